This is an optimization exercise on Yosys and OpenROAD, whose aim is small area, not a production implementation. RTL that was checked went through simulation tests only; none was proved equivalent to the original. The runs stand in the order in which they began. Some may have run side by side, so a run need not build on the results above it, and the first need not be the original design. Not every run is shown, and edits may drop behaviour that the tests do not exercise. The RTL of run 1 was laid out without a check of its function. No activity file was given, so power comes from the tool's default toggle rates.

`flow/run.sh`:
```
#!/bin/bash
# synth_recipe.tcl (not shown) runs the flow's synth.tcl, then flattens the netlist and writes it again
# the make line also repeats each setting of config.mk as NAME=value (left out here)
make -C /OpenROAD-flow-scripts/flow DESIGN_CONFIG=/design/flow/config.mk WORK_HOME=/design/flow/orfs CLKGATE_MAP_FILE= SYNTH_SCRIPT=/design/flow/synth_recipe.tcl finish
```
`flow/config.mk`:
```
export PLATFORM = sky130hd
export DESIGN_NAME = mips_core
export DESIGN_NICKNAME = mips_core
export VERILOG_FILES = /design/flow/design.v
export SDC_FILE = /design/flow/constraint.sdc
export NUM_CORES = 4
export LEC_CHECK = 0
export CAP_MARGIN = 20
export CORE_MARGIN = 2
export CORE_UTILIZATION = 40
export PLACE_DENSITY = 0.6
export SLEW_MARGIN = 20
```
`flow/constraint.sdc`:
```
create_clock -name core_clock -period 12.0 [get_ports {clk}]
set_input_delay 2.4000 -clock core_clock [delete_from_list [all_inputs] [get_ports {clk}]]
set_output_delay 2.4000 -clock core_clock [all_outputs]
set_load 0.01 [all_outputs]
```
`flow/design.v`:
```
module IF(
    input wire clk,
    input wire rst,
    input wire[31:0] jpc,
    input wire if_pc_jump,
    input wire if_bubble,
    input wire[31:0] im_data,
    output reg[31:0] im_addr,
    output reg[31:0] npc,  
    output reg[31:0] ins
    );
reg[31:0] data_hold;
reg if_data_hold;
parameter IM_ADDR_INIT = 32'h80000000;
always @(*) begin
    ins <= if_data_hold ? data_hold : im_data;
end
always @(posedge clk or negedge rst) begin
    if (!rst) begin
        npc <= IM_ADDR_INIT;
        im_addr <= IM_ADDR_INIT - 32'd4;
        if_data_hold <= 1'b0;
    end
    else if (!if_bubble) begin
        if (if_pc_jump) begin
            im_addr <= jpc;
            npc <= jpc + 32'd4;
            if_data_hold <= 1'b0;
        end
        else begin
            im_addr <= npc;
            npc <= npc + 32'd4;
            if_data_hold <= 1'b0;
        end
    end
    else begin
        if_data_hold <= 1'b1;
    end
end
always @(posedge clk) begin
    data_hold <= ins;
end
endmodule
module ID(
    input wire clk,
    input wire rst,
    input wire[31:0] ins,
    input wire reg_write,
    input wire[4:0] write_reg,
    input wire[31:0] write_data,
    output reg if_reg_write,
    output reg if_mem_read,
    output reg if_mem_write,
    output reg[5:0] op,
    output reg[5:0] func,
    output reg[31:0] data_a,
    output reg[31:0] data_b,
    output reg[4:0] data_write_reg,
    output reg[31:0] simm,
    output reg[31:0] zimm,
    output reg[25:0] jpc,
    input wire[31:0] npc_i,
    output reg[31:0] npc_o
    );
reg[31:0] registers[0:31];
always@(*) begin
    npc_o <= npc_i;
    op <= ins[31:26];
    func <= ins[5:0];
    jpc <= ins[25:0];
    data_a <= (reg_write && (write_reg == ins[25:21])) ? write_data : registers[ins[25:21]];
    data_b <= (reg_write && (write_reg == ins[20:16])) ? write_data : registers[ins[20:16]];
    simm <= ins[15] ? {16'hffff, ins[15:0]} : {16'h0000, ins[15:0]};
    zimm <= {16'h0000, ins[15:0]};
    data_write_reg <= 5'b00000;
    case (ins[31:26])
        6'b000000, 6'b011100: begin
            if_reg_write <= 1'b0;  
            if_mem_read <= 1'b0;
            if_mem_write <= 1'b0;
            data_write_reg <= ins[15:11];
        end
        6'b010000: begin
            if_reg_write <= 1'b0;  
            if_mem_read <= 1'b0;
            if_mem_write <= 1'b0;
            data_write_reg <= ins[20:16];
        end
        6'b001000, 6'b001001, 6'b001100, 6'b001101, 6'b001110, 6'b001111, 6'b001010, 6'b001011: begin
            if_reg_write <= 1'b0;  
            if_mem_read <= 1'b0;
            if_mem_write <= 1'b0;
            data_write_reg <= ins[20:16];
        end
        6'b100011, 6'b100001, 6'b100101, 6'b100000, 6'b100100: begin
            if_reg_write <= 1'b1;
            if_mem_read <= 1'b1;
            if_mem_write <= 1'b0;
            data_write_reg <= ins[20:16];
        end
        6'b101011, 6'b101001, 6'b101000: begin
            if_reg_write <= 1'b0;
            if_mem_read <= 1'b0;
            if_mem_write <= 1'b1;
        end
        6'b000011, 6'b000001: begin
            if_reg_write <= 1'b0;  
            if_mem_read <= 1'b0;
            if_mem_write <= 1'b0;
            data_write_reg <= 5'b11111;
        end
        default: begin
            if_reg_write <= 1'b0;
            if_mem_read <= 1'b0;
            if_mem_write <= 1'b0;
        end
    endcase
end
always@(posedge clk or negedge rst) begin
    if (!rst) begin
        registers[0] <= 32'b0;
        registers[1] <= 32'b0;
        registers[2] <= 32'b0;
        registers[3] <= 32'b0;
        registers[4] <= 32'b0;
        registers[5] <= 32'b0;
        registers[6] <= 32'b0;
        registers[7] <= 32'b0;
        registers[8] <= 32'b0;
        registers[9] <= 32'b0;
        registers[10] <= 32'b0;
        registers[11] <= 32'b0;
        registers[12] <= 32'b0;
        registers[13] <= 32'b0;
        registers[14] <= 32'b0;
        registers[15] <= 32'b0;
        registers[16] <= 32'b0;
        registers[17] <= 32'b0;
        registers[18] <= 32'b0;
        registers[19] <= 32'b0;
        registers[20] <= 32'b0;
        registers[21] <= 32'b0;
        registers[22] <= 32'b0;
        registers[23] <= 32'b0;
        registers[24] <= 32'b0;
        registers[25] <= 32'b0;
        registers[26] <= 32'b0;
        registers[27] <= 32'b0;
        registers[28] <= 32'b0;
        registers[29] <= 32'b0;
        registers[30] <= 32'b0;
        registers[31] <= 32'b0;
    end
    else if (reg_write && (write_reg != 0)) begin
        registers[write_reg] <= write_data;
        registers[0] <= 32'b0;
    end
    else registers[0] <= 32'b0;
end
endmodule
module EX(
    input wire clk,
    input wire rst,
    input wire[5:0] op,
    input wire[5:0] func,
    input wire ex_stop,
    input wire[31:0] data_a,
    input wire[31:0] data_b,
    input wire[31:0] simm,
    input wire[31:0] zimm,
    input wire[31:0] npc,
    input wire[25:0] jpc,
    input wire if_dealing_ex,
    input wire[5:0] ip_7_2,
    output reg[31:0] result,
    output reg[31:0] mem_data,
    output reg if_pc_jump,
    output reg[31:0] pc_jumpto,
    output reg[4:0] load_byte,
    input wire[2:0] bubble_cnt_last,
    input wire[2:0] ex_stopcnt_last,
    output reg[2:0] bubble_cnt,
    output reg[2:0] ex_stopcnt,
    output wire delay_slot,
    output reg exception,
    output reg if_forward_reg_write,
    input wire if_reg_write_i,
    output reg if_reg_write_o,
    input wire if_mem_read_i,
    output reg if_mem_read_o,
    input wire if_mem_write_i,
    output reg if_mem_write_o,
    input wire[4:0] data_write_reg_i,
    output reg[4:0] data_write_reg_o
    );
wire[3:0] ffclo[0:31];
assign ffclo[0] = 0; assign ffclo[1] = 0; assign ffclo[2] = 0; assign ffclo[3] = 0;
assign ffclo[4] = 0; assign ffclo[5] = 0; assign ffclo[6] = 0; assign ffclo[7] = 0;
assign ffclo[8] = 1; assign ffclo[9] = 1; assign ffclo[10] = 1; assign ffclo[11] = 1;
assign ffclo[12] = 2; assign ffclo[13] = 2; assign ffclo[14] = 3; assign ffclo[15] = 4;
wire[3:0] ffclz[0:31];
assign ffclz[0] = 4; assign ffclz[1] = 3; assign ffclz[2] = 2; assign ffclz[3] = 2;
assign ffclz[4] = 1; assign ffclz[5] = 1; assign ffclz[6] = 1; assign ffclz[7] = 1;
assign ffclz[8] = 0; assign ffclz[9] = 0; assign ffclz[10] = 0; assign ffclz[11] = 0;
assign ffclz[12] = 0; assign ffclz[13] = 0; assign ffclz[14] = 0; assign ffclz[15] = 0;
reg[2:0] bubble_cnt_dec, ex_stopcnt_dec;
reg last_ds, if_b_njump;
assign delay_slot = if_pc_jump;
wire delay_slot_n = if_b_njump;
parameter EX_ADDR_INC = 12'h180;
parameter BVA = 8;
parameter STATUS = 12;
parameter CAUSE = 13;
parameter EPC = 14;
parameter EBASE = 15;
reg [31:0] hi, lo, cp0[0:31];
wire[31:0] sl_addr = data_a + simm;
wire[31:0] EX_ADDR_INIT = (cp0[EBASE] + EX_ADDR_INC);
reg[5:0] ex_cause;
reg [31:0] bad_addr;
wire[32:0] ext_data_a = {data_a[31], data_a};
wire[32:0] ext_data_b = {data_b[31], data_b};
wire[32:0] ext_simm = {simm[31], simm};
wire[32:0] ext_add = ext_data_a + ext_data_b;
wire[32:0] ext_sub = ext_data_a - ext_data_b;
wire[32:0] ext_addsimm = ext_data_a + ext_simm;
reg intq;
always @(*) begin
    if_reg_write_o <= ex_stop ? 1'b0 : if_reg_write_i;
    if_mem_read_o <= ex_stop ? 1'b0 : if_mem_read_i;  
    if_mem_write_o <= ex_stop ? 1'b0 : if_mem_write_i;
    data_write_reg_o <= data_write_reg_i;
    bubble_cnt_dec = bubble_cnt_last ? bubble_cnt_last - 3'b001 : 3'b000;
    ex_stopcnt_dec = ex_stopcnt_last ? ex_stopcnt_last - 3'b001 : 3'b000;
    mem_data <= data_b;
    result <= 32'h00000000;  
    pc_jumpto <= 32'h00000000;  
    load_byte <= 5'b01111;
    if_b_njump <= 1'b0;
    exception <= 1'b0;
    ex_cause <= 5'b00000;
    bad_addr <= 32'h00000000;
    if (intq) begin
        ex_cause <= 5'd0;
        bubble_cnt <= bubble_cnt_dec;
        ex_stopcnt <= ex_stop ? ex_stopcnt_dec : 3'b010;
        if_forward_reg_write <= 1'b0;
        if_pc_jump <= ~ex_stop;
        exception <= ~ex_stop;
        pc_jumpto <= EX_ADDR_INIT;
    end
    else case (op)
    6'b000000: begin
        case (func)
        6'b100000: if (jpc[10:6] != 5'b00000) begin ex_cause <= ~ex_stop ? 5'd10 : 5'd0; bubble_cnt <= bubble_cnt_dec; ex_stopcnt <= ex_stop ? ex_stopcnt_dec : 3'b010; if_forward_reg_write <= 1'b0; if_pc_jump <= ~ex_stop; exception <= ~ex_stop; pc_jumpto <= EX_ADDR_INIT; end else begin
            if (ext_add[32] == ext_add[31]) begin
                result <= data_a + data_b;
                bubble_cnt <= bubble_cnt_dec;
                ex_stopcnt <= ex_stopcnt_dec;
                if_forward_reg_write <= ~ex_stop;
                if_pc_jump <= 1'b0;
            end
            else begin
                ex_cause <= ~ex_stop ? 5'd12 : 5'd0;
                bubble_cnt <= bubble_cnt_dec;
                ex_stopcnt <= ex_stop ? ex_stopcnt_dec : 3'b010;
                if_forward_reg_write <= 1'b0;
                if_pc_jump <= ~ex_stop;
                exception <= ~ex_stop;
                pc_jumpto <= EX_ADDR_INIT;
            end
        end
        6'b100001: if (jpc[10:6] != 5'b00000) begin ex_cause <= ~ex_stop ? 5'd10 : 5'd0; bubble_cnt <= bubble_cnt_dec; ex_stopcnt <= ex_stop ? ex_stopcnt_dec : 3'b010; if_forward_reg_write <= 1'b0; if_pc_jump <= ~ex_stop; exception <= ~ex_stop; pc_jumpto <= EX_ADDR_INIT; end else begin
            result <= data_a + data_b;
            bubble_cnt <= bubble_cnt_dec;
            ex_stopcnt <= ex_stopcnt_dec;
            if_forward_reg_write <= ~ex_stop;
            if_pc_jump <= 1'b0;
        end
        6'b100010: if (jpc[10:6] != 5'b00000) begin ex_cause <= ~ex_stop ? 5'd10 : 5'd0; bubble_cnt <= bubble_cnt_dec; ex_stopcnt <= ex_stop ? ex_stopcnt_dec : 3'b010; if_forward_reg_write <= 1'b0; if_pc_jump <= ~ex_stop; exception <= ~ex_stop; pc_jumpto <= EX_ADDR_INIT; end else begin
            if (ext_sub[32] == ext_sub[31]) begin
                result <= data_a - data_b;
                bubble_cnt <= bubble_cnt_dec;
                ex_stopcnt <= ex_stopcnt_dec;
                if_forward_reg_write <= ~ex_stop;
                if_pc_jump <= 1'b0;
            end
            else begin
                ex_cause <= ~ex_stop ? 5'd12 : 5'd0;
                bubble_cnt <= bubble_cnt_dec;
                ex_stopcnt <= ex_stop ? ex_stopcnt_dec : 3'b010;
                if_forward_reg_write <= 1'b0;
                if_pc_jump <= ~ex_stop;
                exception <= ~ex_stop;
                pc_jumpto <= EX_ADDR_INIT;
            end
        end
        6'b100011: if (jpc[10:6] != 5'b00000) begin ex_cause <= ~ex_stop ? 5'd10 : 5'd0; bubble_cnt <= bubble_cnt_dec; ex_stopcnt <= ex_stop ? ex_stopcnt_dec : 3'b010; if_forward_reg_write <= 1'b0; if_pc_jump <= ~ex_stop; exception <= ~ex_stop; pc_jumpto <= EX_ADDR_INIT; end else begin
            result <= data_a - data_b;
            bubble_cnt <= bubble_cnt_dec;
            ex_stopcnt <= ex_stopcnt_dec;
            if_forward_reg_write <= ~ex_stop;
            if_pc_jump <= 1'b0;
        end
        6'b100100: if (jpc[10:6] != 5'b00000) begin ex_cause <= ~ex_stop ? 5'd10 : 5'd0; bubble_cnt <= bubble_cnt_dec; ex_stopcnt <= ex_stop ? ex_stopcnt_dec : 3'b010; if_forward_reg_write <= 1'b0; if_pc_jump <= ~ex_stop; exception <= ~ex_stop; pc_jumpto <= EX_ADDR_INIT; end else begin
            result <= data_a & data_b;
            bubble_cnt <= bubble_cnt_dec;
            ex_stopcnt <= ex_stopcnt_dec;
            if_forward_reg_write <= ~ex_stop;
            if_pc_jump <= 1'b0;
        end
        6'b100101: if (jpc[10:6] != 5'b00000) begin ex_cause <= ~ex_stop ? 5'd10 : 5'd0; bubble_cnt <= bubble_cnt_dec; ex_stopcnt <= ex_stop ? ex_stopcnt_dec : 3'b010; if_forward_reg_write <= 1'b0; if_pc_jump <= ~ex_stop; exception <= ~ex_stop; pc_jumpto <= EX_ADDR_INIT; end else begin
            result <= data_a | data_b;
            bubble_cnt <= bubble_cnt_dec;
            ex_stopcnt <= ex_stopcnt_dec;
            if_forward_reg_write <= ~ex_stop;
            if_pc_jump <= 1'b0;
        end
        6'b100110: if (jpc[10:6] != 5'b00000) begin ex_cause <= ~ex_stop ? 5'd10 : 5'd0; bubble_cnt <= bubble_cnt_dec; ex_stopcnt <= ex_stop ? ex_stopcnt_dec : 3'b010; if_forward_reg_write <= 1'b0; if_pc_jump <= ~ex_stop; exception <= ~ex_stop; pc_jumpto <= EX_ADDR_INIT; end else begin
            result <= data_a ^ data_b;
            bubble_cnt <= bubble_cnt_dec;
            ex_stopcnt <= ex_stopcnt_dec;
            if_forward_reg_write <= ~ex_stop;
            if_pc_jump <= 1'b0;
        end
        6'b100111: if (jpc[10:6] != 5'b00000) begin ex_cause <= ~ex_stop ? 5'd10 : 5'd0; bubble_cnt <= bubble_cnt_dec; ex_stopcnt <= ex_stop ? ex_stopcnt_dec : 3'b010; if_forward_reg_write <= 1'b0; if_pc_jump <= ~ex_stop; exception <= ~ex_stop; pc_jumpto <= EX_ADDR_INIT; end else begin
            result <= ~(data_a | data_b);
            bubble_cnt <= bubble_cnt_dec;
            ex_stopcnt <= ex_stopcnt_dec;
            if_forward_reg_write <= ~ex_stop;
            if_pc_jump <= 1'b0;
        end
        6'b000000: if (jpc[25:21] != 5'b00000) begin ex_cause <= ~ex_stop ? 5'd10 : 5'd0; bubble_cnt <= bubble_cnt_dec; ex_stopcnt <= ex_stop ? ex_stopcnt_dec : 3'b010; if_forward_reg_write <= 1'b0; if_pc_jump <= ~ex_stop; exception <= ~ex_stop; pc_jumpto <= EX_ADDR_INIT; end else begin
            result <= data_b << zimm[10:6];
            bubble_cnt <= bubble_cnt_dec;
            ex_stopcnt <= ex_stopcnt_dec;
            if_forward_reg_write <= ~ex_stop;
            if_pc_jump <= 1'b0;
        end
        6'b000100: if (jpc[10:6] != 5'b00000) begin ex_cause <= ~ex_stop ? 5'd10 : 5'd0; bubble_cnt <= bubble_cnt_dec; ex_stopcnt <= ex_stop ? ex_stopcnt_dec : 3'b010; if_forward_reg_write <= 1'b0; if_pc_jump <= ~ex_stop; exception <= ~ex_stop; pc_jumpto <= EX_ADDR_INIT; end else begin
            result <= data_b << data_a[4:0];
            bubble_cnt <= bubble_cnt_dec;
            ex_stopcnt <= ex_stopcnt_dec;
            if_forward_reg_write <= ~ex_stop;
            if_pc_jump <= 1'b0;
        end
        6'b000010: if (jpc[25:21] != 5'b00000) begin ex_cause <= ~ex_stop ? 5'd10 : 5'd0; bubble_cnt <= bubble_cnt_dec; ex_stopcnt <= ex_stop ? ex_stopcnt_dec : 3'b010; if_forward_reg_write <= 1'b0; if_pc_jump <= ~ex_stop; exception <= ~ex_stop; pc_jumpto <= EX_ADDR_INIT; end else begin
            result <= data_b >> zimm[10:6];
            bubble_cnt <= bubble_cnt_dec;
            ex_stopcnt <= ex_stopcnt_dec;
            if_forward_reg_write <= ~ex_stop;
            if_pc_jump <= 1'b0;
        end
        6'b000110: if (jpc[10:6] != 5'b00000) begin ex_cause <= ~ex_stop ? 5'd10 : 5'd0; bubble_cnt <= bubble_cnt_dec; ex_stopcnt <= ex_stop ? ex_stopcnt_dec : 3'b010; if_forward_reg_write <= 1'b0; if_pc_jump <= ~ex_stop; exception <= ~ex_stop; pc_jumpto <= EX_ADDR_INIT; end else begin
            result <= data_b >> data_a[4:0];
            bubble_cnt <= bubble_cnt_dec;
            ex_stopcnt <= ex_stopcnt_dec;
            if_forward_reg_write <= ~ex_stop;
            if_pc_jump <= 1'b0;
        end
        6'b000011: if (jpc[25:21] != 5'b00000) begin ex_cause <= ~ex_stop ? 5'd10 : 5'd0; bubble_cnt <= bubble_cnt_dec; ex_stopcnt <= ex_stop ? ex_stopcnt_dec : 3'b010; if_forward_reg_write <= 1'b0; if_pc_jump <= ~ex_stop; exception <= ~ex_stop; pc_jumpto <= EX_ADDR_INIT; end else begin
            result <= ($signed(data_b)) >>> zimm[10:6];
            bubble_cnt <= bubble_cnt_dec;
            ex_stopcnt <= ex_stopcnt_dec;
            if_forward_reg_write <= ~ex_stop;
            if_pc_jump <= 1'b0;
        end
        6'b000111: if (jpc[10:6] != 5'b00000) begin ex_cause <= ~ex_stop ? 5'd10 : 5'd0; bubble_cnt <= bubble_cnt_dec; ex_stopcnt <= ex_stop ? ex_stopcnt_dec : 3'b010; if_forward_reg_write <= 1'b0; if_pc_jump <= ~ex_stop; exception <= ~ex_stop; pc_jumpto <= EX_ADDR_INIT; end else begin
            result <= ($signed(data_b)) >>> data_a[4:0];
            bubble_cnt <= bubble_cnt_dec;
            ex_stopcnt <= ex_stopcnt_dec;
            if_forward_reg_write <= ~ex_stop;
            if_pc_jump <= 1'b0;
        end
        6'b101010: if (jpc[10:6] != 5'b00000) begin ex_cause <= ~ex_stop ? 5'd10 : 5'd0; bubble_cnt <= bubble_cnt_dec; ex_stopcnt <= ex_stop ? ex_stopcnt_dec : 3'b010; if_forward_reg_write <= 1'b0; if_pc_jump <= ~ex_stop; exception <= ~ex_stop; pc_jumpto <= EX_ADDR_INIT; end else begin
            result <= ($signed(data_a) < $signed(data_b));
            bubble_cnt <= bubble_cnt_dec;
            ex_stopcnt <= ex_stopcnt_dec;
            if_forward_reg_write <= ~ex_stop;
            if_pc_jump <= 1'b0;
        end
        6'b101011: if (jpc[10:6] != 5'b00000) begin ex_cause <= ~ex_stop ? 5'd10 : 5'd0; bubble_cnt <= bubble_cnt_dec; ex_stopcnt <= ex_stop ? ex_stopcnt_dec : 3'b010; if_forward_reg_write <= 1'b0; if_pc_jump <= ~ex_stop; exception <= ~ex_stop; pc_jumpto <= EX_ADDR_INIT; end else begin
            result <= data_a < data_b ? 32'h00000001 : 32'h00000000;
            bubble_cnt <= bubble_cnt_dec;
            ex_stopcnt <= ex_stopcnt_dec;
            if_forward_reg_write <= ~ex_stop;
            if_pc_jump <= 1'b0;
        end
        6'b001000: if (jpc[20:11] != 10'b0000000000) begin ex_cause <= ~ex_stop ? 5'd10 : 5'd0; bubble_cnt <= bubble_cnt_dec; ex_stopcnt <= ex_stop ? ex_stopcnt_dec : 3'b010; if_forward_reg_write <= 1'b0; if_pc_jump <= ~ex_stop; exception <= ~ex_stop; pc_jumpto <= EX_ADDR_INIT; end else begin
            bubble_cnt <= bubble_cnt_dec;
            ex_stopcnt <= ex_stop ? ex_stopcnt_dec : 3'b010;
            pc_jumpto <= data_a;
            if_forward_reg_write <= 1'b0;
            if_pc_jump <= ~ex_stop;
        end
        6'b001001: if (jpc[20:16] != 5'b00000) begin ex_cause <= ~ex_stop ? 5'd10 : 5'd0; bubble_cnt <= bubble_cnt_dec; ex_stopcnt <= ex_stop ? ex_stopcnt_dec : 3'b010; if_forward_reg_write <= 1'b0; if_pc_jump <= ~ex_stop; exception <= ~ex_stop; pc_jumpto <= EX_ADDR_INIT; end else begin
            result <= npc + 32'd4;
            bubble_cnt <= bubble_cnt_dec;
            ex_stopcnt <= ex_stop ? ex_stopcnt_dec : 3'b010;
            pc_jumpto <= data_a;
            if_forward_reg_write <= ~ex_stop;
            if_pc_jump <= ~ex_stop;
        end
        6'b010000: if (jpc[10:6] != 5'b00000 || jpc[25:16] != 10'b0000000000) begin ex_cause <= ~ex_stop ? 5'd10 : 5'd0; bubble_cnt <= bubble_cnt_dec; ex_stopcnt <= ex_stop ? ex_stopcnt_dec : 3'b010; if_forward_reg_write <= 1'b0; if_pc_jump <= ~ex_stop; exception <= ~ex_stop; pc_jumpto <= EX_ADDR_INIT; end else begin
            result <= hi;
            bubble_cnt <= bubble_cnt_dec;
            ex_stopcnt <= ex_stopcnt_dec;
            if_forward_reg_write <= ~ex_stop;
            if_pc_jump <= 1'b0;
        end
        6'b010010: if (jpc[10:6] != 5'b00000 || jpc[25:16] != 10'b0000000000) begin ex_cause <= ~ex_stop ? 5'd10 : 5'd0; bubble_cnt <= bubble_cnt_dec; ex_stopcnt <= ex_stop ? ex_stopcnt_dec : 3'b010; if_forward_reg_write <= 1'b0; if_pc_jump <= ~ex_stop; exception <= ~ex_stop; pc_jumpto <= EX_ADDR_INIT; end else begin
            result <= lo;
            bubble_cnt <= bubble_cnt_dec;
            ex_stopcnt <= ex_stopcnt_dec;
            if_forward_reg_write <= ~ex_stop;
            if_pc_jump <= 1'b0;
        end
        6'b010011, 6'b010001: if (jpc[20:6] != 15'b00000000000000) begin ex_cause <= ~ex_stop ? 5'd10 : 5'd0; bubble_cnt <= bubble_cnt_dec; ex_stopcnt <= ex_stop ? ex_stopcnt_dec : 3'b010; if_forward_reg_write <= 1'b0; if_pc_jump <= ~ex_stop; exception <= ~ex_stop; pc_jumpto <= EX_ADDR_INIT; end else begin
            bubble_cnt <= bubble_cnt_dec;
            ex_stopcnt <= ex_stopcnt_dec;
            if_forward_reg_write <= 1'b0;
            if_pc_jump <= 1'b0;
        end
        6'b001100: begin
            ex_cause <= ~ex_stop ? 5'd8 : 5'd0;
            bubble_cnt <= bubble_cnt_dec;
            ex_stopcnt <= ex_stop ? ex_stopcnt_dec : 3'b010;
            if_forward_reg_write <= 1'b0;
            if_pc_jump <= ~ex_stop;
            exception <= ~ex_stop;
            pc_jumpto <= EX_ADDR_INIT;
        end
        6'b001101: begin
            ex_cause <= ~ex_stop ? 5'd9 : 5'd0;
            bubble_cnt <= bubble_cnt_dec;
            ex_stopcnt <= ex_stop ? ex_stopcnt_dec : 3'b010;
            if_forward_reg_write <= 1'b0;
            if_pc_jump <= ~ex_stop;
            exception <= ~ex_stop;
            pc_jumpto <= EX_ADDR_INIT;
        end
        6'b001010: if (jpc[10:6] != 5'b00000) begin ex_cause <= ~ex_stop ? 5'd10 : 5'd0; bubble_cnt <= bubble_cnt_dec; ex_stopcnt <= ex_stop ? ex_stopcnt_dec : 3'b010; if_forward_reg_write <= 1'b0; if_pc_jump <= ~ex_stop; exception <= ~ex_stop; pc_jumpto <= EX_ADDR_INIT; end else begin
            result <= data_a;
            bubble_cnt <= bubble_cnt_dec;
            ex_stopcnt <= ex_stopcnt_dec;
            if_forward_reg_write <= ~ex_stop & (data_b == 32'h00000000);
            if_pc_jump <= 1'b0;
        end
        default: begin ex_cause <= ~ex_stop ? 5'd10 : 5'd0; bubble_cnt <= bubble_cnt_dec; ex_stopcnt <= ex_stop ? ex_stopcnt_dec : 3'b010; if_forward_reg_write <= 1'b0; if_pc_jump <= ~ex_stop; exception <= ~ex_stop; pc_jumpto <= EX_ADDR_INIT; end
        endcase
    end
    6'b011100: begin
        case (func)
        6'b100000: if (jpc[10:6] != 5'b00000) begin ex_cause <= ~ex_stop ? 5'd10 : 5'd0; bubble_cnt <= bubble_cnt_dec; ex_stopcnt <= ex_stop ? ex_stopcnt_dec : 3'b010; if_forward_reg_write <= 1'b0; if_pc_jump <= ~ex_stop; exception <= ~ex_stop; pc_jumpto <= EX_ADDR_INIT; end else begin
            result <= ((data_a[31:16] == 16'h0000)
                ? (5'd16 + ((data_a[15:8] == 8'h00)
                    ? (4'd8 + (data_a[7:4] == 4'h0)
                        ? 3'd4 + ffclz[data_a[3:0]]
                        : ffclz[data_a[7:4]])
                    : ((data_a[15:12] == 4'h0)
                        ? 3'd4 + ffclz[data_a[11:8]]
                        : ffclz[data_a[15:12]])))
                : ((data_a[31:24] == 8'h00)
                    ? (4'd8 + ((data_a[23:20] == 4'h0)
                        ? 3'd4 + ffclz[data_a[19:16]]
                        : ffclz[data_a[23:20]]))
                    : ((data_a[31:28] == 4'h0)
                        ? 3'd4 + ffclz[data_a[27:24]]
                        : ffclz[data_a[31:28]])));
            bubble_cnt <= bubble_cnt_dec;
            ex_stopcnt <= ex_stopcnt_dec;
            if_forward_reg_write <= ~ex_stop;
            if_pc_jump <= 1'b0;
        end
        6'b100001: if (jpc[10:6] != 5'b00000) begin ex_cause <= ~ex_stop ? 5'd10 : 5'd0; bubble_cnt <= bubble_cnt_dec; ex_stopcnt <= ex_stop ? ex_stopcnt_dec : 3'b010; if_forward_reg_write <= 1'b0; if_pc_jump <= ~ex_stop; exception <= ~ex_stop; pc_jumpto <= EX_ADDR_INIT; end else begin
            result <= ((data_a[31:16] == 16'hFFFF)
                ? (5'd16 + ((data_a[15:8] == 8'hFF)
                    ? (4'd8 + (data_a[7:4] == 4'hF)
                        ? 3'd4 + ffclo[data_a[3:0]]
                        : ffclo[data_a[7:4]])
                    : ((data_a[15:12] == 4'hF)
                        ? 3'd4 + ffclo[data_a[11:8]]
                        : ffclo[data_a[15:12]])))
                : ((data_a[31:24] == 8'hFF)
                    ? (4'd8 + ((data_a[23:20] == 4'hF)
                        ? 3'd4 + ffclo[data_a[19:16]]
                        : ffclo[data_a[23:20]]))
                    : ((data_a[31:28] == 4'hF)
                        ? 3'd4 + ffclo[data_a[27:24]]
                        : ffclo[data_a[31:28]])));
            bubble_cnt <= bubble_cnt_dec;
            ex_stopcnt <= ex_stopcnt_dec;
            if_forward_reg_write <= ~ex_stop;
            if_pc_jump <= 1'b0;
        end
        default: begin ex_cause <= ~ex_stop ? 5'd10 : 5'd0; bubble_cnt <= bubble_cnt_dec; ex_stopcnt <= ex_stop ? ex_stopcnt_dec : 3'b010; if_forward_reg_write <= 1'b0; if_pc_jump <= ~ex_stop; exception <= ~ex_stop; pc_jumpto <= EX_ADDR_INIT; end
        endcase
    end
    6'b010000: begin
        case (jpc[25:21])
        5'b00100: if (jpc[10:3] != 8'b00000000) begin ex_cause <= ~ex_stop ? 5'd10 : 5'd0; bubble_cnt <= bubble_cnt_dec; ex_stopcnt <= ex_stop ? ex_stopcnt_dec : 3'b010; if_forward_reg_write <= 1'b0; if_pc_jump <= ~ex_stop; exception <= ~ex_stop; pc_jumpto <= EX_ADDR_INIT; end else begin
            bubble_cnt <= bubble_cnt_dec;
            ex_stopcnt <= ex_stopcnt_dec;
            if_pc_jump <= 1'b0;
            if_forward_reg_write <= 1'b0;
        end
        5'b00000: if (jpc[10:3] != 8'b00000000) begin ex_cause <= ~ex_stop ? 5'd10 : 5'd0; bubble_cnt <= bubble_cnt_dec; ex_stopcnt <= ex_stop ? ex_stopcnt_dec : 3'b010; if_forward_reg_write <= 1'b0; if_pc_jump <= ~ex_stop; exception <= ~ex_stop; pc_jumpto <= EX_ADDR_INIT; end else begin
            result <= cp0[jpc[15:11]];
            bubble_cnt <= bubble_cnt_dec;
            ex_stopcnt <= ex_stopcnt_dec;
            if_pc_jump <= 1'b0;
            if_forward_reg_write <= ~ex_stop;
        end
        5'b10000: begin
            if (jpc == 26'b10000000000000000000011000) begin
                bubble_cnt <= bubble_cnt_dec;
                ex_stopcnt <= ex_stop ? ex_stopcnt_dec : 3'b010;
                if_forward_reg_write <= 1'b0;
                if_pc_jump <= ~ex_stop;
                pc_jumpto <= {cp0[EPC][31:2], 2'b00};  
            end
            else begin ex_cause <= ~ex_stop ? 5'd10 : 5'd0; bubble_cnt <= bubble_cnt_dec; ex_stopcnt <= ex_stop ? ex_stopcnt_dec : 3'b010; if_forward_reg_write <= 1'b0; if_pc_jump <= ~ex_stop; exception <= ~ex_stop; pc_jumpto <= EX_ADDR_INIT; end
        end
        default: begin ex_cause <= ~ex_stop ? 5'd10 : 5'd0; bubble_cnt <= bubble_cnt_dec; ex_stopcnt <= ex_stop ? ex_stopcnt_dec : 3'b010; if_forward_reg_write <= 1'b0; if_pc_jump <= ~ex_stop; exception <= ~ex_stop; pc_jumpto <= EX_ADDR_INIT; end
        endcase
    end
    6'b001000: begin
        if (ext_addsimm[32] == ext_addsimm[31]) begin
            bubble_cnt <= bubble_cnt_dec;
            ex_stopcnt <= ex_stopcnt_dec;
            if_pc_jump <= 1'b0;
            result <= data_a + simm;
            if_forward_reg_write <= ~ex_stop;
        end
        else begin
            ex_cause <= ~ex_stop ? 5'd12 : 5'd0;
            bubble_cnt <= bubble_cnt_dec;
            ex_stopcnt <= ex_stop ? ex_stopcnt_dec : 3'b010;
            if_forward_reg_write <= 1'b0;
            if_pc_jump <= ~ex_stop;
            exception <= ~ex_stop;
            pc_jumpto <= EX_ADDR_INIT;
        end
    end
    6'b001001: begin
        bubble_cnt <= bubble_cnt_dec;
        ex_stopcnt <= ex_stopcnt_dec;
        if_pc_jump <= 1'b0;
        result <= data_a + simm;
        if_forward_reg_write <= ~ex_stop;
    end
    6'b001100: begin
        bubble_cnt <= bubble_cnt_dec;
        ex_stopcnt <= ex_stopcnt_dec;
        if_pc_jump <= 1'b0;
        result <= data_a & zimm;
        if_forward_reg_write <= ~ex_stop;
    end
    6'b001101: begin
        bubble_cnt <= bubble_cnt_dec;
        ex_stopcnt <= ex_stopcnt_dec;
        if_pc_jump <= 1'b0;
        result <= data_a | zimm;
        if_forward_reg_write <= ~ex_stop;
    end
    6'b001110: begin
        bubble_cnt <= bubble_cnt_dec;
        ex_stopcnt <= ex_stopcnt_dec;
        if_pc_jump <= 1'b0;
        result <= data_a ^ zimm;
        if_forward_reg_write <= ~ex_stop;
    end
    6'b001010: begin
        bubble_cnt <= bubble_cnt_dec;
        ex_stopcnt <= ex_stopcnt_dec;
        if_pc_jump <= 1'b0;
        result <= ($signed(data_a) < $signed(simm));
        if_forward_reg_write <= ~ex_stop;
    end
    6'b001011: begin
        bubble_cnt <= bubble_cnt_dec;
        ex_stopcnt <= ex_stopcnt_dec;
        if_pc_jump <= 1'b0;
        result <= data_a < simm ? 32'h00000001 : 32'h00000000;
        if_forward_reg_write <= ~ex_stop;
    end
    6'b001111: if (jpc[25:21] != 5'b00000) begin ex_cause <= ~ex_stop ? 5'd10 : 5'd0; bubble_cnt <= bubble_cnt_dec; ex_stopcnt <= ex_stop ? ex_stopcnt_dec : 3'b010; if_forward_reg_write <= 1'b0; if_pc_jump <= ~ex_stop; exception <= ~ex_stop; pc_jumpto <= EX_ADDR_INIT; end else begin
        bubble_cnt <= bubble_cnt_dec;
        ex_stopcnt <= ex_stopcnt_dec;
        if_pc_jump <= 1'b0;
        result <= (zimm << 16);
        if_forward_reg_write <= ~ex_stop;
    end
    6'b000010: begin
        bubble_cnt <= bubble_cnt_dec;
        ex_stopcnt <= ex_stop ? ex_stopcnt_dec : 3'b010;
        if_pc_jump <= ~ex_stop;
        pc_jumpto <= {npc[31:28], jpc, 2'b00};  
        if_forward_reg_write <= 1'b0;
    end
    6'b000011: begin
        result <= npc + 32'd4;
        bubble_cnt <= bubble_cnt_dec;
        ex_stopcnt <= ex_stop ? ex_stopcnt_dec : 3'b010;
        if_pc_jump <= ~ex_stop;
        pc_jumpto <= {npc[31:28], jpc, 2'b00};  
        if_forward_reg_write <= ~ex_stop;
    end
    6'b000100: begin
        bubble_cnt <= bubble_cnt_dec;
        pc_jumpto <= npc + {simm[29:0], 2'b00};
        if_forward_reg_write <= 1'b0;
        if (data_a == data_b) begin
            ex_stopcnt <= ex_stop ? ex_stopcnt_dec : 3'b010;  
            if_pc_jump <= ~ex_stop;
            if_b_njump <= 1'b0;
        end
        else begin
            ex_stopcnt <= ex_stopcnt_dec;  
            if_pc_jump <= 1'b0;
            if_b_njump <= ~ex_stop;
        end
    end
    6'b000101: begin
        bubble_cnt <= bubble_cnt_dec;
        pc_jumpto <= npc + {simm[29:0], 2'b00};
        if_forward_reg_write <= 1'b0;
        if (data_a != data_b) begin
            ex_stopcnt <= ex_stop ? ex_stopcnt_dec : 3'b010;  
            if_pc_jump <= ~ex_stop;
            if_b_njump <= 1'b0;
        end
        else begin
            ex_stopcnt <= ex_stopcnt_dec;  
            if_pc_jump <= 1'b0;
            if_b_njump <= ~ex_stop;
        end
    end
    6'b000111: if (jpc[20:16] != 5'b00000) begin ex_cause <= ~ex_stop ? 5'd10 : 5'd0; bubble_cnt <= bubble_cnt_dec; ex_stopcnt <= ex_stop ? ex_stopcnt_dec : 3'b010; if_forward_reg_write <= 1'b0; if_pc_jump <= ~ex_stop; exception <= ~ex_stop; pc_jumpto <= EX_ADDR_INIT; end else begin
        bubble_cnt <= bubble_cnt_dec;
        pc_jumpto <= npc + {simm[29:0], 2'b00};
        if_forward_reg_write <= 1'b0;
        if ($signed(data_a) > $signed(data_b)) begin  
            ex_stopcnt <= ex_stop ? ex_stopcnt_dec : 3'b010;  
            if_pc_jump <= ~ex_stop;
            if_b_njump <= 1'b0;
        end
        else begin
            ex_stopcnt <= ex_stopcnt_dec;  
            if_pc_jump <= 1'b0;
            if_b_njump <= ~ex_stop;
        end
    end
    6'b000110: if (jpc[20:16] != 5'b00000) begin ex_cause <= ~ex_stop ? 5'd10 : 5'd0; bubble_cnt <= bubble_cnt_dec; ex_stopcnt <= ex_stop ? ex_stopcnt_dec : 3'b010; if_forward_reg_write <= 1'b0; if_pc_jump <= ~ex_stop; exception <= ~ex_stop; pc_jumpto <= EX_ADDR_INIT; end else begin
        bubble_cnt <= bubble_cnt_dec;
        pc_jumpto <= npc + {simm[29:0], 2'b00};
        if_forward_reg_write <= 1'b0;
        if ($signed(data_a) <= $signed(data_b)) begin  
            ex_stopcnt <= ex_stop ? ex_stopcnt_dec : 3'b010;  
            if_pc_jump <= ~ex_stop;
            if_b_njump <= 1'b0;
        end
        else begin
            ex_stopcnt <= ex_stopcnt_dec;  
            if_pc_jump <= 1'b0;
            if_b_njump <= ~ex_stop;
        end
    end
    6'b000001: begin
        bubble_cnt <= bubble_cnt_dec;
        pc_jumpto <= npc + {simm[29:0], 2'b00};
        result <= npc + 32'd4;
        case (jpc[20:16])  
        5'b00000, 5'b10000: begin
            if_forward_reg_write <= (~ex_stop) & jpc[20];
            if (data_a[31]) begin  
                ex_stopcnt <= ex_stop ? ex_stopcnt_dec : 3'b010;  
                if_pc_jump <= ~ex_stop;
                if_b_njump <= 1'b0;
            end
            else begin
                ex_stopcnt <= ex_stopcnt_dec;  
                if_pc_jump <= 1'b0;
                if_b_njump <= ~ex_stop;
            end
        end
        5'b00001, 5'b10001: begin
            if_forward_reg_write <= (~ex_stop) & jpc[20];
            if (~data_a[31]) begin  
                ex_stopcnt <= ex_stop ? ex_stopcnt_dec : 3'b010;  
                if_pc_jump <= ~ex_stop;
                if_b_njump <= 1'b0;
            end
            else begin
                ex_stopcnt <= ex_stopcnt_dec;  
                if_pc_jump <= 1'b0;
                if_b_njump <= ~ex_stop;
            end
        end
        default: begin ex_cause <= ~ex_stop ? 5'd10 : 5'd0; bubble_cnt <= bubble_cnt_dec; ex_stopcnt <= ex_stop ? ex_stopcnt_dec : 3'b010; if_forward_reg_write <= 1'b0; if_pc_jump <= ~ex_stop; exception <= ~ex_stop; pc_jumpto <= EX_ADDR_INIT; end
        endcase
    end
    6'b100011: begin
        if (sl_addr[1:0] == 2'b00) begin
            result <= sl_addr;
            bubble_cnt <= ex_stop ? bubble_cnt_dec : 3'b001;  
            ex_stopcnt <= ex_stop ? ex_stopcnt_dec : 3'b001;  
            if_pc_jump <= 1'b0;
            if_forward_reg_write <= 1'b0;
        end
        else begin
            ex_cause <= ~ex_stop ? 5'd4 : 5'd0;
            bad_addr <= sl_addr;
            bubble_cnt <= bubble_cnt_dec;
            ex_stopcnt <= ex_stop ? ex_stopcnt_dec : 3'b010;
            if_forward_reg_write <= 1'b0;
            if_pc_jump <= ~ex_stop;
            exception <= ~ex_stop;
            pc_jumpto <= EX_ADDR_INIT;
        end
    end
    6'b100001, 6'b100101: begin
        if (sl_addr[0] == 1'b0) begin
            load_byte <= {op[2], sl_addr[1], sl_addr[1], ~sl_addr[1], ~sl_addr[1]};
            result <= sl_addr;
            bubble_cnt <= ex_stop ? bubble_cnt_dec : 3'b001;  
            ex_stopcnt <= ex_stop ? ex_stopcnt_dec : 3'b001;  
            if_pc_jump <= 1'b0;
            if_forward_reg_write <= 1'b0;
        end
        else begin
            ex_cause <= ~ex_stop ? 5'd4 : 5'd0;
            bad_addr <= sl_addr;
            bubble_cnt <= bubble_cnt_dec;
            ex_stopcnt <= ex_stop ? ex_stopcnt_dec : 3'b010;
            if_forward_reg_write <= 1'b0;
            if_pc_jump <= ~ex_stop;
            exception <= ~ex_stop;
            pc_jumpto <= EX_ADDR_INIT;
        end
    end
    6'b100000, 6'b100100: begin
        load_byte <= {op[2],
            sl_addr[1] & sl_addr[0], sl_addr[1] & ~sl_addr[0],
            ~sl_addr[1] & sl_addr[0], ~sl_addr[1] & ~sl_addr[0]};
        result <= sl_addr;
        bubble_cnt <= ex_stop ? bubble_cnt_dec : (sl_addr == 32'hBFD003F8 ? 3'b111 : 3'b001);  
        ex_stopcnt <= ex_stop ? ex_stopcnt_dec : (sl_addr == 32'hBFD003F8 ? 3'b111 : 3'b001);  
        if_pc_jump <= 1'b0;
        if_forward_reg_write <= 1'b0;
    end
    6'b101011: begin
        if (sl_addr[1:0] == 2'b00) begin
            result <= sl_addr;
            mem_data <= data_b;  
            bubble_cnt <= ex_stop ? bubble_cnt_dec : 3'b001;  
            ex_stopcnt <= ex_stop ? ex_stopcnt_dec : 3'b001;
            if_pc_jump <= 1'b0;
            if_forward_reg_write <= 1'b0;
        end
        else begin
            ex_cause <= ~ex_stop ? 5'd5 : 5'd0;
            bad_addr <= sl_addr;
            bubble_cnt <= bubble_cnt_dec;
            ex_stopcnt <= ex_stop ? ex_stopcnt_dec : 3'b010;
            if_forward_reg_write <= 1'b0;
            if_pc_jump <= ~ex_stop;
            exception <= ~ex_stop;
            pc_jumpto <= EX_ADDR_INIT;
        end
    end
    6'b101001: begin
        if (sl_addr[0] == 1'b0) begin
            load_byte <= {1'b0, sl_addr[1], sl_addr[1], ~sl_addr[1], ~sl_addr[1]};
            result <= sl_addr;
            mem_data <= data_b;  
            bubble_cnt <= ex_stop ? bubble_cnt_dec : (sl_addr == 32'hBFD003F8 ? 3'b111 : 3'b001);  
            ex_stopcnt <= ex_stop ? ex_stopcnt_dec : (sl_addr == 32'hBFD003F8 ? 3'b111 : 3'b001);  
            if_pc_jump <= 1'b0;
            if_forward_reg_write <= 1'b0;
        end
        else begin
            ex_cause <= ~ex_stop ? 5'd5 : 5'd0;
            bad_addr <= sl_addr;
            bubble_cnt <= bubble_cnt_dec;
            ex_stopcnt <= ex_stop ? ex_stopcnt_dec : 3'b010;
            if_forward_reg_write <= 1'b0;
            if_pc_jump <= ~ex_stop;
            exception <= ~ex_stop;
            pc_jumpto <= EX_ADDR_INIT;
        end
    end
    6'b101000: begin
        load_byte <= {1'b0,
            sl_addr[1] & sl_addr[0], sl_addr[1] & ~sl_addr[0],
            ~sl_addr[1] & sl_addr[0], ~sl_addr[1] & ~sl_addr[0]};
        result <= sl_addr;
        mem_data <= data_b;  
        bubble_cnt <= ex_stop ? bubble_cnt_dec : 3'b001;  
        ex_stopcnt <= ex_stop ? ex_stopcnt_dec : 3'b001;
        if_pc_jump <= 1'b0;
        if_forward_reg_write <= 1'b0;
    end
    default: begin ex_cause <= ~ex_stop ? 5'd10 : 5'd0; bubble_cnt <= bubble_cnt_dec; ex_stopcnt <= ex_stop ? ex_stopcnt_dec : 3'b010; if_forward_reg_write <= 1'b0; if_pc_jump <= ~ex_stop; exception <= ~ex_stop; pc_jumpto <= EX_ADDR_INIT; end
    endcase
end
always@(posedge clk) begin
    if (ip_7_2[2] == 1'b1) begin     
        intq <= cp0[STATUS][0] == 1  
            && cp0[STATUS][12] == 1  
            && cp0[STATUS][1] == 0;  
    end
    else begin
        intq <= 0;
    end
end
always@(posedge clk or negedge rst) begin
    if (!rst) last_ds <= 1'b0;
    else last_ds <= delay_slot | delay_slot_n;
end
always@(posedge clk or negedge rst) begin
    if (!rst) begin
        hi <= 32'b0;
        lo <= 32'b0;
        cp0[0] <= 32'b0;
        cp0[1] <= 32'b0;
        cp0[2] <= 32'b0;
        cp0[3] <= 32'b0;
        cp0[4] <= 32'b0;
        cp0[5] <= 32'b0;
        cp0[6] <= 32'b0;
        cp0[7] <= 32'b0;
        cp0[8] <= 32'b0;
        cp0[9] <= 32'b0;
        cp0[10] <= 32'b0;
        cp0[11] <= 32'b0;
        cp0[12] <= 32'b0;  
        cp0[13] <= 32'h00000001;  
        cp0[14] <= 32'b0;  
        cp0[15] <= 32'h80001000;  
        cp0[16] <= 32'b0;
        cp0[17] <= 32'b0;
        cp0[18] <= 32'b0;
        cp0[19] <= 32'b0;
        cp0[20] <= 32'b0;
        cp0[21] <= 32'b0;
        cp0[22] <= 32'b0;
        cp0[23] <= 32'b0;
        cp0[24] <= 32'b0;
        cp0[25] <= 32'b0;
        cp0[26] <= 32'b0;
        cp0[27] <= 32'b0;
        cp0[28] <= 32'b0;
        cp0[29] <= 32'b0;
        cp0[30] <= 32'b0;
        cp0[31] <= 32'b0;
    end
    else begin
        if (exception) begin
            cp0[CAUSE][15:10] <= ip_7_2;
            cp0[CAUSE][6:2] <= ex_cause;  
            if (cp0[STATUS][1] == 1'b0) begin
                cp0[CAUSE][31] <= last_ds;  
                cp0[STATUS][1] <= 1;  
                cp0[EPC] <= npc - (last_ds ?  32'd8 : 32'd4);  
            end
            if (ex_cause == 5'd4 || ex_cause == 5'd5)
                cp0[BVA] <= bad_addr;  
        end
        else case (op)
        6'b000000:
            case (func)
            6'b010001: hi <= data_a;
            6'b010011: lo <= data_a;
            endcase
        6'b010000: begin
            if (jpc[25:21] == 5'b00100) begin
                cp0[jpc[15:11]] <= data_b;
            end
            else if (func == 6'b011000) begin 
                cp0[STATUS][1] <= 0;  
            end
        end
        endcase
    end
end
endmodule
    module MEM(
    input wire mem_read,
    input wire mem_write,
    output reg mem_read_o,
    input wire if_reg_write_i,
    output reg if_reg_write_o,
    input wire[31:0] ex_res_i,
    output reg[31:0] ex_res_o,
    input wire[4:0] data_write_reg_i,
    output reg[4:0] data_write_reg_o
    );
always @(*) begin
    mem_read_o <= mem_read;
    if_reg_write_o <= if_reg_write_i;
    ex_res_o <= ex_res_i;
    data_write_reg_o <= data_write_reg_i;
end
endmodule
`default_nettype none
module mips_core(
    input  wire        clk,
    input  wire        rst_n,       
    input  wire        int_req,     
    output wire [31:0] mem_addr,    
    output wire        mem_rd,      
    output wire        mem_wr,      
    output wire [3:0]  mem_be,      
    output wire [31:0] mem_wdata,   
    input  wire [31:0] mem_rdata    
);
wire rst = rst_n;
wire mmu_read_wire, mmu_write_wire;
wire[31:0] mmu_addr_wire, mmu_out_data, mmu_in_data;
wire ex_if_bubble, ex_reg_bubble, ex_if_ifpcjump;
wire ex_ex_i_delayslot;
wire ex_ex_i_exc;
reg  ex_ex_o_exc;
wire[2:0] ex_ex_i_bubblecnt, ex_ex_i_stopcnt;
reg [2:0] ex_ex_o_bubblecnt, ex_ex_o_stopcnt;  
wire[31:0] ex_if_pcjumpto;
wire ex_id_f_ifregwrite;
wire id_ifregwrite;
wire[4:0] id_regwrite;
wire[31:0] id_regdata;
wire[31:0] if_id_i_ins, if_id_i_npc;
reg [31:0] if_id_o_ins, if_id_o_npc;
wire[31:0] if_imdata, if_imaddr;
IF if_instance(
    .clk(clk),
    .rst(rst),
    .jpc(ex_if_pcjumpto),
    .if_pc_jump(ex_if_ifpcjump),
    .if_bubble(ex_if_bubble),
    .im_data(if_imdata),
    .im_addr(if_imaddr),
    .npc(if_id_i_npc),
    .ins(if_id_i_ins)
);
always@(posedge clk) begin
    if (!ex_reg_bubble) begin
        if_id_o_npc <= if_id_i_npc;
        if_id_o_ins <= if_id_i_ins;
    end
end
wire id_ex_i_ifregwrite, id_ex_i_ifmemread, id_ex_i_ifmemwrite;
reg  id_ex_o_ifregwrite, id_ex_o_ifmemread, id_ex_o_ifmemwrite;
wire[5:0] id_ex_i_op, id_ex_i_func;
reg [5:0] id_ex_o_op, id_ex_o_func;
wire[4:0] id_ex_i_regwrite;
reg [4:0] id_ex_o_regwrite;
wire[25:0] id_ex_i_jpc;
reg [25:0] id_ex_o_jpc;
wire[31:0] id_ex_i_data1, id_ex_i_data2, id_ex_i_zeroimm, id_ex_i_signimm, id_ex_i_npc;
reg [31:0] id_ex_o_data1, id_ex_o_data2, id_ex_o_zeroimm, id_ex_o_signimm, id_ex_o_npc;
ID id_instance(
    .clk(clk),
    .rst(rst),
    .ins(if_id_o_ins),
    .reg_write(id_ifregwrite),
    .write_reg(id_regwrite),
    .write_data(id_regdata),
    .npc_i(if_id_o_npc),
    .if_reg_write(id_ex_i_ifregwrite),
    .if_mem_read(id_ex_i_ifmemread),
    .if_mem_write(id_ex_i_ifmemwrite),
    .op(id_ex_i_op),
    .func(id_ex_i_func),
    .data_a(id_ex_i_data1),
    .data_b(id_ex_i_data2),
    .data_write_reg(id_ex_i_regwrite),
    .simm(id_ex_i_signimm),
    .zimm(id_ex_i_zeroimm),
    .jpc(id_ex_i_jpc),
    .npc_o(id_ex_i_npc)
);
reg id_ex_exstop;
assign ex_if_bubble = (ex_ex_i_bubblecnt != 0);
assign ex_reg_bubble = (ex_ex_i_bubblecnt != 0);
always@(posedge clk or negedge rst) begin
    if (!rst) begin
        id_ex_exstop <= 1'b1;
        id_ex_o_ifregwrite <= 0;
        id_ex_o_ifmemread <= 0;
        id_ex_o_ifmemwrite <= 0;
        id_ex_o_op <= 6'b000000;
        id_ex_o_func <= 6'b000000;
        ex_ex_o_bubblecnt <= 3'b000;
        ex_ex_o_stopcnt <= 3'b011;
        ex_ex_o_exc <= 1'b0;
    end
    else begin
        ex_ex_o_bubblecnt <= ex_ex_i_bubblecnt;
        ex_ex_o_stopcnt <= ex_ex_i_stopcnt;
        ex_ex_o_exc <= ex_ex_i_exc;
        if (!ex_reg_bubble) begin
            id_ex_exstop <= (~ex_ex_i_delayslot | ex_ex_i_exc) & (ex_ex_i_stopcnt != 0);
            id_ex_o_ifregwrite <= id_ex_i_ifregwrite;
            id_ex_o_ifmemread <= id_ex_i_ifmemread;
            id_ex_o_ifmemwrite <= id_ex_i_ifmemwrite;
            id_ex_o_op <= id_ex_i_op;
            id_ex_o_func <= id_ex_i_func;
        end
        else begin
            id_ex_exstop <= 1'b1;
        end
    end
end
always@(posedge clk) begin
    if (rst && !ex_reg_bubble) begin
        id_ex_o_npc <= id_ex_i_npc;
        id_ex_o_regwrite <= id_ex_i_regwrite;
        id_ex_o_data1 <= id_ex_i_data1;
        id_ex_o_data2 <= id_ex_i_data2;
        id_ex_o_zeroimm <= id_ex_i_zeroimm;
        id_ex_o_signimm <= id_ex_i_signimm;
        id_ex_o_jpc <= id_ex_i_jpc;
    end
end
wire ex_mem_i_ifregwrite, ex_mem_i_ifmemread, ex_mem_i_ifmemwrite;
reg  ex_mem_o_ifregwrite, ex_mem_o_ifmemread, ex_mem_o_ifmemwrite;
wire[4:0] ex_mem_i_regwrite, ex_mem_i_loadbyte;
reg [4:0] ex_mem_o_regwrite, ex_mem_o_loadbyte;
wire[31:0] ex_mem_i_res, ex_mem_i_memwrite;
reg [31:0] ex_mem_o_res, ex_mem_o_memwrite;
wire[5:0] ex_ip = {3'b000, int_req, 2'b00};
EX ex_instance(
    .clk(clk),
    .rst(rst),
    .op(id_ex_o_op),
    .func(id_ex_o_func),
    .ex_stop(id_ex_exstop),
    .data_a(id_ex_o_data1),
    .data_b(id_ex_o_data2),
    .simm(id_ex_o_signimm),
    .zimm(id_ex_o_zeroimm),
    .npc(id_ex_o_npc),
    .jpc(id_ex_o_jpc),
    .if_reg_write_i(id_ex_o_ifregwrite),
    .if_mem_read_i(id_ex_o_ifmemread),
    .if_mem_write_i(id_ex_o_ifmemwrite),
    .data_write_reg_i(id_ex_o_regwrite),
    .if_dealing_ex(ex_ex_o_exc),
    .ip_7_2(ex_ip),
    .bubble_cnt_last(ex_ex_o_bubblecnt),
    .ex_stopcnt_last(ex_ex_o_stopcnt),
    .bubble_cnt(ex_ex_i_bubblecnt),
    .ex_stopcnt(ex_ex_i_stopcnt),
    .delay_slot(ex_ex_i_delayslot),
    .exception(ex_ex_i_exc),
    .if_forward_reg_write(ex_id_f_ifregwrite),
    .result(ex_mem_i_res),
    .mem_data(ex_mem_i_memwrite),
    .if_pc_jump(ex_if_ifpcjump),
    .pc_jumpto(ex_if_pcjumpto),
    .load_byte(ex_mem_i_loadbyte),
    .if_reg_write_o(ex_mem_i_ifregwrite),
    .if_mem_read_o(ex_mem_i_ifmemread),
    .if_mem_write_o(ex_mem_i_ifmemwrite),
    .data_write_reg_o(ex_mem_i_regwrite)
);
always@(posedge clk or negedge rst) begin
    if (!rst) begin
        ex_mem_o_ifregwrite <= 0;
        ex_mem_o_ifmemread <= 0;
        ex_mem_o_ifmemwrite <= 0;
    end
    else begin
        ex_mem_o_ifregwrite <= ex_mem_i_ifregwrite;
        ex_mem_o_ifmemread <= ex_mem_i_ifmemread;
        ex_mem_o_ifmemwrite <= ex_mem_i_ifmemwrite;
    end
end
always@(posedge clk) begin
    if (rst) begin
        ex_mem_o_regwrite <= ex_mem_i_regwrite;
        ex_mem_o_res <= ex_mem_i_res;
        ex_mem_o_loadbyte <= ex_mem_i_loadbyte;
        ex_mem_o_memwrite <= ex_mem_i_memwrite;
    end
end
wire mem_wb_i_ifregwrite, mem_wb_i_ifmemread;
wire[4:0] mem_wb_i_regwrite;
wire[31:0] mem_wb_i_res, mem_wb_i_memread;
assign id_ifregwrite = (mem_wb_i_ifregwrite & ~ex_ex_o_exc) | ex_id_f_ifregwrite;
assign id_regwrite = mem_wb_i_ifregwrite ? mem_wb_i_regwrite : ex_mem_i_regwrite;
assign id_regdata = mem_wb_i_ifregwrite ? (mem_wb_i_ifmemread ? mem_wb_i_memread : mem_wb_i_res) : ex_mem_i_res;
MEM mem_instance(
    .mem_read(ex_mem_o_ifmemread),
    .mem_write(ex_mem_o_ifmemwrite),
    .ex_res_i(ex_mem_o_res),
    .if_reg_write_i(ex_mem_o_ifregwrite),
    .data_write_reg_i(ex_mem_o_regwrite),
    .mem_read_o(mem_wb_i_ifmemread),
    .ex_res_o(mem_wb_i_res),
    .if_reg_write_o(mem_wb_i_ifregwrite),
    .data_write_reg_o(mem_wb_i_regwrite)
);
wire mmu_ifmem = (ex_mem_o_ifmemread | ex_mem_o_ifmemwrite) & ~ex_ex_o_exc;
wire[4:0] mmu_bytemode = mmu_ifmem ? ex_mem_o_loadbyte : 5'b01111;
assign mmu_read_wire = mmu_ifmem ? ex_mem_o_ifmemread : 1'b1;
assign mmu_write_wire = mmu_ifmem ? ex_mem_o_ifmemwrite : 1'b0;
assign mmu_addr_wire = mmu_ifmem ? ex_mem_o_res : if_imaddr;
assign if_imdata = mmu_out_data;
assign mem_wb_i_memread = mmu_out_data;
assign mmu_in_data = ex_mem_o_memwrite;
reg[31:0] load_data, store_data;
always @(*) begin
    case (mmu_bytemode)
        5'b01000: load_data = {{24{mem_rdata[31]}}, mem_rdata[31:24]};
        5'b11000: load_data = {24'h000000, mem_rdata[31:24]};
        5'b00100: load_data = {{24{mem_rdata[23]}}, mem_rdata[23:16]};
        5'b10100: load_data = {24'h000000, mem_rdata[23:16]};
        5'b00010: load_data = {{24{mem_rdata[15]}}, mem_rdata[15:8]};
        5'b10010: load_data = {24'h000000, mem_rdata[15:8]};
        5'b00001: load_data = {{24{mem_rdata[7]}}, mem_rdata[7:0]};
        5'b10001: load_data = {24'h000000, mem_rdata[7:0]};
        5'b01100: load_data = {{16{mem_rdata[31]}}, mem_rdata[31:16]};
        5'b11100: load_data = {16'h0000, mem_rdata[31:16]};
        5'b00011: load_data = {{16{mem_rdata[15]}}, mem_rdata[15:0]};
        5'b10011: load_data = {16'h0000, mem_rdata[15:0]};
        default: load_data = mem_rdata;
    endcase
    case (mmu_bytemode[3:0])
        4'b1000: store_data = {mmu_in_data[7:0], 24'h000000};
        4'b0100: store_data = {8'h00, mmu_in_data[7:0], 16'h0000};
        4'b0010: store_data = {16'h0000, mmu_in_data[7:0], 8'h00};
        4'b0001: store_data = {24'h000000, mmu_in_data[7:0]};
        4'b1100: store_data = {mmu_in_data[15:0], 16'h0000};
        4'b0011: store_data = {16'h0000, mmu_in_data[15:0]};
        default: store_data = mmu_in_data;
    endcase
end
assign mmu_out_data = mmu_read_wire ? load_data : 32'h00000000;
assign mem_addr  = mmu_addr_wire;
assign mem_rd    = mmu_read_wire;
assign mem_wr    = mmu_write_wire;
assign mem_be    = mmu_bytemode[3:0];
assign mem_wdata = store_data;
endmodule
```
==> flow_metrics.env, run 1 <==
export IMPL_synthesis_nets=13511
export IMPL_outcome="finished clean"
export IMPL_setup_tns_ps=0
export IMPL_clock_root_buffer="clkbuf_16"
export IMPL_clk_pin_slew_worst_paths_ps=70
export IMPL_rows=214
export IMPL_clockBufferDepth=4
export IMPL_ctsHoldBuffers=0
export IMPL_register_area_sq_mm=0.0630
export IMPL_slew_violations=0
export IMPL_core_sq_mm=0.340
export IMPL_critPathBufInv=4
export IMPL_io_buffers=104
export IMPL_ir_drop_mv=0.152
export IMPL_die_w_um=588
export IMPL_ys_types=127
export IMPL_async_flop_share_pct=87.9
export IMPL_pwr_density_cell_mw_per_mm2=227
export IMPL_synth_seq_area_share_pct=46.2
export IMPL_finalSetupViolCount=0
export IMPL_reg2reg_setup_slack_ps=2610
export IMPL_synth_edf_count=265
export IMPL_critPathArrivalTime_ps=10170
export IMPL_largestRegisters="ex_instance.cp0 (1024), id_instance.registers (992)"
export IMPL_cts_buffers=282
export IMPL_grt_pass1_vias=118083
export IMPL_drive_gt1_share_pct=21.7
export IMPL_syn_cell_area_sq_mm=0.136
export IMPL_area_growth_pct=12.4
export IMPL_initial_core_util_pct=40.1
export IMPL_routabilityCongestion=1.08
export IMPL_nets=13211
export IMPL_insertion_delay_ps=960
export IMPL_grt_first_pass_wirelength_um=995000
export IMPL_nFillCells=32483
export IMPL_synth_flop_cell="dfrtp_1"
export IMPL_grt_max_degree=180
export IMPL_critPathKind="reg -> reg"
export IMPL_slowest_stage="and2_2"
export IMPL_post_cts_buffers=0
export IMPL_first_pass_iters=10
export IMPL_leakagePower_nw=66.2
export IMPL_cp_end_kind="flip-flop"
export IMPL_slew_headroom_pct=8.35
export IMPL_fmax_mhz=106
export IMPL_multi_input_area_sq_mm=0.0688
export IMPL_cp_start_kind="flip-flop"
export IMPL_routed_wl_um=728000
export IMPL_antenna_found_initial=60
export IMPL_via_count=125912
export IMPL_drtIter0Drc=20419
export IMPL_avgSynthCellArea_sq_um=10.3
export IMPL_hold_viol=0
export IMPL_critPathMaxFanout=51
export IMPL_maxCapViolCount=0
export IMPL_worstMarginPinSlew_ps=1370
export IMPL_holdWs_ps=396
export IMPL_synth_cells=13249
export IMPL_tritoncts="built"
export IMPL_h_tree_depth=5
export IMPL_hold_path_class="reg -> reg"
export IMPL_die_area_sq_mm=0.345
export IMPL_ant_nets=0
export IMPL_finClkSkew_ps=69.2
export IMPL_grt_use_total_pct=40.8
export IMPL_cts_resized=0
export IMPL_fin_crit_ps=9390
export IMPL_ys_seq_elements=2468
export IMPL_dp_hpwl_um=476000
export IMPL_largest_reg_flops=1024
export IMPL_gr_total_overflow=0
export IMPL_ios=105
export IMPL_rsz0062_at_grt="no"
export IMPL_regMostFlops="ex_instance.cp0"
export IMPL_drc=0
export IMPL_routedWlPerCell_um=41.0
export IMPL_ys_warn_count=7
export IMPL_required_ps=12780
export IMPL_fp_dieH_um=588
export IMPL_fin_crit_sh_pct=78.3
export IMPL_viasPerCell=7.09
export IMPL_cts_num_sinks=2468
export IMPL_critPathMaxStageDelay_ps=790
export IMPL_crit_family="compound AO/OA/AOI/OAI gates"
## through the flow
stage / util (%) / power [mW] / setup WS (ps) / instances / instance area (sq um)
after floorplan: - / 18.5 / 4700 / 13249 / 136000
after global placement: 42.2 / 25.0 / 3160 / 17197 / 143000
after detailed placement: 42.3 / 25.0 / 3010 / 17199 / 143000
after CTS: 45.0 / 33.9 / 2930 / 17704 / 153000
after global routing: 45.1 / 35.5 / 2510 / 17708 / 153000
final: 45.1 / 34.7 / 2610 / 17753 / 153000
## final cells by class
| cell class | instances | area share [%] |
|---|---|---|
| multi-input cells | 9366 | 45.0 |
| flip-flops and latches | 2468 | 41.1 |
| clock buffers | 400 | 5.40 |
| well taps | 4536 | 3.71 |
| repair buffers | 642 | 3.49 |
| clock inverters | 105 | 0.768 |
| inverters | 189 | 0.464 |
| diodes | 47 | 0.0768 |
## cells in the mapped netlist, types with 103 or more instances
library cell	instances	area, sq um
buf_1	133	499
dfrtp_1	2134	53400
nor3_1	188	941
nand3_1	228	1140
clkbuf_1	753	2830
xnor2_1	103	902
edfxtp_1	265	7960
nor2_1	805	3020
a21oi_1	530	2650
inv_1	179	672
nor4_1	119	744
nand4_1	223	1400
a22oi_1	911	6840
o21ai_0	1000	5000
a22o_1	323	2830
ha_1	222	2780
mux2_2	1303	14700
a222oi_1	110	1100
mux2i_1	134	1340
a221oi_1	299	2620
mux4_2	114	2570
buf_2	295	1480
nand2_1	1330	4990
## cell families (layout without fill, tap and decap cells)
kind of cell / count (synthesis) / count (layout) / synth area share, %
AND/OR/NAND/NOR: 3331 / 3331 / 11.5
adder cells (fa/ha/maj): 227 / 227 / 2.11
AO/OA/AOI/OAI: 4012 / 4012 / 20.4
XOR/XNOR: 166 / 166 / 1.07
other: 0 / 47 / 0
multiplexers: 1630 / 1630 / 14.4
buffers and inverters: 1415 / 1336 / 4.38
flip-flops: 2468 / 2468 / 46.2
## placed cells by master, fill, tap and decap left out, types with 45 or more instances in the layout
cell type and n:
o21ai_0 997, clkbuf_8 58, o22ai_1 66, xnor2_1 103, xor2_1 63, a31oi_1 98, a22oi_1 909, mux4_2 114
o31ai_1 45, a221oi_1 298, a211oi_1 71, a21oi_1 520, ha_1 222, nor3_1 163, mux2i_1 132, mux2_2 1303
nand2_1 1329, nand2b_1 50, clkbuf_16 291, a222oi_1 110, a21o_1 53, diode_2 47, nor2_4 93, nor4_1 110
edfxtp_1 265, o211ai_1 57, nor2_1 698, clkdlybuf4s50_1 103, or3_1 58, dfrtp_1 2129, clkbuf_1 51, nand4_1 223
a22o_1 323, nand3_1 197, mux2_1 51, inv_1 177, buf_4 515, clkinv_2 46
## power breakdown
group	leakage, nW	switching (mW)	internal (mW)
sequential	29.6	1.54	9.93
combinational	31.9	10.2	4.03
clock	4.66	3.84	5.18
## routing by layer
layer	GRT usage (%)	wire length, um	share of wire (%)
met5	0.137	229	0.031
met4	33.6	74600	10
met3	12.5	90500	12
met2	58.5	301000	41
met1	50.4	261000	36
## worst paths after layout
path | start | end | cells past startpoint
max reg2reg | id_ex_o_data2[5] | ex_instance.cp0[17][15] | 25
min reg2reg | if_id_o_npc[21] | id_ex_o_npc[21] | 0
min in group asynchronous | rst_n | ex_instance.cp0[1][13] | 1
max | id_ex_o_data2[5] | ex_instance.cp0[17][15] | 25
min | if_id_o_npc[21] | id_ex_o_npc[21] | 0
max in group asynchronous | rst_n | id_instance.registers[11][19] | 4
==> run 2, diff against run 1 <==
==> flow/design.v (replaced) <==
module IF(
    input  wire        clk,
    input  wire        rst,
    input  wire [31:0] jpc,
    input  wire        if_pc_jump,
    input  wire        if_bubble,
    input  wire [31:0] im_data,      
    output reg  [31:0] pc,
    output wire [31:0] npc,
    output wire [31:0] ins
);
reg [31:0] data_hold;
reg if_data_hold;
assign npc = pc + 32'd4;
assign ins = if_data_hold ? data_hold : im_data;
always @(posedge clk or negedge rst) begin
    if (!rst) begin
        pc <= 32'h7ffffffc;
        if_data_hold <= 1'b0;
    end
    else if (!if_bubble) begin
        pc <= if_pc_jump ? jpc : npc;
        if_data_hold <= 1'b0;
    end
    else begin
        if_data_hold <= 1'b1;
    end
end
always @(posedge clk) begin
    data_hold <= ins;
end
endmodule
module ID(
    input  wire        clk,
    input  wire        rst,
    input  wire [31:0] ins,
    input  wire        reg_write,
    input  wire [4:0]  write_reg,
    input  wire [31:0] write_data,
    output wire [31:0] data_a,
    output wire [31:0] data_b
);
wire [31:0] rf [0:31];
assign rf[0] = 32'h00000000;
wire [31:0] wd = write_data & {32{rst}};
genvar g;
generate for (g = 1; g < 32; g = g + 1) begin : regs
    reg [31:0] r;
    wire en = (reg_write && write_reg == g) | ~rst;
    always @(posedge clk) begin
        if (en) r <= wd;
    end
    assign rf[g] = r;
end endgenerate
wire [4:0] ra = ins[25:21];
wire [4:0] rb = ins[20:16];
assign data_a = (reg_write && write_reg == ra) ? write_data : rf[ra];
assign data_b = (reg_write && write_reg == rb) ? write_data : rf[rb];
endmodule
module EX(
    input  wire        clk,
    input  wire        rst,
    input  wire [5:0]  op,
    input  wire [25:0] jpc,         
    input  wire        ex_stop,
    input  wire [31:0] data_a,
    input  wire [31:0] data_b,
    input  wire [31:0] npc,
    input  wire        int_req,
    input  wire [2:0]  bubble_cnt_last,
    input  wire [2:0]  ex_stopcnt_last,
    output wire [2:0]  bubble_cnt,
    output wire [2:0]  ex_stopcnt,
    output wire        if_pc_jump,
    output wire        if_b_njump,
    output reg  [31:0] pc_jumpto,
    output wire        exception,
    output wire        if_forward_reg_write,
    output reg  [31:0] result,
    output wire [4:0]  write_reg,
    output wire [31:0] sl_addr,
    output wire [4:0]  load_byte,
    output wire        mem_read,
    output wire        mem_write
);
wire [5:0] func = jpc[5:0];
wire [4:0] f_rs = jpc[25:21];
wire [4:0] f_rt = jpc[20:16];
wire [4:0] f_rd = jpc[15:11];
wire sa0 = (jpc[10:6] == 5'd0);
wire [31:0] simm = {{16{jpc[15]}}, jpc[15:0]};
reg intq;
reg last_ds;
reg k_ri, k_ovf, k_sys, k_brk, k_jump, k_br, k_wr, k_ld, k_st;
reg [2:0] k_res;    
localparam R_SUM = 3'd0, R_LOG = 3'd1, R_SLT = 3'd2, R_SH = 3'd3,
           R_LNK = 3'd4, R_MV = 3'd5, R_CL = 3'd6, R_LUI = 3'd7;
reg [1:0] k_mv;     
wire b_zero = (data_b == 32'h00000000);
always @(*) begin
    k_ri = 1'b0; k_ovf = 1'b0; k_sys = 1'b0; k_brk = 1'b0;
    k_jump = 1'b0; k_br = 1'b0; k_wr = 1'b0; k_ld = 1'b0; k_st = 1'b0;
    k_res = R_SUM; k_mv = 2'd0;
    case (op)
    6'b000000: case (func)
        6'b100000, 6'b100010: begin k_ri = ~sa0; k_ovf = 1'b1; k_wr = 1'b1; end    
        6'b100001, 6'b100011: begin k_ri = ~sa0; k_wr = 1'b1; end                  
        6'b100100, 6'b100101, 6'b100110, 6'b100111: begin k_ri = ~sa0; k_wr = 1'b1; k_res = R_LOG; end
        6'b101010, 6'b101011: begin k_ri = ~sa0; k_wr = 1'b1; k_res = R_SLT; end
        6'b000000, 6'b000010, 6'b000011: begin k_ri = (f_rs != 5'd0); k_wr = 1'b1; k_res = R_SH; end
        6'b000100, 6'b000110, 6'b000111: begin k_ri = ~sa0; k_wr = 1'b1; k_res = R_SH; end
        6'b001000: begin k_ri = (jpc[20:11] != 10'd0); k_jump = 1'b1; end                
        6'b001001: begin k_ri = (f_rt != 5'd0); k_jump = 1'b1; k_wr = 1'b1; k_res = R_LNK; end  
        6'b010000: begin k_ri = ~sa0 | (jpc[25:16] != 10'd0); k_wr = 1'b1; k_res = R_MV; k_mv = 2'd0; end
        6'b010010: begin k_ri = ~sa0 | (jpc[25:16] != 10'd0); k_wr = 1'b1; k_res = R_MV; k_mv = 2'd1; end
        6'b010011, 6'b010001: k_ri = (jpc[20:6] != 15'd0);                                
        6'b001100: k_sys = 1'b1;
        6'b001101: k_brk = 1'b1;
        6'b001010: begin k_ri = ~sa0; k_wr = b_zero; k_res = R_MV; k_mv = 2'd3; end        
        default: k_ri = 1'b1;
        endcase
    6'b011100: case (func)
        6'b100000, 6'b100001: begin k_ri = ~sa0; k_wr = 1'b1; k_res = R_CL; end
        default: k_ri = 1'b1;
        endcase
    6'b010000: case (f_rs)
        5'b00100: k_ri = (jpc[10:3] != 8'd0);                                             
        5'b00000: begin k_ri = (jpc[10:3] != 8'd0); k_wr = 1'b1; k_res = R_MV; k_mv = 2'd2; end  
        5'b10000: begin k_ri = (jpc != 26'b10000000000000000000011000); k_jump = 1'b1; end  
        default: k_ri = 1'b1;
        endcase
    6'b001000: begin k_ovf = 1'b1; k_wr = 1'b1; end                                       
    6'b001001: k_wr = 1'b1;                                                               
    6'b001100, 6'b001101, 6'b001110: begin k_wr = 1'b1; k_res = R_LOG; end
    6'b001010, 6'b001011: begin k_wr = 1'b1; k_res = R_SLT; end
    6'b001111: begin k_ri = (f_rs != 5'd0); k_wr = 1'b1; k_res = R_LUI; end
    6'b000010: k_jump = 1'b1;                                                             
    6'b000011: begin k_jump = 1'b1; k_wr = 1'b1; k_res = R_LNK; end                       
    6'b000100, 6'b000101: k_br = 1'b1;
    6'b000111, 6'b000110: begin k_ri = (f_rt != 5'd0); k_br = 1'b1; end
    6'b000001: begin
        k_ri = (f_rt[3:1] != 3'd0);
        k_br = 1'b1; k_wr = f_rt[4]; k_res = R_LNK;
    end
    6'b100011, 6'b100001, 6'b100101, 6'b100000, 6'b100100: k_ld = 1'b1;
    6'b101011, 6'b101001, 6'b101000: k_st = 1'b1;
    default: k_ri = 1'b1;
    endcase
end
wire use_imm = op[5] | (op[5:3] == 3'b001);
wire do_sub  = (op == 6'b000000) ? func[1] :
               (op[5:3] == 3'b001) ? (op[2:1] == 2'b01) :
               (op[5:2] == 4'b0001);
wire [31:0] opb  = use_imm ? simm : data_b;
wire [31:0] opbx = opb ^ {32{do_sub}};
wire [32:0] sum  = {1'b0, data_a} + {1'b0, opbx} + {32'd0, do_sub};
wire ovf    = (data_a[31] == opbx[31]) & (sum[31] != data_a[31]);
wire lt_s   = sum[31] ^ ovf;
wire lt_u   = ~sum[32];
wire eq     = (sum[31:0] == 32'h00000000);
assign sl_addr = sum[31:0];
reg cond;
always @(*) begin
    case (op[2:0])
    3'b100: cond = eq;             
    3'b101: cond = ~eq;            
    3'b111: cond = ~lt_s & ~eq;    
    3'b110: cond = lt_s | eq;      
    default: cond = f_rt[0] ^ data_a[31];    
    endcase
end
wire a1 = sum[1], a0 = sum[0];
wire sz_word = (op[1:0] == 2'b11);
wire sz_half = (op[1:0] == 2'b01);
wire mis = sz_word ? (a1 | a0) : (sz_half ? a0 : 1'b0);
wire special = (sum[31:0] == 32'hBFD003F8) & (op[1:0] == (op[3] ? 2'b01 : 2'b00));
assign load_byte = sz_word ? 5'b01111 :
                   sz_half ? {op[2], a1, a1, ~a1, ~a1} :
                             {op[2], a1 & a0, a1 & ~a0, ~a1 & a0, ~a1 & ~a0};
wire go = ~ex_stop;
wire [2:0] bubble_cnt_dec = (bubble_cnt_last != 3'd0) ? bubble_cnt_last - 3'd1 : 3'd0;
wire [2:0] ex_stopcnt_dec = (ex_stopcnt_last != 3'd0) ? ex_stopcnt_last - 3'd1 : 3'd0;
wire e_ovf  = k_ovf & ovf;
wire e_mis  = (k_ld | k_st) & mis;
wire exc_any = intq | k_ri | e_ovf | k_sys | k_brk | e_mis;
wire taken  = ~intq & (k_jump | (k_br & cond));
wire mem_ok = ~intq & (k_ld | k_st) & ~mis;
wire [2:0] mem_cnt = special ? 3'b111 : 3'b001;
assign exception = go & exc_any;
assign if_pc_jump = go & (exc_any | taken);
assign if_b_njump = go & ~exc_any & k_br & ~cond;
assign if_forward_reg_write = go & ~exc_any & k_wr;
assign bubble_cnt = (go & mem_ok) ? mem_cnt : bubble_cnt_dec;
assign ex_stopcnt = if_pc_jump ? 3'b010 : (go & mem_ok) ? mem_cnt : ex_stopcnt_dec;
wire is_ld_op = (op == 6'b100011) | (op == 6'b100001) | (op == 6'b100101) |
                (op == 6'b100000) | (op == 6'b100100);
wire is_st_op = (op == 6'b101011) | (op == 6'b101001) | (op == 6'b101000);
assign mem_read  = go & is_ld_op;
assign mem_write = go & is_st_op;
assign write_reg = ((op == 6'b000000) | (op == 6'b011100)) ? f_rd :
                   ((op == 6'b000011) | (op == 6'b000001)) ? 5'b11111 : f_rt;
wire [5:0] ex_cause = intq ? 6'd0 : k_ri ? 6'd10 : e_ovf ? 6'd12 : k_sys ? 6'd8 :
                      k_brk ? 6'd9 : k_ld ? 6'd4 : 6'd5;
wire mtc0   = ~exception & (op == 6'b010000) & (f_rs == 5'b00100);
wire eret_w = ~exception & (op == 6'b010000) & (f_rs != 5'b00100) & (func == 6'b011000);
wire mthi   = ~exception & (op == 6'b000000) & (func == 6'b010001);
wire mtlo   = ~exception & (op == 6'b000000) & (func == 6'b010011);
wire nrst   = ~rst;
wire [31:0] a_g = data_a & {32{rst}};
wire [31:0] b_g = data_b & {32{rst}};
reg [31:0] hi, lo;
always @(posedge clk) begin
    if (mthi | nrst) hi <= a_g;
    if (mtlo | nrst) lo <= a_g;
end
wire [31:0] cp0 [0:31];
wire [31:0] status = cp0[12];
wire [31:0] epc    = cp0[14];
wire [31:0] ebase  = cp0[15];
wire exl = status[1];
wire exc_first = exception & ~exl;
wire exc_bva = exception & ((ex_cause == 6'd4) | (ex_cause == 6'd5));
wire [31:0] ex_addr = ebase + 32'h00000180;
wire [31:0] cp0_rd = cp0[f_rd];
genvar gc;
generate for (gc = 0; gc < 32; gc = gc + 1) begin : cp0_regs
    reg [31:0] r;
    wire wr = mtc0 && f_rd == gc;
    assign cp0[gc] = r;
    if (gc == 8) begin : bva
        always @(posedge clk)
            if (exc_bva | wr | nrst) r <= exc_bva ? sl_addr : b_g;
    end
    else if (gc == 12) begin : st
        always @(posedge clk) begin
            if (wr | nrst) {r[31:2], r[0]} <= {b_g[31:2], b_g[0]};
            if (exc_first | wr | eret_w | nrst) r[1] <= exc_first | (wr & data_b[1]);
        end
    end
    else if (gc == 13) begin : ca
        always @(posedge clk) begin
            if (wr | nrst) {r[30:16], r[9:7], r[1:0]} <= {b_g[30:16], b_g[9:7], b_g[1], b_g[0] | nrst};
            if (exception | wr | nrst) {r[15:10], r[6:2]} <= exception ? {3'b000, int_req, 2'b00, ex_cause[4:0]} : {b_g[15:10], b_g[6:2]};
            if (exc_first | wr | nrst) r[31] <= exc_first ? last_ds : b_g[31];
        end
    end
    else if (gc == 14) begin : ep
        always @(posedge clk)
            if (exc_first | wr | nrst) r <= exc_first ? npc - (last_ds ? 32'd8 : 32'd4) : b_g;
    end
    else if (gc == 15) begin : eb
        always @(posedge clk)
            if (wr | nrst) r <= {b_g[31] | nrst, b_g[30:13], b_g[12] | nrst, b_g[11:0]};
    end
    else begin : plain
        always @(posedge clk)
            if (wr | nrst) r <= b_g;
    end
end endgenerate
always @(posedge clk or negedge rst) begin
    if (!rst) last_ds <= 1'b0;
    else last_ds <= if_pc_jump | if_b_njump;
end
always @(posedge clk) begin
    intq <= rst & int_req & status[0] & status[12] & ~exl;
end
wire [31:0] opz = use_imm ? {16'h0000, jpc[15:0]} : data_b;
wire [1:0] lop = (op == 6'b000000) ? func[1:0] : op[1:0];
reg [31:0] logic_res;
always @(*) begin
    case (lop)
    2'b00: logic_res = data_a & opz;
    2'b01: logic_res = data_a | opz;
    2'b10: logic_res = data_a ^ opz;
    default: logic_res = ~(data_a | opz);
    endcase
end
wire [4:0] shamt = func[2] ? data_a[4:0] : jpc[10:6];
wire sh_right = func[1];
wire [31:0] sh_in;
genvar g;
generate for (g = 0; g < 32; g = g + 1) begin : rev_in
    assign sh_in[g] = sh_right ? data_b[g] : data_b[31 - g];
end endgenerate
wire sh_fill = sh_right & func[0] & data_b[31];
wire [32:0] sh_full = $signed({sh_fill, sh_in}) >>> shamt;
wire [31:0] sh_res;
generate for (g = 0; g < 32; g = g + 1) begin : rev_out
    assign sh_res[g] = sh_right ? sh_full[g] : sh_full[31 - g];
end endgenerate
wire[3:0] ffclo[0:15];
assign ffclo[0] = 0; assign ffclo[1] = 0; assign ffclo[2] = 0; assign ffclo[3] = 0;
assign ffclo[4] = 0; assign ffclo[5] = 0; assign ffclo[6] = 0; assign ffclo[7] = 0;
assign ffclo[8] = 1; assign ffclo[9] = 1; assign ffclo[10] = 1; assign ffclo[11] = 1;
assign ffclo[12] = 2; assign ffclo[13] = 2; assign ffclo[14] = 3; assign ffclo[15] = 4;
wire[3:0] ffclz[0:15];
assign ffclz[0] = 4; assign ffclz[1] = 3; assign ffclz[2] = 2; assign ffclz[3] = 2;
assign ffclz[4] = 1; assign ffclz[5] = 1; assign ffclz[6] = 1; assign ffclz[7] = 1;
assign ffclz[8] = 0; assign ffclz[9] = 0; assign ffclz[10] = 0; assign ffclz[11] = 0;
assign ffclz[12] = 0; assign ffclz[13] = 0; assign ffclz[14] = 0; assign ffclz[15] = 0;
wire [31:0] clz_res = ((data_a[31:16] == 16'h0000)
                ? (5'd16 + ((data_a[15:8] == 8'h00)
                    ? (4'd8 + (data_a[7:4] == 4'h0)
                        ? 3'd4 + ffclz[data_a[3:0]]
                        : ffclz[data_a[7:4]])
                    : ((data_a[15:12] == 4'h0)
                        ? 3'd4 + ffclz[data_a[11:8]]
                        : ffclz[data_a[15:12]])))
                : ((data_a[31:24] == 8'h00)
                    ? (4'd8 + ((data_a[23:20] == 4'h0)
                        ? 3'd4 + ffclz[data_a[19:16]]
                        : ffclz[data_a[23:20]]))
                    : ((data_a[31:28] == 4'h0)
                        ? 3'd4 + ffclz[data_a[27:24]]
                        : ffclz[data_a[31:28]])));
wire [31:0] clo_res = ((data_a[31:16] == 16'hFFFF)
                ? (5'd16 + ((data_a[15:8] == 8'hFF)
                    ? (4'd8 + (data_a[7:4] == 4'hF)
                        ? 3'd4 + ffclo[data_a[3:0]]
                        : ffclo[data_a[7:4]])
                    : ((data_a[15:12] == 4'hF)
                        ? 3'd4 + ffclo[data_a[11:8]]
                        : ffclo[data_a[15:12]])))
                : ((data_a[31:24] == 8'hFF)
                    ? (4'd8 + ((data_a[23:20] == 4'hF)
                        ? 3'd4 + ffclo[data_a[19:16]]
                        : ffclo[data_a[23:20]]))
                    : ((data_a[31:28] == 4'hF)
                        ? 3'd4 + ffclo[data_a[27:24]]
                        : ffclo[data_a[31:28]])));
always @(*) begin
    case (k_res)
    R_SUM: result = sum[31:0];
    R_LOG: result = logic_res;
    R_SLT: result = {31'd0, (op == 6'b000000 ? func[0] : op[0]) ? lt_u : lt_s};
    R_SH:  result = sh_res;
    R_LNK: result = npc + 32'd4;
    R_MV: case (k_mv)
        2'd0: result = hi;
        2'd1: result = lo;
        2'd2: result = cp0_rd;
        default: result = data_a;
        endcase
    R_CL:  result = func[0] ? clo_res : clz_res;
    default: result = {jpc[15:0], 16'h0000};
    endcase
end
always @(*) begin
    if (exc_any) pc_jumpto = ex_addr;
    else if (op == 6'b000000) pc_jumpto = data_a;                           
    else if (op[5:1] == 5'b00001) pc_jumpto = {npc[31:28], jpc, 2'b00};     
    else if (op == 6'b010000) pc_jumpto = {epc[31:2], 2'b00};               
    else pc_jumpto = npc + {simm[29:0], 2'b00};                             
end
endmodule
module MEM(
    input  wire [4:0]  bytemode,
    input  wire [31:0] rdata,
    input  wire [31:0] wdata_i,
    output reg  [31:0] load_data,
    output reg  [31:0] store_data
);
always @(*) begin
    case (bytemode)
        5'b01000: load_data = {{24{rdata[31]}}, rdata[31:24]};
        5'b11000: load_data = {24'h000000, rdata[31:24]};
        5'b00100: load_data = {{24{rdata[23]}}, rdata[23:16]};
        5'b10100: load_data = {24'h000000, rdata[23:16]};
        5'b00010: load_data = {{24{rdata[15]}}, rdata[15:8]};
        5'b10010: load_data = {24'h000000, rdata[15:8]};
        5'b00001: load_data = {{24{rdata[7]}}, rdata[7:0]};
        5'b10001: load_data = {24'h000000, rdata[7:0]};
        5'b01100: load_data = {{16{rdata[31]}}, rdata[31:16]};
        5'b11100: load_data = {16'h0000, rdata[31:16]};
        5'b00011: load_data = {{16{rdata[15]}}, rdata[15:0]};
        5'b10011: load_data = {16'h0000, rdata[15:0]};
        default:  load_data = rdata;
    endcase
    case (bytemode[3:0])
        4'b1000: store_data = {wdata_i[7:0], 24'h000000};
        4'b0100: store_data = {8'h00, wdata_i[7:0], 16'h0000};
        4'b0010: store_data = {16'h0000, wdata_i[7:0], 8'h00};
        4'b0001: store_data = {24'h000000, wdata_i[7:0]};
        4'b1100: store_data = {wdata_i[15:0], 16'h0000};
        4'b0011: store_data = {16'h0000, wdata_i[15:0]};
        default: store_data = wdata_i;
    endcase
end
endmodule
`default_nettype none
module mips_core(
    input  wire        clk,
    input  wire        rst_n,       
    input  wire        int_req,     
    output wire [31:0] mem_addr,    
    output wire        mem_rd,      
    output wire        mem_wr,      
    output wire [3:0]  mem_be,      
    output wire [31:0] mem_wdata,   
    input  wire [31:0] mem_rdata    
);
wire rst = rst_n;
wire [2:0] ex_bubblecnt, ex_stopcnt;
reg  [2:0] ex_o_bubblecnt, ex_o_stopcnt;
reg  ex_o_exc;
wire ex_pc_jump, ex_b_njump, ex_exception;
wire [31:0] ex_pc_jumpto;
wire bubble = (ex_bubblecnt != 3'd0);
wire [31:0] if_pc, if_npc, if_ins;
IF if_instance(
    .clk(clk),
    .rst(rst),
    .jpc(ex_pc_jumpto),
    .if_pc_jump(ex_pc_jump),
    .if_bubble(bubble),
    .im_data(mem_rdata),
    .pc(if_pc),
    .npc(if_npc),
    .ins(if_ins)
);
reg [31:0] if_id_npc, if_id_ins;
always @(posedge clk) begin
    if (!bubble) begin
        if_id_npc <= if_npc;
        if_id_ins <= if_ins;
    end
end
wire reg_write;
wire [4:0] write_reg;
wire [31:0] write_data;
wire [31:0] id_data_a, id_data_b;
ID id_instance(
    .clk(clk),
    .rst(rst),
    .ins(if_id_ins),
    .reg_write(reg_write),
    .write_reg(write_reg),
    .write_data(write_data),
    .data_a(id_data_a),
    .data_b(id_data_b)
);
reg id_ex_stop;
reg [5:0] id_ex_op;
reg [5:0] id_ex_func;
reg [25:6] id_ex_ins;
reg [31:0] id_ex_npc, id_ex_data_a, id_ex_data_b;
always @(posedge clk or negedge rst) begin
    if (!rst) begin
        id_ex_stop <= 1'b1;
        id_ex_op <= 6'b000000;
        id_ex_func <= 6'b000000;
        ex_o_bubblecnt <= 3'b000;
        ex_o_stopcnt <= 3'b011;
        ex_o_exc <= 1'b0;
    end
    else begin
        ex_o_bubblecnt <= ex_bubblecnt;
        ex_o_stopcnt <= ex_stopcnt;
        ex_o_exc <= ex_exception;
        if (!bubble) begin
            id_ex_stop <= (~ex_pc_jump | ex_exception) & (ex_stopcnt != 3'd0);
            id_ex_op <= if_id_ins[31:26];
            id_ex_func <= if_id_ins[5:0];
        end
        else begin
            id_ex_stop <= 1'b1;
        end
    end
end
always @(posedge clk) begin
    if (!bubble) begin
        id_ex_npc <= if_id_npc;
        id_ex_data_a <= id_data_a;
        id_ex_data_b <= id_data_b;
        id_ex_ins <= if_id_ins[25:6];
    end
end
wire ex_fwd_write, ex_mem_read, ex_mem_write;
wire [31:0] ex_result, ex_sl_addr;
wire [4:0] ex_load_byte;
EX ex_instance(
    .clk(clk),
    .rst(rst),
    .op(id_ex_op),
    .jpc({id_ex_ins, id_ex_func}),
    .ex_stop(id_ex_stop),
    .data_a(id_ex_data_a),
    .data_b(id_ex_data_b),
    .npc(id_ex_npc),
    .int_req(int_req),
    .bubble_cnt_last(ex_o_bubblecnt),
    .ex_stopcnt_last(ex_o_stopcnt),
    .bubble_cnt(ex_bubblecnt),
    .ex_stopcnt(ex_stopcnt),
    .if_pc_jump(ex_pc_jump),
    .if_b_njump(ex_b_njump),
    .pc_jumpto(ex_pc_jumpto),
    .exception(ex_exception),
    .if_forward_reg_write(ex_fwd_write),
    .result(ex_result),
    .write_reg(write_reg),
    .sl_addr(ex_sl_addr),
    .load_byte(ex_load_byte),
    .mem_read(ex_mem_read),
    .mem_write(ex_mem_write)
);
reg ex_mem_read_q, ex_mem_write_q;
always @(posedge clk or negedge rst) begin
    if (!rst) begin
        ex_mem_read_q <= 1'b0;
        ex_mem_write_q <= 1'b0;
    end
    else begin
        ex_mem_read_q <= ex_mem_read;
        ex_mem_write_q <= ex_mem_write;
    end
end
wire [31:0] load_data, store_data;
MEM mem_instance(
    .bytemode(ex_load_byte),
    .rdata(mem_rdata),
    .wdata_i(id_ex_data_b),
    .load_data(load_data),
    .store_data(store_data)
);
assign reg_write = (ex_mem_read_q & ~ex_o_exc) | ex_fwd_write;
assign write_data = ex_mem_read_q ? load_data : ex_result;
wire mem_op = (ex_mem_read_q | ex_mem_write_q) & ~ex_o_exc;
assign mem_addr  = mem_op ? ex_sl_addr : if_pc;
assign mem_rd    = ~(mem_op & ~ex_mem_read_q);
assign mem_wr    = mem_op & ex_mem_write_q;
assign mem_be    = ex_load_byte[3:0];
assign mem_wdata = store_data;
endmodule
==> run 2 against run 1 <==
Via count decreased by 30%; critical path depth decreased by 10; wire length decreased by 27%; global-route usage decreased by 3.1 points; core utilization increased by 0.95 points; synthesized area decreased by 21%.
==> flow_metrics.env, run 2 <==
export IMPL_outcome="finished clean"
export IMPL_viasPerCell=7.21
export IMPL_final_common_cell="edfxtp_1"
export IMPL_hold_path_class="reg -> reg"
export IMPL_clockBufferDepth=4
export IMPL_first_pass_iters=12
export IMPL_met3_usage_pct=13.7
export IMPL_synthTopCellsByCount="edfxtp_1, a22oi_1, nand2_1, nor2_1, clkbuf_1"
export IMPL_layout_setup_ws_ps=2450
export IMPL_avgSynthCellArea_sq_um=13.1
export IMPL_final_cell_mix="edfxtp_1, a22oi_1, nand2_1, nor2_1, buf_4"
export IMPL_h_tree_depth=4
export IMPL_largestRegisters="ex_instance.cp0_regs.r (1024), id_instance.regs.r (992)"
export IMPL_ys_warn_count=5
export IMPL_final_cell_area_sq_mm=0.123
export IMPL_nFillCells=23761
export IMPL_core_sq_mm=0.268
export IMPL_worstMarginPinSlew_ps=1340
export IMPL_largest_reg_flops=1024
export IMPL_clk_pin_slew_worst_paths_ps=60
export IMPL_synth_cells=8231
export IMPL_dp_hpwl_um=334000
export IMPL_grt_use_total_pct=37.7
export IMPL_rsz0062_at_grt="no"
export IMPL_ys_seq_elements=2349
export IMPL_regMostFlops="ex_instance.cp0_regs.r"
export IMPL_fin_crit_sh_pct=79.6
export IMPL_post_cts_buffers=0
export IMPL_yosysTopAreaCell="edfxtp_1"
export IMPL_critPathMaxFanout=18
export IMPL_hold_viol=0
export IMPL_yosysTopAreaCellShare_pct=63.1
export IMPL_insertion_delay_ps=940
export IMPL_slew_violations=0
export IMPL_io_buffers=104
export IMPL_die_w_um=523
export IMPL_fin_crit_ps=9550
export IMPL_drtIter0Drc=17449
export IMPL_nets=8536
export IMPL_async_flop_share_pct=2.38
export IMPL_cts_resized=0
export IMPL_critPathArrivalTime_ps=7150
export IMPL_fmax_mhz=105
export IMPL_gr_total_overflow=0
export IMPL_rows=190
export IMPL_ys_types=96
export IMPL_area_growth_pct=14.5
export IMPL_gr_usage_met2_pct=56.5
export IMPL_slew_headroom_pct=9.79
export IMPL_routedWlPerCell_um=43.7
export IMPL_grt_max_degree=161
export IMPL_routed_wl_um=531000
export IMPL_drc=0
export IMPL_tritoncts="built"
export IMPL_synth_seq_area_share_pct=65.0
export IMPL_ctsHoldBuffers=0
export IMPL_synth_flop_cell="edfxtp_1"
export IMPL_finalSetupViolCount=0
export IMPL_initial_core_util_pct=40.2
export IMPL_required_ps=9600
export IMPL_cts_num_sinks=2349
export IMPL_clock_root_buffer="clkbuf_16"
export IMPL_antenna_found_initial=56
export IMPL_setup_tns_ps=0
export IMPL_met1_usage_pct=44.1
export IMPL_maxCapViolCount=0
export IMPL_die_area_sq_mm=0.273
export IMPL_synth_most_common_cell="edfxtp_1"
export IMPL_cp_start_kind="flip-flop"
export IMPL_grt_pass1_vias=81356
export IMPL_drive_gt1_share_pct=12.9
export IMPL_synth_area_leaders="edfxtp_1, a22oi_1, nand2_1"
export IMPL_placed_area_sq_mm=0.115
export IMPL_busiest_layer="met2"
export IMPL_critPathKind="reg -> out"
export IMPL_syn_cell_area_sq_mm=0.108
export IMPL_cts_buffers=240
export IMPL_dp_slack_ps=2810
export IMPL_ant_nets=0
export IMPL_finClkSkew_ps=63.9
export IMPL_via_count=87516
export IMPL_fp_dieH_um=523
export IMPL_routabilityCongestion=1.07
export IMPL_synthesis_nets=8410
export IMPL_ios=105
export IMPL_synth_edf_count=2260
export IMPL_grt_first_pass_wirelength_um=703000
export IMPL_cp_end_kind="output port"
## run 2: final cells by class
| cell class | count | area [sq um] | share of cell area (%) |
|---|---|---|---|
| Antenna cell | 41 | 103 | 0.0833 |
| Clock inverter | 151 | 1490 | 1.21 |
| Tap cell | 3552 | 4440 | 3.61 |
| Multi-Input combinational cell | 5176 | 36600 | 29.7 |
| Clock buffer | 286 | 6280 | 5.10 |
| Sequential cell | 2349 | 70000 | 56.8 |
| Inverter | 123 | 462 | 0.375 |
| Timing Repair Buffer | 467 | 3830 | 3.11 |
## run 2: layer usage
metal / vias up / routed length [um]
met3: 2744 / 76400
li1: 33351 / -
met1: 42650 / 173000
met5: - / 233
met2: 8739 / 228000
met4: 32 / 53100
## run 2: kinds of logic (layout without fill, tap and decap cells)
group | Yosys count | count (layout) | synth area share (%)
compound gates | 2554 | 2554 | 17.2
buf+inv | 706 | 1027 | 2.52
fa+ha+maj | 144 | 144 | 1.70
other cells | 0 | 41 | 0
mux | 245 | 245 | 2.73
xor+xnor | 212 | 212 | 1.73
simple gates | 2021 | 2021 | 9.13
flops | 2349 | 2349 | 65.0
## run 2: per-stage QoR
stage          hold slack [ps]  std cells  utilization (%)
6_report                   400      12145             46.0
5_1_grt                    418      12112             46.0
4_1_cts                    382      12101             46.0
3_5_place_dp               405      11664             43.1
3_3_place_gp               401      11664             43.1
2_1_floorplan              400       8231                -
## run 2: critical path: stages (launching register included)
cell and delay [ps]:
dfrtp_1 530, nor2b_1 250, nor2_4 520, buf_4 410, mux2i_1 370, xor2_1 260, ha_1 310, a21oi_1 390
o21a_1 220, o21ai_0 140, a31oi_1 330, o21ai_1 250, or3_1 390, o211ai_1 1000, o21ai_0 320, clkdlybuf4s50_1 550
## run 2: final timing paths
check	from	to	slack [ps]	depth (start not counted)
max	id_ex_op[3]	mem_addr[27]	2450	15
min	if_id_npc[4]	id_ex_npc[4]	400	0
max reg2reg	id_ex_op[3]	ex_instance.cp0_regs[13].r[5]	2720	21
min reg2reg	if_id_npc[4]	id_ex_npc[4]	400	0
max in group asynchronous	rst_n	ex_o_exc	9100	2
min in group asynchronous	rst_n	if_instance.if_data_hold	1580	1
Power of run 2 is not shown: the default activity estimate is doubtful for this run.
==> run 3, diff against run 2 <==
==> flow/design.v (replaced) <==
module c_aoi222(input a1, a2, b1, b2, c1, c2, output y);
assign y = ~((a1 & a2) | (b1 & b2) | (c1 & c2));
endmodule
module c_a21o(input a1, a2, b, output y);
assign y = (a1 & a2) | b;
endmodule
module c_a221o(input a1, a2, b1, b2, c, output y);
assign y = (a1 & a2) | (b1 & b2) | c;
endmodule
module c_nand2(input a, b, output y);
assign y = ~(a & b);
endmodule
module c_mux2i(input a0, a1, s, output y);
assign y = ~(s ? a1 : a0);
endmodule
module c_nand4(input a, b, c, d, output y);
assign y = ~(a & b & c & d);
endmodule
module c_nand3(input a, b, c, output y);
assign y = ~(a & b & c);
endmodule
module c_or3(input a, b, c, output y);
assign y = a | b | c;
endmodule
module c_lut2(input [3:0] t, input a, input b, output y);
assign y = t[{a, b}];
endmodule
module c_sel9(input [8:0] s, input [8:0] d, output y);
wire [2:0] t;
genvar k;
generate for (k = 0; k < 3; k = k + 1) begin : g
    c_aoi222 u(.a1(s[3*k]), .a2(d[3*k]), .b1(s[3*k+1]), .b2(d[3*k+1]), .c1(s[3*k+2]), .c2(d[3*k+2]), .y(t[k]));
end endgenerate
c_nand3 x(.a(t[0]), .b(t[1]), .c(t[2]), .y(y));
endmodule
module c_sel32(input [31:0] s, input [31:0] d, output y);
wire [9:0] t;
genvar k;
generate for (k = 0; k < 10; k = k + 1) begin : g
    c_aoi222 u(.a1(s[3*k]), .a2(d[3*k]), .b1(s[3*k+1]), .b2(d[3*k+1]), .c1(s[3*k+2]), .c2(d[3*k+2]), .y(t[k]));
end endgenerate
wire n0, n1, n2, o;
c_nand4 x0(.a(t[0]), .b(t[1]), .c(t[2]), .d(t[3]), .y(n0));
c_nand4 x1(.a(t[4]), .b(t[5]), .c(t[6]), .d(t[7]), .y(n1));
c_nand2 x2(.a(t[8]), .b(t[9]), .y(n2));
c_or3 x3(.a(n0), .b(n1), .c(n2), .y(o));
c_a221o x4(.a1(s[30]), .a2(d[30]), .b1(s[31]), .b2(d[31]), .c(o), .y(y));
endmodule
module c_sel8(input [7:0] s, input [7:0] d, output y);
wire [1:0] t;
wire n;
c_aoi222 u0(.a1(s[0]), .a2(d[0]), .b1(s[1]), .b2(d[1]), .c1(s[2]), .c2(d[2]), .y(t[0]));
c_aoi222 u1(.a1(s[3]), .a2(d[3]), .b1(s[4]), .b2(d[4]), .c1(s[5]), .c2(d[5]), .y(t[1]));
c_nand2 x0(.a(t[0]), .b(t[1]), .y(n));
c_a221o x1(.a1(s[6]), .a2(d[6]), .b1(s[7]), .b2(d[7]), .c(n), .y(y));
endmodule
module c_sel10(input [9:0] s, input [9:0] d, output y);
wire n;
c_sel9 u(.s(s[8:0]), .d(d[8:0]), .y(n));
c_a21o x(.a1(s[9]), .a2(d[9]), .b(n), .y(y));
endmodule
module c_sel11(input [10:0] s, input [10:0] d, output y);
wire n;
c_sel9 u(.s(s[8:0]), .d(d[8:0]), .y(n));
c_a221o x(.a1(s[9]), .a2(d[9]), .b1(s[10]), .b2(d[10]), .c(n), .y(y));
endmodule
module sel32x32(input [31:0] s, input [32*32-1:0] d, output [31:0] y);
genvar i, b;
generate for (b = 0; b < 32; b = b + 1) begin : bits
    wire [31:0] col;
    for (i = 0; i < 32; i = i + 1) begin : c
        assign col[i] = d[i*32 + b];
    end
    c_sel32 u(.s(s), .d(col), .y(y[b]));
end endgenerate
endmodule
module add_bk #(parameter W = 32, parameter L = 5) (input [W-1:0] a, input [W-1:0] b, input ci, output [W-1:0] s, output co);
wire [W-1:0] p0 = a ^ b;
wire [W-1:0] gl [0:2*L];
wire [W-1:0] pl [0:2*L];
assign gl[0] = (a & b) | ({{(W-1){1'b0}}, ci} & p0);
assign pl[0] = p0;
genvar l, m, i;
generate
    for (l = 0; l < L; l = l + 1) begin : up
        for (i = 0; i < W; i = i + 1) begin : b
            if (((i + 1) % (1 << (l + 1))) == 0) begin : n
                assign gl[l+1][i] = gl[l][i] | (pl[l][i] & gl[l][i - (1 << l)]);
                assign pl[l+1][i] = pl[l][i] & pl[l][i - (1 << l)];
            end
            else begin : t
                assign gl[l+1][i] = gl[l][i];
                assign pl[l+1][i] = pl[l][i];
            end
        end
    end
    for (m = 0; m < L - 1; m = m + 1) begin : dn
        localparam integer l = L - 2 - m;
        for (i = 0; i < W; i = i + 1) begin : b
            if (((i + 1) % (1 << (l + 1))) == (1 << l) && i >= (1 << (l + 1))) begin : n
                assign gl[2*L-1-l][i] = gl[2*L-2-l][i] | (pl[2*L-2-l][i] & gl[2*L-2-l][i - (1 << l)]);
                assign pl[2*L-1-l][i] = pl[2*L-2-l][i];
            end
            else begin : t
                assign gl[2*L-1-l][i] = gl[2*L-2-l][i];
                assign pl[2*L-1-l][i] = pl[2*L-2-l][i];
            end
        end
    end
endgenerate
wire [W-1:0] c = gl[2*L-1];
assign s = p0 ^ {c[W-2:0], ci};
assign co = c[W-1];
endmodule
module add_br(input [31:2] npc, input [15:0] off, output [31:2] t);
wire [16:0] c;
assign c[0] = 1'b0;
genvar i;
generate for (i = 0; i < 16; i = i + 1) begin : lo
    assign t[i+2] = npc[i+2] ^ off[i] ^ c[i];
    assign c[i+1] = (npc[i+2] & off[i]) | (c[i] & (npc[i+2] ^ off[i]));
end endgenerate
wire [13:0] hi = npc[31:18];
wire [14:0] ic, dc;           
wire [13:0] inc, dec;
assign ic[0] = 1'b1;
assign dc[0] = 1'b1;
generate for (i = 0; i < 14; i = i + 1) begin : h
    assign inc[i] = hi[i] ^ ic[i];
    assign ic[i+1] = hi[i] & ic[i];
    assign dec[i] = hi[i] ^ dc[i];
    assign dc[i+1] = ~hi[i] & dc[i];
end endgenerate
wire neg = off[15];
assign t[31:18] = (neg == c[16]) ? hi : (c[16] ? inc : dec);
endmodule
`default_nettype none
module mips_core(
    input  wire        clk,
    input  wire        rst_n,       
    input  wire        int_req,     
    output wire [31:0] mem_addr,    
    output wire        mem_rd,      
    output wire        mem_wr,      
    output wire [3:0]  mem_be,      
    output wire [31:0] mem_wdata,   
    input  wire [31:0] mem_rdata    
);
wire rst = rst_n;
genvar gc;
genvar g;
wire [2:0] bubble_cnt, ex_stopcnt;
reg  [2:0] bubble_cnt_last, ex_stopcnt_last;
reg  ex_o_exc;
wire if_pc_jump, if_b_njump, exception;
reg  [31:0] pc_jumpto;
wire bubble = (bubble_cnt != 3'd0);
reg [31:0] pc;
reg [31:0] data_hold;
reg if_data_hold;
wire [31:0] if_npc;
wire [32:2] pc_c;
assign pc_c[2] = 1'b1;
generate for (gc = 2; gc < 32; gc = gc + 1) begin : pc_inc
    assign if_npc[gc] = pc[gc] ^ pc_c[gc];
    assign pc_c[gc+1] = pc[gc] & pc_c[gc];
end endgenerate
assign if_npc[1:0] = pc[1:0];
wire [31:0] if_ins = if_data_hold ? data_hold : mem_rdata;
always @(posedge clk or negedge rst) begin
    if (!rst) begin
        pc <= 32'h7ffffffc;
        if_data_hold <= 1'b0;
    end
    else if (!bubble) begin
        pc <= if_pc_jump ? pc_jumpto : if_npc;
        if_data_hold <= 1'b0;
    end
    else begin
        if_data_hold <= 1'b1;
    end
end
always @(posedge clk) begin
    data_hold <= if_ins;
end
reg [31:0] if_id_npc, if_id_ins;
always @(posedge clk) begin
    if (!bubble) begin
        if_id_npc <= if_npc;
        if_id_ins <= if_ins;
    end
end
wire reg_write;
wire [4:0] write_reg;
wire [31:0] write_data;
wire [31:0] wd_g = write_data & {32{rst}};
wire [32*32-1:0] rf_flat;
assign rf_flat[31:0] = write_data;
generate for (gc = 1; gc < 32; gc = gc + 1) begin : regs
    reg [31:0] r;
    wire en = (reg_write && write_reg == gc) | ~rst;
    always @(posedge clk) begin
        if (en) r <= wd_g;
    end
    assign rf_flat[gc*32 +: 32] = r;
end endgenerate
wire [4:0] ra = if_id_ins[25:21];
wire [4:0] rb = if_id_ins[20:16];
wire fwd_a = reg_write && write_reg == ra;
wire fwd_b = reg_write && write_reg == rb;
wire [31:0] sel_a, sel_b;
assign sel_a[0] = fwd_a;
assign sel_b[0] = fwd_b;
generate for (gc = 1; gc < 32; gc = gc + 1) begin : rf_dec
    assign sel_a[gc] = ~fwd_a & (ra == gc);
    assign sel_b[gc] = ~fwd_b & (rb == gc);
end endgenerate
wire [31:0] id_data_a, id_data_b;
sel32x32 rf_port_a(.s(sel_a), .d(rf_flat), .y(id_data_a));
sel32x32 rf_port_b(.s(sel_b), .d(rf_flat), .y(id_data_b));
reg ex_stop;
reg [5:0] op;
reg [5:0] id_ex_func;
reg [25:6] id_ex_ins;
reg [31:0] npc, data_a, data_b;
wire [25:0] jpc = {id_ex_ins, id_ex_func};
always @(posedge clk or negedge rst) begin
    if (!rst) begin
        ex_stop <= 1'b1;
        op <= 6'b000000;
        id_ex_func <= 6'b000000;
        bubble_cnt_last <= 3'b000;
        ex_stopcnt_last <= 3'b011;
        ex_o_exc <= 1'b0;
    end
    else begin
        bubble_cnt_last <= bubble_cnt;
        ex_stopcnt_last <= ex_stopcnt;
        ex_o_exc <= exception;
        if (!bubble) begin
            ex_stop <= (~if_pc_jump | exception) & (ex_stopcnt != 3'd0);
            op <= if_id_ins[31:26];
            id_ex_func <= if_id_ins[5:0];
        end
        else begin
            ex_stop <= 1'b1;
        end
    end
end
always @(posedge clk) begin
    if (!bubble) begin
        npc <= if_id_npc;
        data_a <= id_data_a;
        data_b <= id_data_b;
        id_ex_ins <= if_id_ins[25:6];
    end
end
wire if_forward_reg_write, mem_read, mem_write;
wire [31:0] sl_addr;
wire [4:0] load_byte;
wire [5:0] func = jpc[5:0];
wire [4:0] f_rs = jpc[25:21];
wire [4:0] f_rt = jpc[20:16];
wire [4:0] f_rd = jpc[15:11];
wire sa0 = (jpc[10:6] == 5'd0);
wire [31:0] simm = {{16{jpc[15]}}, jpc[15:0]};
reg intq;
reg last_ds;
reg k_ri, k_ovf, k_sys, k_brk, k_jump, k_br, k_wr, k_ld, k_st;
reg [2:0] k_res;    
localparam R_SUM = 3'd0, R_LOG = 3'd1, R_SLT = 3'd2, R_SH = 3'd3,
           R_LNK = 3'd4, R_MV = 3'd5, R_CL = 3'd6, R_LUI = 3'd7;
reg [1:0] k_mv;     
wire b_zero = (data_b == 32'h00000000);
always @(*) begin
    k_ri = 1'b0; k_ovf = 1'b0; k_sys = 1'b0; k_brk = 1'b0;
    k_jump = 1'b0; k_br = 1'b0; k_wr = 1'b0; k_ld = 1'b0; k_st = 1'b0;
    k_res = R_SUM; k_mv = 2'd0;
    case (op)
    6'b000000: case (func)
        6'b100000, 6'b100010: begin k_ri = ~sa0; k_ovf = 1'b1; k_wr = 1'b1; end    
        6'b100001, 6'b100011: begin k_ri = ~sa0; k_wr = 1'b1; end                  
        6'b100100, 6'b100101, 6'b100110, 6'b100111: begin k_ri = ~sa0; k_wr = 1'b1; k_res = R_LOG; end
        6'b101010, 6'b101011: begin k_ri = ~sa0; k_wr = 1'b1; k_res = R_SLT; end
        6'b000000, 6'b000010, 6'b000011: begin k_ri = (f_rs != 5'd0); k_wr = 1'b1; k_res = R_SH; end
        6'b000100, 6'b000110, 6'b000111: begin k_ri = ~sa0; k_wr = 1'b1; k_res = R_SH; end
        6'b001000: begin k_ri = (jpc[20:11] != 10'd0); k_jump = 1'b1; end                
        6'b001001: begin k_ri = (f_rt != 5'd0); k_jump = 1'b1; k_wr = 1'b1; k_res = R_LNK; end  
        6'b010000: begin k_ri = ~sa0 | (jpc[25:16] != 10'd0); k_wr = 1'b1; k_res = R_MV; k_mv = 2'd0; end
        6'b010010: begin k_ri = ~sa0 | (jpc[25:16] != 10'd0); k_wr = 1'b1; k_res = R_MV; k_mv = 2'd1; end
        6'b010011, 6'b010001: k_ri = (jpc[20:6] != 15'd0);                                
        6'b001100: k_sys = 1'b1;
        6'b001101: k_brk = 1'b1;
        6'b001010: begin k_ri = ~sa0; k_wr = b_zero; k_res = R_MV; k_mv = 2'd3; end        
        default: k_ri = 1'b1;
        endcase
    6'b011100: case (func)
        6'b100000, 6'b100001: begin k_ri = ~sa0; k_wr = 1'b1; k_res = R_CL; end
        default: k_ri = 1'b1;
        endcase
    6'b010000: case (f_rs)
        5'b00100: k_ri = (jpc[10:3] != 8'd0);                                             
        5'b00000: begin k_ri = (jpc[10:3] != 8'd0); k_wr = 1'b1; k_res = R_MV; k_mv = 2'd2; end  
        5'b10000: begin k_ri = (jpc != 26'b10000000000000000000011000); k_jump = 1'b1; end  
        default: k_ri = 1'b1;
        endcase
    6'b001000: begin k_ovf = 1'b1; k_wr = 1'b1; end                                       
    6'b001001: k_wr = 1'b1;                                                               
    6'b001100, 6'b001101, 6'b001110: begin k_wr = 1'b1; k_res = R_LOG; end
    6'b001010, 6'b001011: begin k_wr = 1'b1; k_res = R_SLT; end
    6'b001111: begin k_ri = (f_rs != 5'd0); k_wr = 1'b1; k_res = R_LUI; end
    6'b000010: k_jump = 1'b1;                                                             
    6'b000011: begin k_jump = 1'b1; k_wr = 1'b1; k_res = R_LNK; end                       
    6'b000100, 6'b000101: k_br = 1'b1;
    6'b000111, 6'b000110: begin k_ri = (f_rt != 5'd0); k_br = 1'b1; end
    6'b000001: begin
        k_ri = (f_rt[3:1] != 3'd0);
        k_br = 1'b1; k_wr = f_rt[4]; k_res = R_LNK;
    end
    6'b100011, 6'b100001, 6'b100101, 6'b100000, 6'b100100: k_ld = 1'b1;
    6'b101011, 6'b101001, 6'b101000: k_st = 1'b1;
    default: k_ri = 1'b1;
    endcase
end
wire use_imm = op[5] | (op[5:3] == 3'b001);
wire do_sub  = (op == 6'b000000) ? func[1] :
               (op[5:3] == 3'b001) ? (op[2:1] == 2'b01) :
               (op[5:2] == 4'b0001);
wire log_imm = (op[5:2] == 4'b0011) & (op[1:0] != 2'b11);
wire link    = (k_res == R_LNK);
wire [31:0] opa  = link ? npc : data_a;
wire [31:0] opb  = link ? 32'd4 : use_imm ? {{16{jpc[15] & ~log_imm}}, jpc[15:0]} : data_b;
wire [31:0] opbx = opb ^ {32{do_sub}};
wire [32:0] sum;
add_bk #(32) add_main(.a(opa), .b(opbx), .ci(do_sub), .s(sum[31:0]), .co(sum[32]));
wire ovf    = (opa[31] == opbx[31]) & (sum[31] != opa[31]);
wire lt_s   = sum[31] ^ ovf;
wire lt_u   = ~sum[32];
wire eq     = (sum[31:0] == 32'h00000000);
assign sl_addr = sum[31:0];
reg cond;
always @(*) begin
    case (op[2:0])
    3'b100: cond = eq;             
    3'b101: cond = ~eq;            
    3'b111: cond = ~lt_s & ~eq;    
    3'b110: cond = lt_s | eq;      
    default: cond = f_rt[0] ^ data_a[31];    
    endcase
end
wire a1 = sum[1], a0 = sum[0];
wire sz_word = (op[1:0] == 2'b11);
wire sz_half = (op[1:0] == 2'b01);
wire mis = sz_word ? (a1 | a0) : (sz_half ? a0 : 1'b0);
wire special = (sum[31:0] == 32'hBFD003F8) & (op[1:0] == (op[3] ? 2'b01 : 2'b00));
assign load_byte = sz_word ? 5'b01111 :
                   sz_half ? {op[2], a1, a1, ~a1, ~a1} :
                             {op[2], a1 & a0, a1 & ~a0, ~a1 & a0, ~a1 & ~a0};
wire go = ~ex_stop;
wire [2:0] bubble_cnt_dec = (bubble_cnt_last != 3'd0) ? bubble_cnt_last - 3'd1 : 3'd0;
wire [2:0] ex_stopcnt_dec = (ex_stopcnt_last != 3'd0) ? ex_stopcnt_last - 3'd1 : 3'd0;
wire e_ovf  = k_ovf & ovf;
wire e_mis  = (k_ld | k_st) & mis;
wire exc_any = intq | k_ri | e_ovf | k_sys | k_brk | e_mis;
wire taken  = ~intq & (k_jump | (k_br & cond));
wire mem_ok = ~intq & (k_ld | k_st) & ~mis;
wire [2:0] mem_cnt = special ? 3'b111 : 3'b001;
assign exception = go & exc_any;
assign if_pc_jump = go & (exc_any | taken);
assign if_b_njump = go & ~exc_any & k_br & ~cond;
assign if_forward_reg_write = go & ~exc_any & k_wr;
assign bubble_cnt = (go & mem_ok) ? mem_cnt : bubble_cnt_dec;
assign ex_stopcnt = if_pc_jump ? 3'b010 : (go & mem_ok) ? mem_cnt : ex_stopcnt_dec;
wire is_ld_op = (op == 6'b100011) | (op == 6'b100001) | (op == 6'b100101) |
                (op == 6'b100000) | (op == 6'b100100);
wire is_st_op = (op == 6'b101011) | (op == 6'b101001) | (op == 6'b101000);
assign mem_read  = go & is_ld_op;
assign mem_write = go & is_st_op;
assign write_reg = ((op == 6'b000000) | (op == 6'b011100)) ? f_rd :
                   ((op == 6'b000011) | (op == 6'b000001)) ? 5'b11111 : f_rt;
wire [5:0] ex_cause = intq ? 6'd0 : k_ri ? 6'd10 : e_ovf ? 6'd12 : k_sys ? 6'd8 :
                      k_brk ? 6'd9 : k_ld ? 6'd4 : 6'd5;
wire mtc0   = ~exception & (op == 6'b010000) & (f_rs == 5'b00100);
wire eret_w = ~exception & (op == 6'b010000) & (f_rs != 5'b00100) & (func == 6'b011000);
wire mthi   = ~exception & (op == 6'b000000) & (func == 6'b010001);
wire mtlo   = ~exception & (op == 6'b000000) & (func == 6'b010011);
wire nrst   = ~rst;
wire [31:0] a_g = data_a & {32{rst}};
wire [31:0] b_g = data_b & {32{rst}};
reg [31:0] hi, lo;
always @(posedge clk) begin
    if (mthi | nrst) hi <= a_g;
    if (mtlo | nrst) lo <= a_g;
end
wire [31:0] cp0 [0:31];
wire [31:0] status = cp0[12];
wire [31:0] epc    = cp0[14];
wire [31:0] ebase  = cp0[15];
wire exl = status[1];
wire exc_first = exception & ~exl;
wire exc_bva = exception & ((ex_cause == 6'd4) | (ex_cause == 6'd5));
wire [31:0] ex_addr;
wire [32:7] ea_c;
assign ea_c[7] = 1'b0;
generate for (gc = 7; gc < 32; gc = gc + 1) begin : ea_add
    if (gc == 7 || gc == 8) begin : one
        assign ex_addr[gc] = ~(ebase[gc] ^ ea_c[gc]);
        assign ea_c[gc+1] = ebase[gc] | ea_c[gc];
    end
    else begin : zero
        assign ex_addr[gc] = ebase[gc] ^ ea_c[gc];
        assign ea_c[gc+1] = ebase[gc] & ea_c[gc];
    end
end endgenerate
assign ex_addr[6:0] = ebase[6:0];
wire [31:0] epc_new;
wire [31:0] epc_k = {28'hFFFFFFF, 1'b1, ~last_ds, 2'b00};
wire [32:2] ep_c;
assign ep_c[2] = 1'b0;
generate for (gc = 2; gc < 32; gc = gc + 1) begin : ep_add
    assign epc_new[gc] = npc[gc] ^ epc_k[gc] ^ ep_c[gc];
    assign ep_c[gc+1] = (npc[gc] & epc_k[gc]) | (ep_c[gc] & (npc[gc] ^ epc_k[gc]));
end endgenerate
assign epc_new[1:0] = npc[1:0];
wire [31:0] cp0_sel;
generate for (gc = 0; gc < 32; gc = gc + 1) begin : cp0_dec
    assign cp0_sel[gc] = (f_rd == gc);
end endgenerate
wire [32*32-1:0] cp0_flat;
wire [31:0] cp0_rd;
sel32x32 cp0_rdport(.s(cp0_sel), .d(cp0_flat), .y(cp0_rd));
generate for (gc = 0; gc < 32; gc = gc + 1) begin : cp0_regs
    reg [31:0] r;
    wire wr = mtc0 && f_rd == gc;
    assign cp0[gc] = r;
    assign cp0_flat[gc*32 +: 32] = r;
    if (gc == 8) begin : bva
        always @(posedge clk)
            if (exc_bva | wr | nrst) r <= exc_bva ? sl_addr : b_g;
    end
    else if (gc == 12) begin : st
        always @(posedge clk) begin
            if (wr | nrst) {r[31:2], r[0]} <= {b_g[31:2], b_g[0]};
            if (exc_first | wr | eret_w | nrst) r[1] <= exc_first | (wr & data_b[1]);
        end
    end
    else if (gc == 13) begin : ca
        always @(posedge clk) begin
            if (wr | nrst) {r[30:16], r[9:7], r[1:0]} <= {b_g[30:16], b_g[9:7], b_g[1], b_g[0] | nrst};
            if (exception | wr | nrst) {r[15:10], r[6:2]} <= exception ? {3'b000, int_req, 2'b00, ex_cause[4:0]} : {b_g[15:10], b_g[6:2]};
            if (exc_first | wr | nrst) r[31] <= exc_first ? last_ds : b_g[31];
        end
    end
    else if (gc == 14) begin : ep
        always @(posedge clk)
            if (exc_first | wr | nrst) r <= exc_first ? epc_new : b_g;
    end
    else if (gc == 15) begin : eb
        always @(posedge clk)
            if (wr | nrst) r <= {b_g[31] | nrst, b_g[30:13], b_g[12] | nrst, b_g[11:0]};
    end
    else begin : plain
        always @(posedge clk)
            if (wr | nrst) r <= b_g;
    end
end endgenerate
always @(posedge clk or negedge rst) begin
    if (!rst) last_ds <= 1'b0;
    else last_ds <= if_pc_jump | if_b_njump;
end
always @(posedge clk) begin
    intq <= rst & int_req & status[0] & status[12] & ~exl;
end
wire [31:0] opz = opb;
wire [1:0] lop = (op == 6'b000000) ? func[1:0] : op[1:0];
wire [3:0] lut = {lop == 2'b00 || lop == 2'b01,           
                  lop == 2'b01 || lop == 2'b10,           
                  lop == 2'b01 || lop == 2'b10,           
                  lop == 2'b11};                          
wire [31:0] logic_res;
generate for (g = 0; g < 32; g = g + 1) begin : log_unit
    c_lut2 u(.t(lut), .a(data_a[g]), .b(opz[g]), .y(logic_res[g]));
end endgenerate
wire [4:0] shamt = func[2] ? data_a[4:0] : jpc[10:6];
wire sh_right = func[1];
wire [31:0] sh_l [0:5];
wire [5:0] sh_f;
assign sh_f[0] = ~(sh_right & func[0] & data_b[31]);
generate for (g = 0; g < 32; g = g + 1) begin : sh_rev
    c_mux2i u(.a0(data_b[31 - g]), .a1(data_b[g]), .s(sh_right), .y(sh_l[0][g]));
end endgenerate
genvar k;
generate for (k = 0; k < 5; k = k + 1) begin : sh_lvl
    assign sh_f[k+1] = ~sh_f[k];
    for (g = 0; g < 32; g = g + 1) begin : b
        if (g + (1 << k) < 32) begin : in
            c_mux2i u(.a0(sh_l[k][g]), .a1(sh_l[k][g + (1 << k)]), .s(shamt[k]), .y(sh_l[k+1][g]));
        end
        else begin : fill
            c_mux2i u(.a0(sh_l[k][g]), .a1(sh_f[k]), .s(shamt[k]), .y(sh_l[k+1][g]));
        end
    end
end endgenerate
wire [31:0] sh_full = sh_l[5];
wire [5:0] cl_z;                          
generate for (g = 0; g < 6; g = g + 1) begin : cl_nz
    wire [3:0] nb = data_a[31 - 4*g -: 4];
    assign cl_z[g] = func[0] ? (nb == 4'hF) : (nb == 4'h0);
end endgenerate
reg [3:0] cl_nib;
reg [2:0] cl_base;
always @(*) begin
    casez (cl_z)
    6'b?????0: begin cl_base = 3'd0; cl_nib = data_a[31:28]; end
    6'b????01: begin cl_base = 3'd1; cl_nib = data_a[27:24]; end
    6'b???011: begin cl_base = 3'd2; cl_nib = data_a[23:20]; end
    6'b??0111: begin cl_base = 3'd3; cl_nib = data_a[19:16]; end
    6'b?01111: begin cl_base = 3'd4; cl_nib = data_a[15:12]; end
    6'b011111: begin cl_base = 3'd5; cl_nib = data_a[11:8]; end
    default:   begin cl_base = 3'd5; cl_nib = data_a[3:0]; end
    endcase
end
wire [3:0] cl_x = cl_nib ^ {4{func[0]}};   
wire [2:0] cl_f = cl_x[3] ? 3'd0 : cl_x[2] ? 3'd1 : cl_x[1] ? 3'd2 : cl_x[0] ? 3'd3 : 3'd4;
wire [31:0] cl_res = {27'd0, {cl_base, 2'b00} + {2'b00, cl_f}};
wire r_sum = ~ex_mem_read_q & ((k_res == R_SUM) | (k_res == R_LNK));
wire r_log = ~ex_mem_read_q & (k_res == R_LOG);
wire r_slt = ~ex_mem_read_q & (k_res == R_SLT);
wire r_shr = ~ex_mem_read_q & (k_res == R_SH) & sh_right;
wire r_shl = ~ex_mem_read_q & (k_res == R_SH) & ~sh_right;
wire r_hi  = ~ex_mem_read_q & (k_res == R_MV) & (k_mv == 2'd0);
wire r_lo  = ~ex_mem_read_q & (k_res == R_MV) & (k_mv == 2'd1);
wire r_cp0 = ~ex_mem_read_q & (k_res == R_MV) & (k_mv == 2'd2);
wire r_a   = ~ex_mem_read_q & (k_res == R_MV) & (k_mv == 2'd3);
wire r_cl  = ~ex_mem_read_q & (k_res == R_CL);
wire r_lui = ~ex_mem_read_q & (k_res == R_LUI);
wire slt_bit = (op == 6'b000000 ? func[0] : op[0]) ? lt_u : lt_s;
generate for (g = 0; g < 32; g = g + 1) begin : res_mux
    wire [8:0] rs = {ex_mem_read_q, r_sum, r_log, r_shr, r_shl, r_hi, r_lo, r_cp0, r_a};
    wire [8:0] rd = {load_data[g], sum[g], logic_res[g], sh_full[g], sh_full[31 - g], hi[g], lo[g], cp0_rd[g], data_a[g]};
    if (g == 0) begin : b0
        c_sel11 u(.s({r_slt, r_cl, rs}), .d({slt_bit, cl_res[g], rd}), .y(write_data[g]));
    end
    else if (g < 5) begin : bl
        c_sel10 u(.s({r_cl, rs}), .d({cl_res[g], rd}), .y(write_data[g]));
    end
    else if (g >= 16) begin : bh
        c_sel10 u(.s({r_lui, rs}), .d({jpc[g - 16], rd}), .y(write_data[g]));
    end
    else begin : bm
        c_sel9 u(.s(rs), .d(rd), .y(write_data[g]));
    end
end endgenerate
wire [31:0] br_t;
add_br add_br(.npc(npc[31:2]), .off(jpc[15:0]), .t(br_t[31:2]));
assign br_t[1:0] = npc[1:0];
always @(*) begin
    if (exc_any) pc_jumpto = ex_addr;
    else if (op == 6'b000000) pc_jumpto = data_a;                           
    else if (op[5:1] == 5'b00001) pc_jumpto = {npc[31:28], jpc, 2'b00};     
    else if (op == 6'b010000) pc_jumpto = {epc[31:2], 2'b00};               
    else pc_jumpto = br_t;                                                  
end
reg ex_mem_read_q, ex_mem_write_q;
always @(posedge clk or negedge rst) begin
    if (!rst) begin
        ex_mem_read_q <= 1'b0;
        ex_mem_write_q <= 1'b0;
    end
    else begin
        ex_mem_read_q <= mem_read;
        ex_mem_write_q <= mem_write;
    end
end
reg [31:0] load_data, store_data;
always @(*) begin
    case (load_byte)
        5'b01000: load_data = {{24{mem_rdata[31]}}, mem_rdata[31:24]};
        5'b11000: load_data = {24'h000000, mem_rdata[31:24]};
        5'b00100: load_data = {{24{mem_rdata[23]}}, mem_rdata[23:16]};
        5'b10100: load_data = {24'h000000, mem_rdata[23:16]};
        5'b00010: load_data = {{24{mem_rdata[15]}}, mem_rdata[15:8]};
        5'b10010: load_data = {24'h000000, mem_rdata[15:8]};
        5'b00001: load_data = {{24{mem_rdata[7]}}, mem_rdata[7:0]};
        5'b10001: load_data = {24'h000000, mem_rdata[7:0]};
        5'b01100: load_data = {{16{mem_rdata[31]}}, mem_rdata[31:16]};
        5'b11100: load_data = {16'h0000, mem_rdata[31:16]};
        5'b00011: load_data = {{16{mem_rdata[15]}}, mem_rdata[15:0]};
        5'b10011: load_data = {16'h0000, mem_rdata[15:0]};
        default:  load_data = mem_rdata;
    endcase
    case (load_byte[3:0])
        4'b1000: store_data = {data_b[7:0], 24'h000000};
        4'b0100: store_data = {8'h00, data_b[7:0], 16'h0000};
        4'b0010: store_data = {16'h0000, data_b[7:0], 8'h00};
        4'b0001: store_data = {24'h000000, data_b[7:0]};
        4'b1100: store_data = {data_b[15:0], 16'h0000};
        4'b0011: store_data = {16'h0000, data_b[15:0]};
        default: store_data = data_b;
    endcase
end
assign reg_write = (ex_mem_read_q & ~ex_o_exc) | if_forward_reg_write;
wire mem_op = (ex_mem_read_q | ex_mem_write_q) & ~ex_o_exc;
assign mem_addr  = mem_op ? sl_addr : pc;
assign mem_rd    = ~(mem_op & ~ex_mem_read_q);
assign mem_wr    = mem_op & ex_mem_write_q;
assign mem_be    = load_byte[3:0];
assign mem_wdata = store_data;
endmodule
--- a/flow/config.mk
+++ b/flow/config.mk
@@ -7,6 +7,9 @@
 export LEC_CHECK = 0
 export CAP_MARGIN = 20
 export CORE_MARGIN = 2
-export CORE_UTILIZATION = 40
-export PLACE_DENSITY = 0.6
+export CORE_UTILIZATION = 50
+export CTS_CLUSTER_DIAMETER = 100
+export CTS_CLUSTER_SIZE = 24
+export PLACE_DENSITY = 0.65
 export SLEW_MARGIN = 20
+export SYNTH_HIERARCHICAL = 1
==> run 3 against run 2 <==
Core utilization up 9.6 points; sequential share of layout area increased by 6.3 points; hold slack gained 21 ps.
==> flow_metrics.env, run 3 <==
export IMPL_die_w_um=451
export IMPL_final_common_cell="edfxtp_1"
export IMPL_via_count=72220
export IMPL_drtIter0Drc=18113
export IMPL_r2r_cells=32
export IMPL_synth_edf_count=2260
export IMPL_h_tree_depth=3
export IMPL_die_area_sq_mm=0.203
export IMPL_yosysTopAreaCellShare_pct=67.9
export IMPL_cp_end_kind="flip-flop"
export IMPL_drc=0
export IMPL_clockBufferDepth=3
export IMPL_first_pass_iters=14
export IMPL_async_flop_share_pct=2.38
export IMPL_yosysTopAreaCell="edfxtp_1"
export IMPL_setup_tns_ps=0
export IMPL_drive_gt1_share_pct=13.1
export IMPL_core_sq_mm=0.199
export IMPL_critPathArrivalTime_ps=11340
export IMPL_critPathMaxFanout=26
export IMPL_rsz0062_at_grt="no"
export IMPL_rows=164
export IMPL_avgSynthCellArea_sq_um=16.0
export IMPL_cts_buffers=113
export IMPL_io_buffers=104
export IMPL_grt_pass1_vias=67016
export IMPL_worstReg2RegEnd="data_b[14]"
export IMPL_cts_num_sinks=2349
export IMPL_required_ps=12560
export IMPL_final_cell_mix="edfxtp_1, a222oi_1, nand2_1, buf_4, mux2i_1"
export IMPL_worstMarginPinSlew_ps=1320
export IMPL_syn_cell_area_sq_mm=0.0999
export IMPL_largest_reg_flops=1024
export IMPL_finalSetupViolCount=0
export IMPL_hold_viol=0
export IMPL_routed_wl_um=394000
export IMPL_slew_violations=0
export IMPL_synth_cells=6242
export IMPL_ys_types=97
export IMPL_ios=105
export IMPL_tritoncts="built"
export IMPL_routabilityCongestion=1.02
export IMPL_post_cts_buffers=0
export IMPL_reg2reg_setup_slack_ps=1230
export IMPL_largestRegisters="cp0_regs.r (1024), regs.r (992)"
export IMPL_critPathMaxStageDelay_ps=1030
export IMPL_ctsHoldBuffers=0
export IMPL_slowest_stage="o2111a_1"
export IMPL_synthTopCellsByCount="edfxtp_1, a222oi_1, nand2_1, mux2i_1, nor2_1"
export IMPL_finClkSkew_ps=91.7
export IMPL_maxCapViolCount=0
export IMPL_viasPerCell=7.72
export IMPL_cp_start_kind="flip-flop"
export IMPL_grt_first_pass_wirelength_um=535000
export IMPL_grt_use_total_pct=37.5
export IMPL_clk_pin_slew_worst_paths_ps=100
export IMPL_nFillCells=15661
export IMPL_antenna_found_initial=33
export IMPL_nets=6806
export IMPL_ant_nets=0
export IMPL_synth_area_leaders="edfxtp_1, a222oi_1, mux2i_1"
export IMPL_initial_core_util_pct=50.2
export IMPL_fin_crit_sh_pct=89.8
export IMPL_synth_flop_cell="edfxtp_1"
export IMPL_fp_dieH_um=451
export IMPL_routedWlPerCell_um=42.1
export IMPL_holdPathEnd="npc[5]"
export IMPL_ys_seq_elements=2349
export IMPL_synth_seq_area_share_pct=70.0
export IMPL_hp_start="if_id_npc[5]"
export IMPL_fin_crit_ps=10770
export IMPL_final_cell_area_sq_mm=0.111
export IMPL_fmax_mhz=92.8
export IMPL_area_growth_pct=11.0
export IMPL_critPathKind="reg -> reg"
export IMPL_insertion_delay_ps=880
export IMPL_regMostFlops="cp0_regs.r"
export IMPL_regToRegStartpoint="op[1]"
export IMPL_slew_headroom_pct=11.7
export IMPL_clock_root_buffer="clkbuf_16"
export IMPL_synth_most_common_cell="edfxtp_1"
export IMPL_dp_hpwl_um=258000
export IMPL_gr_total_overflow=0
export IMPL_grt_max_degree=86
export IMPL_cts_resized=0
export IMPL_outcome="finished clean"
export IMPL_placed_area_sq_mm=0.107
export IMPL_ys_warn_count=8
export IMPL_hold_depth=0
export IMPL_synthesis_nets=6425
export IMPL_hold_path_class="reg -> reg"
-- run 3: cell type report --
cell class	count	area [sq um]	area share, %
Clock inverter	22	360	0.325
Tap cell	2656	3320	3.00
Multi-Input combinational cell	3600	30100	27.1
Clock buffer	139	2930	2.64
Antenna cell	27	67.6	0.0609
Sequential cell	2349	70000	63.1
Inverter	126	473	0.427
Timing Repair Buffer	433	3700	3.34
-- run 3: worst max path at each step --
stage	start	to
after floorplan	id_ex_func[1]	data_a[0]
after global placement	op[1]	data_b[14]
after detailed placement	op[1]	data_b[14]
after CTS	op[1]	mem_addr[21]
after global routing	op[1]	data_b[14]
final	op[1]	data_b[14]
-- run 3: metrics by stage --
stage / instances / utilization, % / hold slack (ps) / worst slack [ps]
after CTS: 9314 / 55.5 / 417 / 1320
after global placement: 9150 / 53.8 / 401 / 1710
final: 9352 / 55.7 / 421 / 1230
after global routing: 9326 / 55.6 / 430 / 1050
after detailed placement: 9153 / 53.8 / 405 / 1670
after floorplan: 6242 / - / 400 / 936
-- run 3: worst max-delay path, delay by kind of cell (launching register included) --
kind                       cells  cell delay [ps]
DFF                            1              370
AOI/OAI and AO/OA             11             4080
adders and majority gates      3              990
buffers and inverters          5              880
muxes                          1              150
and+or+nand+nor               10             3620
xor gates and xnor gates       2              360
-- run 3: routing by layer --
metal  vias up  share of wire (%)  GRT usage, %
met5         -              0.043         0.213
met4        12                7.4          21.1
met3      1298                 14          10.3
met2      6340                 45          58.2
met1     36179                 34          47.8
li1      28391                  -             -
-- run 3: kinds of logic (layout without fill, tap and decap cells) --
kind of cell | count (synthesis) | in the layout | share of synthesized area (%)
DFF | 2349 | 2349 | 70.0
AOI/OAI and AO/OA | 1703 | 1703 | 15.2
and+or+nand+nor | 1302 | 1302 | 6.66
muxes | 365 | 365 | 4.17
buffers and inverters | 293 | 720 | 1.13
adders and majority gates | 149 | 149 | 2.10
xor gates and xnor gates | 81 | 81 | 0.710
other | 0 | 27 | 0
-- run 3: Yosys stat by module, one instance, submodules excluded, excerpt --
module	flip-flops and latches	area, sq um	copies in the design	cells
c_nand2	0	3.75	96	1
mips_core	2349	81000	1	4176
c_nand4	0	6.26	192	1
c_mux2i	0	10.0	192	1
c_a221o	0	10.0	97	1
c_nand3	0	5.00	32	1
c_a21o	0	7.51	20	1
c_lut2	0	22.5	32	1
c_or3	0	6.26	96	1
c_aoi222	0	10.0	1056	1
add_br	0	796	1	90
Power of run 3 is left out: the tool's default activity adds up to more than one toggle a clock period on the data nets, which glitch-free logic cannot reach.
==> run 4, diff against run 3 <==
--- a/flow/config.mk
+++ b/flow/config.mk
@@ -7,9 +7,9 @@
 export LEC_CHECK = 0
 export CAP_MARGIN = 20
 export CORE_MARGIN = 2
-export CORE_UTILIZATION = 50
+export CORE_UTILIZATION = 40
 export CTS_CLUSTER_DIAMETER = 100
 export CTS_CLUSTER_SIZE = 24
-export PLACE_DENSITY = 0.65
+export PLACE_DENSITY = 0.6
 export SLEW_MARGIN = 20
 export SYNTH_HIERARCHICAL = 1
==> run 4 against run 3 <==
Still clean; final area increased by 0.74%; critical path depth decreased by 1; core utilization decreased by 11 points; largest cell class unchanged.
==> flow_metrics.env, run 4 <==
export IMPL_layoutNonFillerInstCount=10037
export IMPL_outcome="finished clean"
export IMPL_core_sq_mm=0.248
export IMPL_avgSynthCellArea_sq_um=16.0
export IMPL_critPathKind="reg -> reg"
export IMPL_synth_flop_cell="edfxtp_1"
export IMPL_initial_core_util_pct=40.2
export IMPL_clock_root_buffer="clkbuf_16"
export IMPL_dp_cells=9833
export IMPL_grt_use_total_pct=31.1
export IMPL_yosysTopAreaCell="edfxtp_1"
export IMPL_rows=183
export IMPL_synth_edf_count=2260
export IMPL_setup_tns_ps=0
export IMPL_synthesis_nets=6425
export IMPL_nets=6807
export IMPL_io_buffers=104
export IMPL_cts_num_sinks=2349
export IMPL_final_common_cell="edfxtp_1"
export IMPL_critPathArrivalTime_ps=11490
export IMPL_final_cell_mix="edfxtp_1, a222oi_1, nand2_1, buf_4, mux2i_1"
export IMPL_routed_wl_um=411000
export IMPL_slew_violations=0
export IMPL_critPathMaxStageDelay_ps=820
export IMPL_async_flop_share_pct=2.38
export IMPL_drtIter0Drc=18506
export IMPL_grt_max_degree=134
export IMPL_viasPerCell=7.24
export IMPL_critPathMaxFanout=26
export IMPL_regMostFlops="cp0_regs.r"
export IMPL_hold_viol=0
export IMPL_ctsHoldBuffers=0
export IMPL_routabilityCongestion=0.998
export IMPL_grt_first_pass_wirelength_um=558000
export IMPL_first_pass_iters=14
export IMPL_via_count=72674
export IMPL_grt_pass1_vias=67961
export IMPL_die_area_sq_mm=0.254
export IMPL_largest_reg_flops=1024
export IMPL_worstMarginPinSlew_ps=1300
export IMPL_synth_cells=6242
export IMPL_die_w_um=504
export IMPL_synth_most_common_cell="edfxtp_1"
export IMPL_synthTopCellsByCount="edfxtp_1, a222oi_1, nand2_1, mux2i_1, nor2_1"
export IMPL_fp_dieH_um=504
export IMPL_layout_setup_ws_ps=1080
export IMPL_cp_end_kind="flip-flop"
export IMPL_insertion_delay_ps=860
export IMPL_drive_gt1_share_pct=13.0
export IMPL_finClkSkew_ps=63.7
export IMPL_ys_types=97
export IMPL_largestRegisters="cp0_regs.r (1024), regs.r (992)"
export IMPL_finalSetupViolCount=0
export IMPL_clk_pin_slew_worst_paths_ps=110
export IMPL_ys_seq_elements=2349
export IMPL_cp_start_kind="flip-flop"
export IMPL_slowest_stage="xor2_1"
export IMPL_hold_path_class="reg -> reg"
export IMPL_cts_buffers=112
export IMPL_synth_seq_area_share_pct=70.0
export IMPL_clockBufferDepth=3
export IMPL_dp_slack_ps=1510
export IMPL_yosysTopAreaCellShare_pct=67.9
export IMPL_required_ps=12570
export IMPL_ys_warn_count=8
export IMPL_ios=105
export IMPL_area_growth_pct=11.8
export IMPL_fmax_mhz=91.6
export IMPL_post_cts_buffers=0
export IMPL_tritoncts="built"
export IMPL_maxCapViolCount=0
export IMPL_ant_nets=0
export IMPL_dp_hpwl_um=263000
export IMPL_fin_crit_sh_pct=91.0
export IMPL_rsz0062_at_grt="no"
export IMPL_synth_area_leaders="edfxtp_1, a222oi_1, mux2i_1"
export IMPL_gr_total_overflow=0
export IMPL_cpMostUsedCell="buf_4"
export IMPL_h_tree_depth=3
export IMPL_cts_resized=0
export IMPL_fin_crit_ps=10920
export IMPL_drc=0
export IMPL_syn_cell_area_sq_mm=0.0999
export IMPL_antenna_found_initial=47
export IMPL_slew_headroom_pct=13.1
export IMPL_routedWlPerCell_um=41.0
-- run 4: cell count changes in the layout (fill, tap and decap cells not counted), moves of 4 or more --
cell	before	now
inv_1	119	123
o21ai_2	8	4
clkinv_8	5	1
clkbuf_1	26	34
inv_6	1	5
buf_8	7	1
o21ai_4	57	61
-- run 4: kinds of logic (layout without fill, tap and decap cells) --
logic type               Yosys count  after routing  synth area share [%]
other                              0             30                     0
adder cells (fa/ha/maj)          149            149                  2.10
buffers and inverters            293            728                  1.13
XOR/XNOR                          81             81                 0.710
flip-flops                      2349           2349                  70.0
AND/OR/NAND/NOR                 1302           1302                  6.66
multiplexers                     365            365                  4.17
AO/OA/AOI/OAI                   1703           1703                  15.2
-- run 4: critical path, delay by kind of cell (launching register included) --
kind | cells | cell delay (ps)
adders and majority gates | 2 | 710
AOI/OAI and AO/OA | 11 | 3020
xor gates and xnor gates | 2 | 990
and+or+nand+nor | 11 | 4220
buffers and inverters | 4 | 1120
muxes | 1 | 190
DFF | 1 | 380
-- run 4: stage by stage --
stage | cell area (sq um) | hold slack, ps | utilization [%]
2_1_floorplan | 99900 | 400 | -
3_3_place_gp | 108000 | 402 | 43.5
3_5_place_dp | 108000 | 405 | 43.6
4_1_cts | 111000 | 408 | 44.9
5_1_grt | 112000 | 413 | 45.0
6_report | 112000 | 401 | 45.0
-- run 4: area by class of cell --
class                   instances  area [sq um]
fillers                     21705        137000
flip-flops and latches       2349         70000
multi-input cells            3600         30100
well taps                    3330          4170
repair buffers                435          3720
clock buffers                 148          2950
inverters                     126           473
clock inverters                19           283
diodes                         30          75.1
-- run 4: routing by layer --
layer | track usage (%) | vias to the layer above | share of wire, %
li1 | - | 28361 | -
met1 | 38.5 | 36628 | 34
met2 | 47.9 | 6192 | 45
met3 | 8.55 | 1459 | 13
met4 | 20.5 | 34 | 8.0
met5 | 0.375 | - | 0.085
-- run 4: final timing paths --
path,startpoint,endpoint,slack [ps],cells after the start
max in group asynchronous,rst_n,pc[13],9180,2
hold reg to reg,if_id_npc[30],npc[30],400,0
min in group asynchronous,rst_n,if_data_hold,1580,1
setup reg to reg,op[1],data_b[21],1080,31
setup / recovery,op[1],data_b[21],1080,31
hold / removal,if_id_npc[30],npc[30],400,0
-- run 4: Yosys stat by module, one instance, submodules excluded, a selection --
module	times used	flops+latches	cells inside	area, sq um
add_br	1	0	90	796
c_lut2	32	0	1	22.5
c_nand3	32	0	1	5.00
c_nand4	192	0	1	6.26
c_aoi222	1056	0	1	10.0
c_or3	96	0	1	6.26
c_nand2	96	0	1	3.75
c_a221o	97	0	1	10.0
mips_core	1	2349	4176	81000
c_mux2i	192	0	1	10.0
c_a21o	20	0	1	7.51
Power of run 4 is not shown: the default activity estimate is doubtful for this run.

[re-timing with driven ports]
The flow's constraints put no driver on any port. The routed layouts listed below were extracted and timed again, unchanged, in two steps.
Step 1 sets driving cells, clkbuf_16 on the clock port and buf_2 on the other inputs (assumed; they add their load-dependent delay and slew).
Step 2 adds t to the input delays and takes it off the output delays; t is the mean of the earliest and latest rising clock arrival at the registers after step 1. Input paths then give back, and output paths get back, about the clock's delay inside the block.
Slacks: no drivers / after step 1 / after step 2; pairs: no drivers / after step 1.
| run | t, ns | slack for setup (ns) | worst hold slack (ns) | worst data-port slew with drivers (ns) | pins driven straight from the clock port |
|---|---|---|---|---|---|
| run 1 | 1.032 | 2.610 / 2.610 / 2.610 | 0.396 / 0.396 / 0.396 | 0.08 | 1 |
| run 2 | 1.007 | 2.453 / 2.356 / 2.717 | 0.400 / 0.400 / 0.400 | 0.05 | 1 |
| run 3 | 0.919 | 1.227 / 1.227 / 1.227 | 0.421 / 0.421 / 0.421 | 0.05 | 1 |
| run 4 | 0.917 | 1.079 / 1.079 / 1.079 | 0.401 / 0.401 / 0.401 | 0.18 | 1 |
After both steps every run listed still meets setup and hold.
